This is an optimization exercise on Yosys and OpenROAD, whose aim is small area, a short achievable clock period and few clock cycles per item, not a production implementation.
At most, simulation tests tie the RTL to the original design; equivalence was not proved.
Runs are listed by start time; runs that overlapped did not see each other's results, and the first one shown may already differ from the original design.
The series may have gaps, and a smaller design here may also do less where the tests do not look.
Function not checked in run 4: the RTL went through the layout flow alone.
No activity file was given, so power comes from the tool's default toggle rates.

==> design/flow/design.v <==
`timescale 1ns / 1ps
module signed_floating_point_multiplier(
  input wire [15:0] operand_a,
  input wire [15:0] operand_b,
  input clk,
  input rst,
  output reg [15:0] result
);
  wire sign_a;
  wire sign_b;
  wire sign;
  wire [4:0] exponent_a;
  wire [4:0] exponent_b;
  wire [9:0] fraction_a;
  wire [9:0] fraction_b;
  assign sign_a = operand_a[15];
  assign sign_b = operand_b[15];
  assign sign = sign_a ^ sign_b;
  assign exponent_a = operand_a[14:10];
  assign exponent_b = operand_b[14:10];
  assign fraction_a = operand_a[9:0];
  assign fraction_b = operand_b[9:0];
  reg [4:0] adjusted_exponent;
  reg [9:0] shifted_fraction;
  reg [21:0] multiplied_fraction;
  reg flag;
  always@(posedge clk)begin
    multiplied_fraction = {1'b1, fraction_a} * {1'b1, fraction_b};
    if(multiplied_fraction[21] == 0)
        flag = 0;
    else 
        flag = 1;
    adjusted_exponent = flag ? (exponent_a + exponent_b - 5'b01111 + 1'b1) : (exponent_a + exponent_b - 5'b01111);
    shifted_fraction = flag ? (multiplied_fraction[20:11]) : (multiplied_fraction[19:10]);
    if(operand_a == 16'b0000000000000000 || operand_b == 16'b0000000000000000)begin
        result = 16'b0000000000000000;
    end
    else begin
        result = {sign, adjusted_exponent, shifted_fraction};
    end
    end
endmodule
`timescale 1ns / 1ps
module signed_floating_point_adder(
  input wire [15:0] operand_a,
  input wire [15:0] operand_b,
  input clk,
  input rst,
  output reg [15:0] result
);
    wire sign_a;
    wire sign_b;
    reg sign;
    wire flag;
    wire [4:0] exponent_a;
    wire [4:0] exponent_b;
    wire [9:0] fraction_a;
    wire [9:0] fraction_b;
    assign sign_a = operand_a[15];
    assign sign_b = operand_b[15];
    assign flag = sign_a ^ sign_b;
    assign exponent_a = operand_a[14:10];
    assign exponent_b = operand_b[14:10];
    assign fraction_a = operand_a[9:0];
    assign fraction_b = operand_b[9:0];
    reg [4:0] adjusted_exponent;
    wire [10:0] normalized_fraction_a;
    wire [10:0] normalized_fraction_b;
    assign normalized_fraction_a = {1'b1, fraction_a};
    assign normalized_fraction_b = {1'b1, fraction_b};
    reg [11:0] sum_fraction;
    reg [10:0] shifted_fraction_a;
    reg [10:0] shifted_fraction_b;
    reg [9:0] normalized_sum_fraction;
    reg [3:0] nomal;
    reg [1:0] state;
    always@(posedge clk)begin
        if(rst)begin
            state = 0;
        end
        else begin
        case(state)
        1'b0: begin
            shifted_fraction_a = (exponent_a > exponent_b) ? normalized_fraction_a : normalized_fraction_a >> (exponent_b - exponent_a);
            shifted_fraction_b = (exponent_a > exponent_b) ? normalized_fraction_b >> (exponent_a - exponent_b) : normalized_fraction_b;
            if(flag)begin  
                if(shifted_fraction_a > shifted_fraction_b) begin  
                    sum_fraction = shifted_fraction_a - shifted_fraction_b;
                    sign = sign_a;
                end
                else begin   
                    sum_fraction = shifted_fraction_b - shifted_fraction_a;
                    sign = sign_b;
                end
            end
            else begin  
                sum_fraction = shifted_fraction_a + shifted_fraction_b;
                sign = sign_a;
            end
            state = 1;
        end
        1'b1: begin
            casex(sum_fraction)
                12'b1xxxxxxxxxxx: begin nomal = 4'b1011; end 
                12'b01xxxxxxxxxx: begin nomal = 4'b1010; end 
                12'b001xxxxxxxxx: begin nomal = 4'b1001; end 
                12'b0001xxxxxxxx: begin nomal = 4'b1000; end 
                12'b00001xxxxxxx: begin nomal = 4'b0111; end 
                12'b000001xxxxxx: begin nomal = 4'b0110; end 
                12'b0000001xxxxx: begin nomal = 4'b0101; end 
                12'b00000001xxxx: begin nomal = 4'b0100; end 
                12'b000000001xxx: begin nomal = 4'b0011; end 
                12'b0000000001xx: begin nomal = 4'b0010; end 
                12'b00000000001x: begin nomal = 4'b0001; end 
                12'b000000000001: begin nomal = 4'b0000; end 
                12'b000000000000: begin nomal = 4'b1111; end 
            endcase
            adjusted_exponent = (exponent_a > exponent_b) ? exponent_a : exponent_b;
            case(nomal)
                4'b1011: begin adjusted_exponent = adjusted_exponent + 1; 
                        normalized_sum_fraction = sum_fraction[10:1]; end 
                4'b1010: begin adjusted_exponent = adjusted_exponent; 
                        normalized_sum_fraction = sum_fraction[9:0]; end 
                4'b1001: begin adjusted_exponent = adjusted_exponent - 1; 
                        normalized_sum_fraction = {sum_fraction[8:0], 1'b0}; end 
                4'b1000: begin adjusted_exponent = adjusted_exponent - 2; 
                        normalized_sum_fraction = {sum_fraction[7:0], 2'b00}; end
                4'b0111: begin adjusted_exponent = adjusted_exponent - 3; 
                        normalized_sum_fraction = {sum_fraction[6:0], 3'b000}; end
                4'b0110: begin adjusted_exponent = adjusted_exponent - 4; 
                        normalized_sum_fraction = {sum_fraction[5:0], 4'b0000}; end
                4'b0101: begin adjusted_exponent = adjusted_exponent - 5; 
                        normalized_sum_fraction = {sum_fraction[4:0], 5'b00000}; end
                4'b0100: begin adjusted_exponent = adjusted_exponent - 6; 
                        normalized_sum_fraction = {sum_fraction[3:0], 6'b000000}; end
                4'b0011: begin adjusted_exponent = adjusted_exponent - 7; 
                        normalized_sum_fraction = {sum_fraction[2:0], 7'b0000000}; end
                4'b0010: begin adjusted_exponent = adjusted_exponent - 8; 
                        normalized_sum_fraction = {sum_fraction[1:0], 8'b00000000}; end
                4'b0001: begin adjusted_exponent = adjusted_exponent - 9; 
                        normalized_sum_fraction = {sum_fraction[0:0], 9'b000000000}; end
                4'b0000: begin adjusted_exponent = adjusted_exponent - 10; 
                        normalized_sum_fraction = {10'b0000000000}; end
                4'b1111: begin adjusted_exponent = 0;  
                        normalized_sum_fraction = {10'b0000000000}; end
            endcase
            if(operand_a == 16'b0000000000000000)
                result = operand_b;
            else if(operand_b == 16'b0000000000000000)
                result = operand_a;
            else if(operand_a == 16'b0000000000000000 && operand_b == 16'b0000000000000000)
                result = 16'b0000000000000000;
            else
                result = {sign, adjusted_exponent, normalized_sum_fraction};
            state = 0;
        end
        endcase
        end
    end
endmodule
`timescale 1ns / 1ps
module attention_score(
    input             clk,
    input             rst,
    input             wr_en,
    input             wr_sel,       
    input      [2:0]  wr_row,
    input      [2:0]  wr_col,
    input      [15:0] wr_data,
    input             start,
    input      [2:0]  rd_row,
    input      [2:0]  rd_col,
    output     [15:0] rd_data,
    output reg        done
    );
    reg [15:0] query [0:63];
    reg [15:0] key   [0:63];
    reg [15:0] QK    [0:63];
    localparam [15:0] scale_dk = 16'b0011010000000000;  
    localparam IDLE  = 4'd0,
               MUL   = 4'd1,
               MWAIT = 4'd2,
               ADD0  = 4'd3,
               ADD1  = 4'd4,
               ADD2  = 4'd5,
               ADD3  = 4'd6,
               ADD4  = 4'd7,
               SCALE = 4'd8,
               SWAIT = 4'd9,
               STORE = 4'd10;
    reg [3:0]  state;
    reg [2:0]  i, j, k;
    reg [15:0] acc;
    reg [15:0] m1_data, m2_data, m3_data, m4_data;
    wire [15:0] mul_num, sum_num;
    always @(posedge clk) begin
        if (wr_en) begin
            if (wr_sel)
                key[{wr_row, wr_col}] <= wr_data;
            else
                query[{wr_row, wr_col}] <= wr_data;
        end
    end
    always @(posedge clk) begin
        if (rst) begin
            state <= IDLE;
            done  <= 1'b0;
            i <= 3'd0;
            j <= 3'd0;
            k <= 3'd0;
            acc <= 16'd0;
            m1_data <= 16'd0;
            m2_data <= 16'd0;
            m3_data <= 16'd0;
            m4_data <= 16'd0;
        end
        else begin
            done <= 1'b0;
            case (state)
                IDLE: begin
                    if (start) begin
                        i <= 3'd0;
                        j <= 3'd0;
                        k <= 3'd0;
                        acc <= 16'd0;
                        state <= MUL;
                    end
                end
                MUL: begin
                    m1_data <= query[{i, j}];
                    m2_data <= key[{k, j}];
                    state <= MWAIT;
                end
                MWAIT: begin
                    state <= ADD0;
                end
                ADD0: begin
                    m3_data <= acc;
                    m4_data <= mul_num;
                    state <= ADD1;
                end
                ADD1: state <= ADD2;
                ADD2: state <= ADD3;
                ADD3: state <= ADD4;
                ADD4: begin
                    acc <= sum_num;
                    j <= j + 3'd1;
                    if (j == 3'd7)
                        state <= SCALE;
                    else
                        state <= MUL;
                end
                SCALE: begin
                    m1_data <= acc;
                    m2_data <= scale_dk;
                    state <= SWAIT;
                end
                SWAIT: begin
                    state <= STORE;
                end
                STORE: begin
                    QK[{i, k}] <= mul_num;
                    acc <= 16'd0;
                    k <= k + 3'd1;
                    if (k == 3'd7) begin
                        i <= i + 3'd1;
                        if (i == 3'd7) begin
                            done <= 1'b1;
                            state <= IDLE;
                        end
                        else
                            state <= MUL;
                    end
                    else
                        state <= MUL;
                end
                default: state <= IDLE;
            endcase
        end
    end
    assign rd_data = QK[{rd_row, rd_col}];
    signed_floating_point_multiplier SFPM(
        .operand_a(m1_data),
        .operand_b(m2_data),
        .clk(clk),
        .rst(rst),
        .result(mul_num)
    );
    signed_floating_point_adder SFPA(
        .operand_a(m3_data),
        .operand_b(m4_data),
        .clk(clk),
        .rst(rst),
        .result(sum_num)
    );
endmodule
==> design/flow/run.sh <==
#!/bin/bash
# synth_recipe.tcl (not shown) runs the flow's synth.tcl, then flattens the netlist and writes it again
# the make line also repeats each setting of config.mk as NAME=value (left out here)
make -C /OpenROAD-flow-scripts/flow DESIGN_CONFIG=/design/flow/config.mk WORK_HOME=/design/flow/orfs CLKGATE_MAP_FILE= SYNTH_SCRIPT=/design/flow/synth_recipe.tcl finish
==> design/flow/config.mk <==
export PLATFORM = sky130hd
export DESIGN_NAME = attention_score
export DESIGN_NICKNAME = attention_score
export VERILOG_FILES = /design/flow/design.v
export SDC_FILE = /design/flow/constraint.sdc
export NUM_CORES = 4
export LEC_CHECK = 0
export CAP_MARGIN = 20
export CORE_MARGIN = 2
export CORE_UTILIZATION = 40
export PLACE_DENSITY = 0.6
export SLEW_MARGIN = 20
==> design/flow/constraint.sdc <==
create_clock -name core_clock -period 10.0 [get_ports {clk}]
set_input_delay 2.0000 -clock core_clock [delete_from_list [all_inputs] [get_ports {clk}]]
set_output_delay 2.0000 -clock core_clock [all_outputs]
set_load 0.01 [all_outputs]
==> impl_metrics.toml, run 1 <==
[outcome]
status = "finished clean"

[grt]
grt_overflow = 0
grt_pass1_vias = 64726
gr-usage-all-layers_pct = 19.06
grt_max_degree = 110
grt_pass1_wl_mm = 461.7
antenna_found_initial = 14

[logic_synthesis]
syn-cell-area_sq_um = 130700
synth_area_per_cell_sq_um = 20.34
ys.flop_type = "edfxtp_1"
synth_nets = 6663
async_reset_ff_share_pct = 0
yosys.area.top_type = "edfxtp_1"
synthTopCellsByArea = "edfxtp_1 71%, mux4_2 16%, dfxtp_1 1.7%"
synth-seq-cells = 3212
yosysUniqueCellTypes = 86
yosysSeqAreaShare_pct = 72.92
synth_edf_count = 3101
yosys_warnings = 3
synthCells = 6427
yosysTopAreaCellShare_pct = 71.22

[floorplan]
num_rows = 209
die_area_sq_um = 331400
coreArea_sq_um = 324800
start_util_pct = 40.26
boundaryPins = 50
die_h_um = 575.7
die-width_um = 575.7

[critical_path]
cp_data_arrival_time_ps = 5370
path_depth = 6
critPathBufInv = 3
critPathLaunchType = "input pin"
critPathMaxFanout = 66
r2r_end = "SFPM.result[8]"
max_stage_delay_ps = 590
r2r_cells = 20
path_delay_family = "multiplexers"
required_ps = 8000
r2r_start = "m1_data[8]"
crit_chain = "buf_8 > buf_12 > mux4_2 > mux4_2 > mux4_2 > clkdlybuf4s50_1"
slowest_stage = "mux4_2"
worstSetupStartpoint = "rd_col[0]"
crit_end = "rd_data[0]"
path_common_cell = "mux4_2"
endpoint_kind = "primary output"
ff2ff_setup_slack_ps = 3300
path_class = "input pin to primary output"

[detailed_routing]
vias = 64246
ant_nets = 0
vias_per_cell = 5.669
wl_per_cell_um = 28.29
drcViolationCount = 0
wirelength_mm = 320.7
dr.pass1.iters = 6
drt_iter0_drc = 7196

[clocking]
clk_pin_slew_worst_paths_ps = 50
cts_setup_buffers = 0
clock-sinks = 3212
clk-insertion-delay-late_ps = 940
postCtsHoldBufs = 0
cts_tree = "yes"
numCtsBuffers = 336
cts.htree.levels = 5
clock-root-buffer = "clkbuf_16"
cts_buffer_depth = 4
cts_repair_resize_count = 0

[timing]
setup_viol = 0
slew_headroom_pct = 19.60
setup-tns-final_ps = 0
skew_ps = 107.2
finalHoldViolCount = 0
final.min_clock_period_ps = 7369
max_freq_mhz = 135.7
tightest_slew_ps = 1203
timing.final.crit_share_pct = 73.69
rsz0062_at_grt = "no"
report.final.slew_viol_count = 0

[final_layout]
final_common_cell = "edfxtp_1"
areaGrowthSynthToFinish_pct = 13.53
drive_gt1_share_pct = 25.72
fin_nets = 6964
instances_no_fill = 11333
final_cell_mix = "3,101 x edfxtp_1, 928 x mux4_2, 347 x clkbuf_16"
n_fill_cell = 27143
ff_latch_area_sq_um = 95390
multi_input_area_sq_um = 33330

[pwr]
powerDensity_nw_per_um2 = 200.9
power_frac_clock_pct = 41.1
ir_worst_vdd_v = 0.0001723
cellLeakagePower_nw = 46.20
comb_power_share_pct = 6.7
swShare_pct = 22.84
seq_power_share_pct = 52.2
power.total_mw = 29.82
power_switching_mw = 6.812
p_int_mw = 23.01

[placed_design]
post-dp-hpwl_mm = 185.3
gp_congestion = 0.8349
dp_cells = 10714
port_buffers = 49

[job]
max_cap_viol_count = 0

[worst_hold_path]
hp-class = "flip-flop to flip-flop"
## cell usage after synthesis (26+ instances only)
cell type  count
buf_2         60
nor2_1       352
mux2i_1      161
and2_1        54
nand3_1       35
nor4_1        38
o21ai_0       57
buf_4         34
nor3_1        43
mux4_2       928
buf_1         60
edfxtp_1    3101
clkbuf_1     197
a21oi_1      149
inv_1        191
nand2b_1      26
ha_1         116
o22ai_1       72
fa_1          87
nand2_1      218
dfxtp_1      111
## metal layers
metal / routed length (um) / up-vias / global-route usage (%)
met2: 156600 / 2279 / 31.23
met5: 61 / - / 0
met1: 135300 / 34561 / 26.79
li1: - / 26926 / -
met4: 8754 / 10 / 5.371
met3: 19930 / 470 / 2.595
## final cells by class
class / instances / share of cell area (%)
well taps: 4325 / 3.646
clock buffers: 423 / 6.069
multi-input cells: 2667 / 22.46
repair buffers: 319 / 1.815
clock inverters: 190 / 1.253
inverters: 192 / 0.4856
flip-flops and latches: 3212 / 64.26
diodes: 5 / 0.008430
## sequential cells by signal (all words and copies together), names as in the netlist, 3 cells and up
name and cells:
QK 1024, key 1024, query 1024, SFPA.result 16, SFPM.result 16, acc 16, m1_data 16, m2_data 16
m3_data 16, m4_data 16, SFPA.sum_fraction 12, state 4, i 3, j 3, k 3
## per-stage QoR
stage | setup WS [ps] | hold slack [ps] | util, % | area, sq um
after floorplan | 3550 | 393.5 | - | 130700
after global placement | 2622 | 407.0 | 42.31 | 137400
after detailed placement | 2571 | 414.4 | 42.33 | 137500
after CTS | 2571 | 427.8 | 45.68 | 148400
after global routing | 2417 | 482.1 | 45.70 | 148400
final | 2631 | 427.0 | 45.70 | 148400
## kinds of logic after synthesis
kind of cell    synth area share (%)
buf+inv                        1.752
compound gates                 2.289
xor+xnor                      0.2814
simple gates                   3.034
fa+ha+maj                      2.442
flops                          72.92
mux                            17.28
## worst min path at each step
stage,startpoint,cells past startpoint,endpoint
global placement,SFPA.state[0],1,SFPA.state[0]
global route,SFPA.state[0],1,SFPA.state[0]
CTS,SFPA.state[0],1,SFPA.state[0]
floorplan,SFPA.state[0],1,SFPA.state[0]
detailed placement,SFPA.state[0],1,SFPA.state[0]
finish,SFPA.state[0],1,SFPA.state[0]
## power by group through the flow
stage	combinational [mW]	clock [mW]	sequential, mW
5_1_grt	2.17	13.0	15.6
2_1_floorplan	1.08	0	15.9
3_3_place_gp	1.94	0	15.8
3_5_place_dp	1.99	0	15.9
4_1_cts	1.99	12.5	15.6
6_report	1.99	12.3	15.6
Testbench counts, summed over its fixed seeds: cycles 124,992, jobs 32.
==> run 2, diff against run 1 <==
==> design/flow/design.v (replaced) <==
`timescale 1ns / 1ps
module signed_floating_point_multiplier(
    input  wire [15:0] operand_a,
    input  wire [15:0] operand_b,
    output wire [15:0] result
);
    wire [11:0] m;
    fmul_core CORE(.fa(operand_a[9:0]), .fb(operand_b[9:0]), .m(m));
    wire [4:0]  es = operand_a[14:10] + operand_b[14:10] - 5'd15;
    wire [4:0]  e  = m[11] ? es + 5'd1 : es;
    wire [9:0]  f  = m[11] ? m[10:1] : m[9:0];
    wire        z  = (operand_a == 16'd0) || (operand_b == 16'd0);
    assign result = z ? 16'd0 : {operand_a[15] ^ operand_b[15], e, f};
endmodule
module fmul_core(
    input  wire [9:0]  fa,
    input  wire [9:0]  fb,
    output wire [11:0] m
    );
    wire pp0_0 = fa[0] & fb[0];
    wire pp0_1 = fa[1] & fb[0];
    wire pp0_2 = fa[2] & fb[0];
    wire pp0_3 = fa[3] & fb[0];
    wire pp0_4 = fa[4] & fb[0];
    wire pp0_5 = fa[5] & fb[0];
    wire pp0_6 = fa[6] & fb[0];
    wire pp0_7 = fa[7] & fb[0];
    wire pp0_8 = fa[8] & fb[0];
    wire pp0_9 = fa[9] & fb[0];
    wire pp1_0 = fa[0] & fb[1];
    wire pp1_1 = fa[1] & fb[1];
    wire pp1_2 = fa[2] & fb[1];
    wire pp1_3 = fa[3] & fb[1];
    wire pp1_4 = fa[4] & fb[1];
    wire pp1_5 = fa[5] & fb[1];
    wire pp1_6 = fa[6] & fb[1];
    wire pp1_7 = fa[7] & fb[1];
    wire pp1_8 = fa[8] & fb[1];
    wire pp1_9 = fa[9] & fb[1];
    wire pp2_0 = fa[0] & fb[2];
    wire pp2_1 = fa[1] & fb[2];
    wire pp2_2 = fa[2] & fb[2];
    wire pp2_3 = fa[3] & fb[2];
    wire pp2_4 = fa[4] & fb[2];
    wire pp2_5 = fa[5] & fb[2];
    wire pp2_6 = fa[6] & fb[2];
    wire pp2_7 = fa[7] & fb[2];
    wire pp2_8 = fa[8] & fb[2];
    wire pp2_9 = fa[9] & fb[2];
    wire pp3_0 = fa[0] & fb[3];
    wire pp3_1 = fa[1] & fb[3];
    wire pp3_2 = fa[2] & fb[3];
    wire pp3_3 = fa[3] & fb[3];
    wire pp3_4 = fa[4] & fb[3];
    wire pp3_5 = fa[5] & fb[3];
    wire pp3_6 = fa[6] & fb[3];
    wire pp3_7 = fa[7] & fb[3];
    wire pp3_8 = fa[8] & fb[3];
    wire pp3_9 = fa[9] & fb[3];
    wire pp4_0 = fa[0] & fb[4];
    wire pp4_1 = fa[1] & fb[4];
    wire pp4_2 = fa[2] & fb[4];
    wire pp4_3 = fa[3] & fb[4];
    wire pp4_4 = fa[4] & fb[4];
    wire pp4_5 = fa[5] & fb[4];
    wire pp4_6 = fa[6] & fb[4];
    wire pp4_7 = fa[7] & fb[4];
    wire pp4_8 = fa[8] & fb[4];
    wire pp4_9 = fa[9] & fb[4];
    wire pp5_0 = fa[0] & fb[5];
    wire pp5_1 = fa[1] & fb[5];
    wire pp5_2 = fa[2] & fb[5];
    wire pp5_3 = fa[3] & fb[5];
    wire pp5_4 = fa[4] & fb[5];
    wire pp5_5 = fa[5] & fb[5];
    wire pp5_6 = fa[6] & fb[5];
    wire pp5_7 = fa[7] & fb[5];
    wire pp5_8 = fa[8] & fb[5];
    wire pp5_9 = fa[9] & fb[5];
    wire pp6_0 = fa[0] & fb[6];
    wire pp6_1 = fa[1] & fb[6];
    wire pp6_2 = fa[2] & fb[6];
    wire pp6_3 = fa[3] & fb[6];
    wire pp6_4 = fa[4] & fb[6];
    wire pp6_5 = fa[5] & fb[6];
    wire pp6_6 = fa[6] & fb[6];
    wire pp6_7 = fa[7] & fb[6];
    wire pp6_8 = fa[8] & fb[6];
    wire pp6_9 = fa[9] & fb[6];
    wire pp7_0 = fa[0] & fb[7];
    wire pp7_1 = fa[1] & fb[7];
    wire pp7_2 = fa[2] & fb[7];
    wire pp7_3 = fa[3] & fb[7];
    wire pp7_4 = fa[4] & fb[7];
    wire pp7_5 = fa[5] & fb[7];
    wire pp7_6 = fa[6] & fb[7];
    wire pp7_7 = fa[7] & fb[7];
    wire pp7_8 = fa[8] & fb[7];
    wire pp7_9 = fa[9] & fb[7];
    wire pp8_0 = fa[0] & fb[8];
    wire pp8_1 = fa[1] & fb[8];
    wire pp8_2 = fa[2] & fb[8];
    wire pp8_3 = fa[3] & fb[8];
    wire pp8_4 = fa[4] & fb[8];
    wire pp8_5 = fa[5] & fb[8];
    wire pp8_6 = fa[6] & fb[8];
    wire pp8_7 = fa[7] & fb[8];
    wire pp8_8 = fa[8] & fb[8];
    wire pp8_9 = fa[9] & fb[8];
    wire pp9_0 = fa[0] & fb[9];
    wire pp9_1 = fa[1] & fb[9];
    wire pp9_2 = fa[2] & fb[9];
    wire pp9_3 = fa[3] & fb[9];
    wire pp9_4 = fa[4] & fb[9];
    wire pp9_5 = fa[5] & fb[9];
    wire pp9_6 = fa[6] & fb[9];
    wire pp9_7 = fa[7] & fb[9];
    wire pp9_8 = fa[8] & fb[9];
    wire pp9_9 = fa[9] & fb[9];
    wire hs0 = pp0_9 ^ pp1_8;
    wire hc0 = pp0_9 & pp1_8;
    wire fs1 = pp1_9 ^ pp2_8 ^ pp3_7;
    wire fc1 = (pp1_9 & pp2_8) | (pp1_9 & pp3_7) | (pp2_8 & pp3_7);
    wire hs2 = pp4_6 ^ pp5_5;
    wire hc2 = pp4_6 & pp5_5;
    wire fs3 = pp2_9 ^ pp3_8 ^ pp4_7;
    wire fc3 = (pp2_9 & pp3_8) | (pp2_9 & pp4_7) | (pp3_8 & pp4_7);
    wire hs4 = pp5_6 ^ pp6_5;
    wire hc4 = pp5_6 & pp6_5;
    wire fs5 = pp3_9 ^ pp4_8 ^ pp5_7;
    wire fc5 = (pp3_9 & pp4_8) | (pp3_9 & pp5_7) | (pp4_8 & pp5_7);
    wire hs6 = pp0_6 ^ pp1_5;
    wire hc6 = pp0_6 & pp1_5;
    wire fs7 = pp0_7 ^ pp1_6 ^ pp2_5;
    wire fc7 = (pp0_7 & pp1_6) | (pp0_7 & pp2_5) | (pp1_6 & pp2_5);
    wire hs8 = pp3_4 ^ pp4_3;
    wire hc8 = pp3_4 & pp4_3;
    wire fs9 = pp0_8 ^ pp1_7 ^ pp2_6;
    wire fc9 = (pp0_8 & pp1_7) | (pp0_8 & pp2_6) | (pp1_7 & pp2_6);
    wire fs10 = pp3_5 ^ pp4_4 ^ pp5_3;
    wire fc10 = (pp3_5 & pp4_4) | (pp3_5 & pp5_3) | (pp4_4 & pp5_3);
    wire hs11 = pp6_2 ^ pp7_1;
    wire hc11 = pp6_2 & pp7_1;
    wire fs12 = hs0 ^ pp2_7 ^ pp3_6;
    wire fc12 = (hs0 & pp2_7) | (hs0 & pp3_6) | (pp2_7 & pp3_6);
    wire fs13 = pp4_5 ^ pp5_4 ^ pp6_3;
    wire fc13 = (pp4_5 & pp5_4) | (pp4_5 & pp6_3) | (pp5_4 & pp6_3);
    wire fs14 = pp7_2 ^ pp8_1 ^ pp9_0;
    wire fc14 = (pp7_2 & pp8_1) | (pp7_2 & pp9_0) | (pp8_1 & pp9_0);
    wire fs15 = hc0 ^ fs1 ^ hs2;
    wire fc15 = (hc0 & fs1) | (hc0 & hs2) | (fs1 & hs2);
    wire fs16 = pp6_4 ^ pp7_3 ^ pp8_2;
    wire fc16 = (pp6_4 & pp7_3) | (pp6_4 & pp8_2) | (pp7_3 & pp8_2);
    wire fs17 = pp9_1 ^ fa[0] ^ fb[0];
    wire fc17 = (pp9_1 & fa[0]) | (pp9_1 & fb[0]) | (fa[0] & fb[0]);
    wire fs18 = fc1 ^ hc2 ^ fs3;
    wire fc18 = (fc1 & hc2) | (fc1 & fs3) | (hc2 & fs3);
    wire fs19 = hs4 ^ pp7_4 ^ pp8_3;
    wire fc19 = (hs4 & pp7_4) | (hs4 & pp8_3) | (pp7_4 & pp8_3);
    wire fs20 = pp9_2 ^ fa[1] ^ fb[1];
    wire fc20 = (pp9_2 & fa[1]) | (pp9_2 & fb[1]) | (fa[1] & fb[1]);
    wire fs21 = fc3 ^ hc4 ^ fs5;
    wire fc21 = (fc3 & hc4) | (fc3 & fs5) | (hc4 & fs5);
    wire fs22 = pp6_6 ^ pp7_5 ^ pp8_4;
    wire fc22 = (pp6_6 & pp7_5) | (pp6_6 & pp8_4) | (pp7_5 & pp8_4);
    wire fs23 = pp9_3 ^ fa[2] ^ fb[2];
    wire fc23 = (pp9_3 & fa[2]) | (pp9_3 & fb[2]) | (fa[2] & fb[2]);
    wire fs24 = fc5 ^ pp4_9 ^ pp5_8;
    wire fc24 = (fc5 & pp4_9) | (fc5 & pp5_8) | (pp4_9 & pp5_8);
    wire fs25 = pp6_7 ^ pp7_6 ^ pp8_5;
    wire fc25 = (pp6_7 & pp7_6) | (pp6_7 & pp8_5) | (pp7_6 & pp8_5);
    wire fs26 = pp9_4 ^ fa[3] ^ fb[3];
    wire fc26 = (pp9_4 & fa[3]) | (pp9_4 & fb[3]) | (fa[3] & fb[3]);
    wire fs27 = pp5_9 ^ pp6_8 ^ pp7_7;
    wire fc27 = (pp5_9 & pp6_8) | (pp5_9 & pp7_7) | (pp6_8 & pp7_7);
    wire fs28 = pp8_6 ^ pp9_5 ^ fa[4];
    wire fc28 = (pp8_6 & pp9_5) | (pp8_6 & fa[4]) | (pp9_5 & fa[4]);
    wire fs29 = pp6_9 ^ pp7_8 ^ pp8_7;
    wire fc29 = (pp6_9 & pp7_8) | (pp6_9 & pp8_7) | (pp7_8 & pp8_7);
    wire hs30 = pp0_4 ^ pp1_3;
    wire hc30 = pp0_4 & pp1_3;
    wire fs31 = pp0_5 ^ pp1_4 ^ pp2_3;
    wire fc31 = (pp0_5 & pp1_4) | (pp0_5 & pp2_3) | (pp1_4 & pp2_3);
    wire hs32 = pp3_2 ^ pp4_1;
    wire hc32 = pp3_2 & pp4_1;
    wire fs33 = hs6 ^ pp2_4 ^ pp3_3;
    wire fc33 = (hs6 & pp2_4) | (hs6 & pp3_3) | (pp2_4 & pp3_3);
    wire fs34 = pp4_2 ^ pp5_1 ^ pp6_0;
    wire fc34 = (pp4_2 & pp5_1) | (pp4_2 & pp6_0) | (pp5_1 & pp6_0);
    wire fs35 = hc6 ^ fs7 ^ hs8;
    wire fc35 = (hc6 & fs7) | (hc6 & hs8) | (fs7 & hs8);
    wire fs36 = pp5_2 ^ pp6_1 ^ pp7_0;
    wire fc36 = (pp5_2 & pp6_1) | (pp5_2 & pp7_0) | (pp6_1 & pp7_0);
    wire fs37 = fc7 ^ hc8 ^ fs9;
    wire fc37 = (fc7 & hc8) | (fc7 & fs9) | (hc8 & fs9);
    wire fs38 = fs10 ^ hs11 ^ pp8_0;
    wire fc38 = (fs10 & hs11) | (fs10 & pp8_0) | (hs11 & pp8_0);
    wire fs39 = fc9 ^ fc10 ^ hc11;
    wire fc39 = (fc9 & fc10) | (fc9 & hc11) | (fc10 & hc11);
    wire fs40 = fs12 ^ fs13 ^ fs14;
    wire fc40 = (fs12 & fs13) | (fs12 & fs14) | (fs13 & fs14);
    wire fs41 = fc12 ^ fc13 ^ fc14;
    wire fc41 = (fc12 & fc13) | (fc12 & fc14) | (fc13 & fc14);
    wire fs42 = fs15 ^ fs16 ^ fs17;
    wire fc42 = (fs15 & fs16) | (fs15 & fs17) | (fs16 & fs17);
    wire fs43 = fc15 ^ fc16 ^ fc17;
    wire fc43 = (fc15 & fc16) | (fc15 & fc17) | (fc16 & fc17);
    wire fs44 = fs18 ^ fs19 ^ fs20;
    wire fc44 = (fs18 & fs19) | (fs18 & fs20) | (fs19 & fs20);
    wire fs45 = fc18 ^ fc19 ^ fc20;
    wire fc45 = (fc18 & fc19) | (fc18 & fc20) | (fc19 & fc20);
    wire fs46 = fs21 ^ fs22 ^ fs23;
    wire fc46 = (fs21 & fs22) | (fs21 & fs23) | (fs22 & fs23);
    wire fs47 = fc21 ^ fc22 ^ fc23;
    wire fc47 = (fc21 & fc22) | (fc21 & fc23) | (fc22 & fc23);
    wire fs48 = fs24 ^ fs25 ^ fs26;
    wire fc48 = (fs24 & fs25) | (fs24 & fs26) | (fs25 & fs26);
    wire fs49 = fc24 ^ fc25 ^ fc26;
    wire fc49 = (fc24 & fc25) | (fc24 & fc26) | (fc25 & fc26);
    wire fs50 = fs27 ^ fs28 ^ fb[4];
    wire fc50 = (fs27 & fs28) | (fs27 & fb[4]) | (fs28 & fb[4]);
    wire fs51 = fc27 ^ fc28 ^ fs29;
    wire fc51 = (fc27 & fc28) | (fc27 & fs29) | (fc28 & fs29);
    wire fs52 = pp9_6 ^ fa[5] ^ fb[5];
    wire fc52 = (pp9_6 & fa[5]) | (pp9_6 & fb[5]) | (fa[5] & fb[5]);
    wire fs53 = fc29 ^ pp7_9 ^ pp8_8;
    wire fc53 = (fc29 & pp7_9) | (fc29 & pp8_8) | (pp7_9 & pp8_8);
    wire fs54 = pp9_7 ^ fa[6] ^ fb[6];
    wire fc54 = (pp9_7 & fa[6]) | (pp9_7 & fb[6]) | (fa[6] & fb[6]);
    wire fs55 = pp8_9 ^ pp9_8 ^ fa[7];
    wire fc55 = (pp8_9 & pp9_8) | (pp8_9 & fa[7]) | (pp9_8 & fa[7]);
    wire hs56 = pp0_3 ^ pp1_2;
    wire hc56 = pp0_3 & pp1_2;
    wire fs57 = hs30 ^ pp2_2 ^ pp3_1;
    wire fc57 = (hs30 & pp2_2) | (hs30 & pp3_1) | (pp2_2 & pp3_1);
    wire fs58 = hc30 ^ fs31 ^ hs32;
    wire fc58 = (hc30 & fs31) | (hc30 & hs32) | (fs31 & hs32);
    wire fs59 = fc31 ^ hc32 ^ fs33;
    wire fc59 = (fc31 & hc32) | (fc31 & fs33) | (hc32 & fs33);
    wire fs60 = fc33 ^ fc34 ^ fs35;
    wire fc60 = (fc33 & fc34) | (fc33 & fs35) | (fc34 & fs35);
    wire fs61 = fc35 ^ fc36 ^ fs37;
    wire fc61 = (fc35 & fc36) | (fc35 & fs37) | (fc36 & fs37);
    wire fs62 = fc37 ^ fc38 ^ fs39;
    wire fc62 = (fc37 & fc38) | (fc37 & fs39) | (fc38 & fs39);
    wire fs63 = fc39 ^ fc40 ^ fs41;
    wire fc63 = (fc39 & fc40) | (fc39 & fs41) | (fc40 & fs41);
    wire fs64 = fc41 ^ fc42 ^ fs43;
    wire fc64 = (fc41 & fc42) | (fc41 & fs43) | (fc42 & fs43);
    wire fs65 = fc43 ^ fc44 ^ fs45;
    wire fc65 = (fc43 & fc44) | (fc43 & fs45) | (fc44 & fs45);
    wire fs66 = fc45 ^ fc46 ^ fs47;
    wire fc66 = (fc45 & fc46) | (fc45 & fs47) | (fc46 & fs47);
    wire fs67 = fc47 ^ fc48 ^ fs49;
    wire fc67 = (fc47 & fc48) | (fc47 & fs49) | (fc48 & fs49);
    wire fs68 = fc49 ^ fc50 ^ fs51;
    wire fc68 = (fc49 & fc50) | (fc49 & fs51) | (fc50 & fs51);
    wire fs69 = fc51 ^ fc52 ^ fs53;
    wire fc69 = (fc51 & fc52) | (fc51 & fs53) | (fc52 & fs53);
    wire fs70 = fc53 ^ fc54 ^ fs55;
    wire fc70 = (fc53 & fc54) | (fc53 & fs55) | (fc54 & fs55);
    wire fs71 = fc55 ^ pp9_9 ^ fa[8];
    wire fc71 = (fc55 & pp9_9) | (fc55 & fa[8]) | (pp9_9 & fa[8]);
    wire hs72 = pp0_2 ^ pp1_1;
    wire hc72 = pp0_2 & pp1_1;
    wire fs73 = hs56 ^ pp2_1 ^ pp3_0;
    wire fc73 = (hs56 & pp2_1) | (hs56 & pp3_0) | (pp2_1 & pp3_0);
    wire fs74 = hc56 ^ fs57 ^ pp4_0;
    wire fc74 = (hc56 & fs57) | (hc56 & pp4_0) | (fs57 & pp4_0);
    wire fs75 = fc57 ^ fs58 ^ pp5_0;
    wire fc75 = (fc57 & fs58) | (fc57 & pp5_0) | (fs58 & pp5_0);
    wire fs76 = fc58 ^ fs59 ^ fs34;
    wire fc76 = (fc58 & fs59) | (fc58 & fs34) | (fs59 & fs34);
    wire fs77 = fc59 ^ fs60 ^ fs36;
    wire fc77 = (fc59 & fs60) | (fc59 & fs36) | (fs60 & fs36);
    wire fs78 = fc60 ^ fs61 ^ fs38;
    wire fc78 = (fc60 & fs61) | (fc60 & fs38) | (fs61 & fs38);
    wire fs79 = fc61 ^ fs62 ^ fs40;
    wire fc79 = (fc61 & fs62) | (fc61 & fs40) | (fs62 & fs40);
    wire fs80 = fc62 ^ fs63 ^ fs42;
    wire fc80 = (fc62 & fs63) | (fc62 & fs42) | (fs63 & fs42);
    wire fs81 = fc63 ^ fs64 ^ fs44;
    wire fc81 = (fc63 & fs64) | (fc63 & fs44) | (fs64 & fs44);
    wire fs82 = fc64 ^ fs65 ^ fs46;
    wire fc82 = (fc64 & fs65) | (fc64 & fs46) | (fs65 & fs46);
    wire fs83 = fc65 ^ fs66 ^ fs48;
    wire fc83 = (fc65 & fs66) | (fc65 & fs48) | (fs66 & fs48);
    wire fs84 = fc66 ^ fs67 ^ fs50;
    wire fc84 = (fc66 & fs67) | (fc66 & fs50) | (fs67 & fs50);
    wire fs85 = fc67 ^ fs68 ^ fs52;
    wire fc85 = (fc67 & fs68) | (fc67 & fs52) | (fs68 & fs52);
    wire fs86 = fc68 ^ fs69 ^ fs54;
    wire fc86 = (fc68 & fs69) | (fc68 & fs54) | (fs69 & fs54);
    wire fs87 = fc69 ^ fs70 ^ fb[7];
    wire fc87 = (fc69 & fs70) | (fc69 & fb[7]) | (fs70 & fb[7]);
    wire fs88 = fc70 ^ fs71 ^ fb[8];
    wire fc88 = (fc70 & fs71) | (fc70 & fb[8]) | (fs71 & fb[8]);
    wire fs89 = fc71 ^ fa[9] ^ fb[9];
    wire fc89 = (fc71 & fa[9]) | (fc71 & fb[9]) | (fa[9] & fb[9]);
    wire [21:0] ra = {1'b0, fc89, fc88, fc87, fc86, fc85, fc84, fc83, fc82, fc81, fc80, fc79, fc78, fc77, fc76, fc75, fc74, fc73, hc72, hs72, pp0_1, pp0_0};
    wire [21:0] rb = {1'b0, 1'b1, fs89, fs88, fs87, fs86, fs85, fs84, fs83, fs82, fs81, fs80, fs79, fs78, fs77, fs76, fs75, fs74, fs73, pp2_0, pp1_0, 1'b0};
    wire [21:0] s = ra + rb;
    assign m = s[21:10];
endmodule
`timescale 1ns / 1ps
module fadd_align(
    input  wire [15:0] operand_a,
    input  wire [15:0] operand_b,
    input  wire        a_zero,       
    output reg  [11:0] s,
    output reg  [4:0]  e,
    output reg         sg
);
    wire        sa = operand_a[15];
    wire        sb = operand_b[15];
    wire [4:0]  ea = operand_a[14:10];
    wire [4:0]  eb = operand_b[14:10];
    wire [10:0] na = {1'b1, operand_a[9:0]};
    wire [10:0] nb = {1'b1, operand_b[9:0]};
    wire        za = a_zero | (operand_a == 16'd0);
    wire        zb = (operand_b == 16'd0);
    wire [5:0]  dab  = {1'b0, ea} - {1'b0, eb};
    wire        a_gt = ~dab[5] & (dab[4:0] != 5'd0);
    wire [4:0]  d    = a_gt ? dab[4:0] : eb - ea;
    wire [4:0]  emax = a_gt ? ea : eb;
    wire [10:0] x    = a_gt ? na : nb;           
    wire [10:0] ys   = a_gt ? nb : na;
    wire [10:0] y    = ys >> d;                  
    wire [11:0] sum  = {1'b0, x} + {1'b0, y};
    wire [11:0] dxy  = {1'b0, x} - {1'b0, y};
    wire [11:0] dyx  = {1'b0, y} - {1'b0, x};
    wire        y_gt = dxy[11];                  
    always @* begin
        if (za) begin
            s  = {1'b0, nb};
            e  = eb;
            sg = sb;
        end else if (zb) begin
            s  = {1'b0, na};
            e  = ea;
            sg = sa;
        end else if (sa == sb) begin
            s  = sum;
            e  = emax;
            sg = sa;
        end else if (y_gt) begin
            s  = dyx;
            e  = emax;
            sg = sa;
        end else begin
            s  = dxy;
            e  = emax;
            sg = a_gt ? sa : sb;
        end
    end
endmodule
module fadd_norm(
    input  wire [11:0] s,
    input  wire [4:0]  e,
    input  wire        sg,
    output wire [15:0] result
);
    reg [3:0] lz;
    integer t;
    always @* begin
        lz = 4'd12;
        for (t = 0; t < 12; t = t + 1)
            if (s[t]) lz = 4'd11 - t[3:0];
    end
    wire [11:0] nrm = s << lz;
    wire [4:0]  en  = e + 5'd1 - {1'b0, lz};
    assign result = (s == 12'd0) ? {sg, 15'd0} : {sg, en, nrm[10:1]};
endmodule
module signed_floating_point_adder(
    input  wire [15:0] operand_a,
    input  wire [15:0] operand_b,
    output wire [15:0] result
);
    wire [11:0] s;
    wire [4:0]  e;
    wire        sg;
    fadd_align AL(.operand_a(operand_a), .operand_b(operand_b), .a_zero(1'b0),
                  .s(s), .e(e), .sg(sg));
    fadd_norm  NO(.s(s), .e(e), .sg(sg), .result(result));
endmodule
`timescale 1ns / 1ps
module attention_score(
    input             clk,
    input             rst,
    input             wr_en,
    input             wr_sel,       
    input      [2:0]  wr_row,
    input      [2:0]  wr_col,
    input      [15:0] wr_data,
    input             start,
    input      [2:0]  rd_row,
    input      [2:0]  rd_col,
    output     [15:0] rd_data,
    output reg        done
    );
    reg [15:0] query [0:63];
    reg [15:0] key   [0:63];
    reg [15:0] QK    [0:63];
    always @(posedge clk) begin
        if (wr_en) begin
            if (wr_sel)
                key[{wr_row, wr_col}] <= wr_data;
            else
                query[{wr_row, wr_col}] <= wr_data;
        end
    end
    reg        busy;
    reg [5:0]  step;       
    wire go = start | busy;
    wire [2:0] s_i = {step[5:4], step[0]};
    wire [2:0] s_j = step[3:1];
    reg        op_v,   prod_v,   mid_v;
    reg        op_f,   prod_f;
    reg        op_l,   prod_l,   mid_l;
    reg [2:0]  op_i,   prod_i,   mid_i;
    always @(posedge clk) begin
        if (rst) begin
            busy   <= 1'b0;
            step   <= 6'd0;
            op_v   <= 1'b0;
            prod_v <= 1'b0;
            mid_v  <= 1'b0;
            done   <= 1'b0;
        end else begin
            if (go) begin
                step <= step + 6'd1;
                busy <= (step != 6'd63);
            end
            op_v   <= go;
            prod_v <= op_v;
            mid_v  <= prod_v;
            done   <= mid_v & mid_l & (mid_i == 3'd7);
        end
    end
    always @(posedge clk) begin
        op_f   <= (s_j == 3'd0);
        op_l   <= (s_j == 3'd7);
        op_i   <= s_i;
        prod_f <= op_f;
        prod_l <= op_l;
        prod_i <= op_i;
        mid_l  <= prod_l;
        mid_i  <= prod_i;
    end
    reg [15:0] q_op;
    always @(posedge clk)
        q_op <= query[{s_i, s_j}];
    wire store = mid_v & mid_l;
    genvar g;
    generate
        for (g = 0; g < 8; g = g + 1) begin : lane
            reg  [15:0] k_op;
            reg  [15:0] prod;
            reg  [11:0] mid_s;
            reg  [4:0]  mid_e;
            reg         mid_sg;
            reg  [15:0] acc;
            wire [15:0] p_w;
            wire [11:0] s_w;
            wire [4:0]  e_w;
            wire        sg_w;
            wire [15:0] sum;
            always @(posedge clk)
                k_op <= key[{g[2:0], s_j}];
            signed_floating_point_multiplier MUL(
                .operand_a(q_op), .operand_b(k_op), .result(p_w));
            fadd_align AL(
                .operand_a(acc), .operand_b(prod), .a_zero(prod_f),
                .s(s_w), .e(e_w), .sg(sg_w));
            fadd_norm NO(
                .s(mid_s), .e(mid_e), .sg(mid_sg), .result(sum));
            wire [15:0] scaled = (sum == 16'd0) ? 16'd0 :
                                 {sum[15], sum[14:10] - 5'd2, sum[9:0]};
            always @(posedge clk) begin
                prod   <= p_w;
                mid_s  <= s_w;
                mid_e  <= e_w;
                mid_sg <= sg_w;
                acc    <= sum;
            end
            integer r;
            always @(posedge clk) begin
                for (r = 0; r < 8; r = r + 1)
                    if (store && mid_i == r)
                        QK[8*r+g] <= scaled;
            end
        end
    endgenerate
    assign rd_data = QK[{rd_row, rd_col}];
endmodule
==> impl_metrics.toml, run 2 <==
[detailed_routing]
drcViolationCount = 0
wirelength_mm = 548.3
drt_iter0_drc = 12246
dr.pass1.iters = 6
vias = 116528
vias_per_cell = 5.706
ant_nets = 0
wl_per_cell_um = 26.85

[logic_synthesis]
async_reset_ff_share_pct = 0
yosysTopAreaCellShare_pct = 49.34
synth_area_per_cell_sq_um = 13.56
syn-cell-area_sq_um = 187000
synth_nets = 15173
synthTopCellsByArea = "edfxtp_1 49%, mux4_2 7.6%, fa_1 7.5%"
synthTopCellsByCount = "3,072 x edfxtp_1, 1,316 x inv_1, 826 x nand2_1"
yosysSeqAreaShare_pct = 55.43
synth_edf_count = 3072
yosysUniqueCellTypes = 109
yosys_warnings = 4
post-synth-top-count-cell = "edfxtp_1"
synthCells = 13787
ys.flop_type = "edfxtp_1"
yosys.area.top_type = "edfxtp_1"
synth-seq-cells = 3641

[critical_path]
critPathMaxFanout = 10
r2r_end = "lane[7].mid_s[10]"
r2r_start = "lane[7].prod[10]"
cp_data_arrival_time_ps = 6440
r2r_cells = 26
critPathLaunchType = "input pin"
endpoint_kind = "primary output"
ff2ff_setup_slack_ps = 2640
required_ps = 8000
path_class = "input pin to primary output"

[timing]
setup_viol = 0
timing.final.crit_share_pct = 84.44
report.final.slew_viol_count = 0
final.min_clock_period_ps = 8444
slew_headroom_pct = 19.55
finalHoldViolCount = 0
skew_ps = 83.77
rsz0062_at_grt = "no"
max_freq_mhz = 118.4
hold_ws_ps = 327.5
setup-tns-final_ps = 0
tightest_slew_ps = 1205

[floorplan]
die_h_um = 687.7
die_area_sq_um = 472900
boundaryPins = 50
coreArea_sq_um = 466400
die-width_um = 687.7
num_rows = 251
start_util_pct = 40.09

[worst_hold_path]
hp-class = "flip-flop to flip-flop"
worstHoldStart = "op_i[0]"
hold_path_end = "prod_i[0]"
whs_path_depth = 0

[clocking]
cts_tree = "yes"
numCtsBuffers = 365
clock-sinks = 3641
postCtsHoldBufs = 0
clk_pin_slew_worst_paths_ps = 60
clk-insertion-delay-late_ps = 990
cts_setup_buffers = 0
cts.htree.levels = 5
cts_buffer_depth = 4
cts_repair_resize_count = 0
clock-root-buffer = "clkbuf_16"

[job]
max_cap_viol_count = 0

[final_layout]
final_common_cell = "edfxtp_1"
n_fill_cell = 41445
areaGrowthSynthToFinish_pct = 11.39
reg.largest.list = "QK (1024), key (1024), query (1024)"
utilization_pct = 44.66
drive_gt1_share_pct = 14.22
fin_nets = 15300
final_cell_mix = "3,072 x edfxtp_1, 1,316 x inv_1, 825 x nand2_1"

[grt]
grt_pass1_wl_mm = 799.4
antenna_found_initial = 25
grt_max_degree = 164
grt_overflow = 0
grt_pass1_vias = 113981
gr-usage-all-layers_pct = 22.78

[placed_design]
gp_congestion = 0.9433
post-dp-hpwl_mm = 369.9
port_buffers = 49

[outcome]
status = "finished clean"
-- run 2: cell types whose count changed in the layout (fill, tap and decap cells not counted), sizes merged, moves of 298 or more --
cell,before,now
and2,55,540
dfxtp,111,569
fa,87,696
ha,116,657
inv,203,1340
mux4,928,630
nand2,218,827
nor2,352,763
-- run 2: worst max path at each step --
stage	from	end	cells after the start
2_1_floorplan	mid_i[0]	QK[0][0]	2
3_3_place_gp	rd_row[1]	rd_data[4]	10
3_5_place_dp	rd_row[1]	rd_data[4]	10
4_1_cts	rd_row[1]	rd_data[4]	10
5_1_grt	rd_col[0]	rd_data[4]	10
6_report	rd_col[0]	rd_data[4]	10
-- run 2: logic make-up after synthesis --
group / share of synthesized area (%)
AO/OA/AOI/OAI: 8.167
multiplexers: 11.02
XOR/XNOR: 1.054
adder cells (fa/ha/maj): 11.85
flip-flops: 55.43
AND/OR/NAND/NOR: 8.493
buffers and inverters: 3.992
-- run 2: per-layer routing --
| layer | up-vias | part of all wire [%] | global-route usage, % |
|---|---|---|---|
| met2 | 5018 | 45 | 35.63 |
| met3 | 975 | 8.0 | 3.449 |
| met1 | 59271 | 43 | 32.41 |
| met5 | - | 0.0098 | 0 |
| li1 | 51256 | - | - |
| met4 | 8 | 4.1 | 8.000 |
-- run 2: layout make-up --
| cell class | instances | area, sq um | share of cell area, % |
|---|---|---|---|
| Antenna cell | 10 | 25.02 | 0.01202 |
| Clock buffer | 495 | 10040 | 4.820 |
| Clock inverter | 172 | 2054 | 0.9864 |
| Inverter | 1321 | 4959 | 2.381 |
| Multi-Input combinational cell | 8183 | 76340 | 36.65 |
| Sequential cell | 3641 | 103700 | 49.79 |
| Tap cell | 6198 | 7755 | 3.723 |
| Timing Repair Buffer | 402 | 3413 | 1.639 |
-- run 2: through the flow --
step	setup WS [ps]	cell area, sq um	std cells
5_1_grt	1654	208300	20414
2_1_floorplan	82.34	187000	13787
3_3_place_gp	1782	196000	19737
3_5_place_dp	1760	196100	19743
4_1_cts	1750	208200	20410
6_report	1556	208300	20422
-- run 2: worst max-delay path, cell delays in order --
cell	delay, ps
clkdlybuf4s50_1	690
nor2b_1	360
nand3_1	280
nor2_2	1000
buf_4	420
a22oi_1	190
nand4_1	180
nor3_1	70
a31oi_1	560
clkdlybuf4s50_1	670
Testbench counts for the RTL of run 2, summed over its fixed seeds: cycles 6,272, jobs 32.
Power of run 2 is not shown: the default activity estimate is doubtful for this run.
==> run 3, diff against run 2 <==
--- a/design/flow/config.mk
+++ b/design/flow/config.mk
@@ -10,3 +10,4 @@
 export CORE_UTILIZATION = 40
 export PLACE_DENSITY = 0.6
+export SETUP_SLACK_MARGIN = 3.5
 export SLEW_MARGIN = 20
==> impl_metrics.toml, run 3 <==
[critical_path]
r2r_cells = 28
critPathMaxFanout = 10
endpoint_kind = "primary output"
path_class = "input pin to primary output"
cp_data_arrival_time_ps = 4580
ff2ff_setup_slack_ps = 3720
r2r_end = "lane[3].mid_s[8]"
required_ps = 8000
r2r_start = "lane[3].acc[10]"
critPathLaunchType = "input pin"

[clocking]
clk-insertion-delay-late_ps = 1000
clk_pin_slew_worst_paths_ps = 60
postCtsHoldBufs = 0
clock-sinks = 3641
cts.htree.levels = 5
cts_tree = "yes"
clock-root-buffer = "clkbuf_16"
numCtsBuffers = 366
cts_buffer_depth = 4

[timing]
setup-tns-final_ps = 0
final.min_clock_period_ps = 6575
rsz0062_at_grt = "yes"
timing.final.crit_share_pct = 65.75
max_freq_mhz = 152.1
skew_ps = 88.64
tightest_slew_ps = 1237
slew_headroom_pct = 17.22
report.final.slew_viol_count = 0
setup_viol = 0
finalHoldViolCount = 0

[logic_synthesis]
syn-cell-area_sq_um = 187000
yosysSeqAreaShare_pct = 55.43
synth_area_per_cell_sq_um = 13.56
yosys.area.top_type = "edfxtp_1"
synth-seq-cells = 3641
yosysUniqueCellTypes = 109
synthCells = 13787
ys.flop_type = "edfxtp_1"
async_reset_ff_share_pct = 0
yosys_warnings = 4
synthTopCellsByArea = "edfxtp_1 49%, mux4_2 7.6%, fa_1 7.5%"
post-synth-top-count-cell = "edfxtp_1"
yosysTopAreaCellShare_pct = 49.34
synth_edf_count = 3072
synth_nets = 15173
synthTopCellsByCount = "3,072 x edfxtp_1, 1,316 x inv_1, 826 x nand2_1"

[floorplan]
start_util_pct = 40.09
die_area_sq_um = 472900
coreArea_sq_um = 466400
die-width_um = 687.7
boundaryPins = 50
die_h_um = 687.7
num_rows = 251

[detailed_routing]
vias = 117962
wl_per_cell_um = 27.04
dr.pass1.iters = 9
wirelength_mm = 558.1
drcViolationCount = 0
vias_per_cell = 5.714
ant_nets = 0
drt_iter0_drc = 12575

[grt]
antenna_found_initial = 23
grt_pass1_vias = 116272
grt_max_degree = 130
gr-usage-all-layers_pct = 23.09
grt_overflow = 0
grt_pass1_wl_mm = 809.2

[final_layout]
reg.largest.list = "QK (1024), key (1024), query (1024)"
final_common_cell = "edfxtp_1"
n_fill_cell = 41166
fin_nets = 15515
areaGrowthSynthToFinish_pct = 13.26
final_cell_mix = "3,072 x edfxtp_1, 1,315 x inv_1, 805 x nand2_1"
drive_gt1_share_pct = 17.24

[outcome]
status = "finished clean"

[placed_design]
post-dp-hpwl_mm = 374.1
gp_congestion = 0.9662
port_buffers = 49

[job]
max_cap_viol_count = 0

[worst_hold_path]
whs_path_depth = 0
worstHoldStart = "prod_l"
hp-class = "flip-flop to flip-flop"
hold_path_end = "mid_l"
## run 3: layout make-up
| type | count | area, sq um | area share [%] |
|---|---|---|---|
| Sequential cell | 3641 | 103700 | 48.97 |
| Multi-Input combinational cell | 8186 | 78180 | 36.92 |
| Clock buffer | 473 | 9818 | 4.636 |
| Tap cell | 6198 | 7755 | 3.662 |
| Timing Repair Buffer | 613 | 5361 | 2.532 |
| Inverter | 1321 | 4959 | 2.341 |
| Clock inverter | 202 | 1967 | 0.9288 |
| Antenna cell | 9 | 22.52 | 0.01064 |
## run 3: metrics by stage
stage / std cells / instance area [sq um] / hold slack (ps) / util (%) / worst slack (ps)
finish: 20643 / 211800 / 328.0 / 45.41 / 3425
global route: 20636 / 211800 / 333.7 / 45.40 / 3334
global placement: 19751 / 196000 / 312.7 / 42.02 / 1718
detailed placement: 19752 / 196000 / 313.2 / 42.03 / 1708
floorplan: 13787 / 187000 / 309.6 / - / 3517
CTS: 20560 / 210000 / 332.5 / 45.04 / 3331
## run 3: timing repair
item                       4_1_cts  5_1_grt
cloned                           2        4
setup endpoints to repair      193      174
pin swaps                       68       64
gates resized for setup        258      251
buffers inserted               131       68
## run 3: metal layers
metal  wire (um)  GRT usage [%]  vias to the layer above
li1            -              -                    51694
met1      231000          31.42                    59917
met2      254500          36.48                     5129
met3       43900          4.128                     1220
met4       28780          9.832                        2
met5          13              0                        -
## run 3: worst max-delay path by stage
| stage | startpoint | end | slack, ps | depth (start not counted) |
|---|---|---|---|---|
| final | rd_row[2] | rd_data[8] | 3420 | 11 |
| after detailed placement | rd_row[1] | rd_data[9] | 1710 | 9 |
| after floorplan | mid_i[0] | QK[48][0] | 3520 | 2 |
| after global routing | lane[6].acc[10] | lane[6].mid_s[10] | 3330 | 31 |
| after CTS | rd_row[1] | rd_data[3] | 3330 | 11 |
| after global placement | rd_row[1] | rd_data[9] | 1720 | 9 |
## run 3: kinds of logic (layout without fill, tap and decap cells)
kind of cell / after synthesis / count (layout) / share of synthesized area (%)
AOI/OAI and AO/OA: 2154 / 2156 / 8.167
other: 0 / 9 / 0
buffers and inverters: 1963 / 2609 / 3.992
and+or+nand+nor: 3212 / 3213 / 8.493
DFF: 3641 / 3641 / 55.43
adders and majority gates: 1353 / 1353 / 11.85
muxes: 1239 / 1239 / 11.02
xor gates and xnor gates: 225 / 225 / 1.054
## run 3: worst max-delay path, stage by stage
cell	delay [ps]
clkbuf_4	200
nand2b_4	240
buf_12	170
nor2_2	50
buf_4	230
a22o_1	250
a221oi_1	250
nand4_1	340
nor3_2	280
a31oi_4	190
dlygate4sd2_1	350
Power of run 3 is not shown: the default activity estimate is doubtful for this run.
==> run 4, diff against run 3 <==
--- a/design/flow/design.v
+++ b/design/flow/design.v
@@ -492,4 +492,14 @@
         end
     endgenerate
-    assign rd_data = QK[{rd_row, rd_col}];
+    wire [7:0]  rd_rs = 8'd1 << rd_row;
+    wire [7:0]  rd_cs = 8'd1 << rd_col;
+    reg  [15:0] rd_w;
+    integer x, y;
+    always @* begin
+        rd_w = 16'd0;
+        for (x = 0; x < 8; x = x + 1)
+            for (y = 0; y < 8; y = y + 1)
+                rd_w = rd_w | (QK[8*x+y] & {16{rd_rs[x] & rd_cs[y]}});
+    end
+    assign rd_data = rd_w;
 endmodule
--- a/design/flow/config.mk
+++ b/design/flow/config.mk
@@ -10,4 +10,4 @@
 export CORE_UTILIZATION = 40
 export PLACE_DENSITY = 0.6
-export SETUP_SLACK_MARGIN = 3.5
+export SETUP_SLACK_MARGIN = 4.0
 export SLEW_MARGIN = 20
==> impl_metrics.toml, run 4 <==
[timing]
report.final.slew_viol_count = 0
hold_ws_ps = 329.3
setup_viol = 0
slew_headroom_pct = 18.07
tightest_slew_ps = 1228
final.min_clock_period_ps = 6352
skew_ps = 134.4
max_freq_mhz = 157.4
setup-tns-final_ps = 0
rsz0062_at_grt = "yes"
timing.final.crit_share_pct = 63.52
finalHoldViolCount = 0

[detailed_routing]
vias = 118783
wirelength_mm = 569.0
drt_iter0_drc = 12785
ant_nets = 0
vias_per_cell = 5.695
drcViolationCount = 0
wl_per_cell_um = 27.28
dr.pass1.iters = 8

[logic_synthesis]
yosysUniqueCellTypes = 119
async_reset_ff_share_pct = 0
synthTopCellsByArea = "edfxtp_1 49%, fa_1 7.5%, mux4_2 7.3%"
synth_area_per_cell_sq_um = 13.60
synthTopCellsByCount = "3,072 x edfxtp_1, 1,544 x inv_1, 746 x nor2_1"
syn-cell-area_sq_um = 186400
ys.flop_type = "edfxtp_1"
yosys_warnings = 4
yosysTopAreaCellShare_pct = 49.49
synth-seq-cells = 3641
yosysSeqAreaShare_pct = 55.60
post-synth-top-count-cell = "edfxtp_1"
synth_nets = 15101
yosys.area.top_type = "edfxtp_1"
synth_edf_count = 3072
synthCells = 13707

[clocking]
clock-root-buffer = "clkbuf_16"
postCtsHoldBufs = 0
cts.htree.levels = 5
cts_buffer_depth = 4
numCtsBuffers = 373
cts_tree = "yes"
clk-insertion-delay-late_ps = 1020
clock-sinks = 3641
clk_pin_slew_worst_paths_ps = 60

[critical_path]
path_delay_family = "simple AND/OR/NAND/NOR gates"
critPathLaunchType = "input pin"
slowest_stage = "or4_4"
r2r_end = "lane[0].mid_s[4]"
endpoint_kind = "primary output"
required_ps = 8000
crit_end = "rd_data[0]"
worstSetupStartpoint = "rd_row[1]"
r2r_cells = 26
path_common_cell = "buf_6"
cp_data_arrival_time_ps = 4350
crit_chain = "buf_12 > or3b_4 > buf_4 > nor2_4 > buf_6 > a22o_1 > a221oi_1 > nand4_1 > or4_4 > buf_6"
critPathMaxFanout = 8
r2r_start = "lane[0].acc[10]"
max_stage_delay_ps = 610
critPathBufInv = 4
path_depth = 10
path_class = "input pin to primary output"
ff2ff_setup_slack_ps = 4010

[grt]
grt_max_degree = 130
grt_pass1_vias = 115707
grt_overflow = 0
antenna_found_initial = 26
grt_pass1_wl_mm = 813.7
gr-usage-all-layers_pct = 23.33

[worst_hold_path]
hp-class = "flip-flop to flip-flop"

[placed_design]
place_area_sq_um = 195200
gp_congestion = 0.9561
port_buffers = 49
post-dp-hpwl_mm = 365.4

[final_layout]
drive_gt1_share_pct = 21.93
design_area_sq_um = 217800
reg.largest.list = "QK (1024), key (1024), query (1024)"
final_cell_mix = "3,072 x edfxtp_1, 1,521 x inv_1, 695 x and2_1"
areaGrowthSynthToFinish_pct = 16.85
fin_nets = 15756
final_common_cell = "edfxtp_1"
n_fill_cell = 40302

[floorplan]
boundaryPins = 50
die-width_um = 686.6
die_area_sq_um = 471400
num_rows = 250
start_util_pct = 40.18
coreArea_sq_um = 463900
die_h_um = 686.6

[job]
max_cap_viol_count = 0

[outcome]
status = "finished clean"
-- run 4: timing repair --
item / 4_1_cts / 5_1_grt
gates cloned: 18 / 15
buffers inserted: 295 / 210
endpoints found under the setup margin: 230 / 194
pin swaps: 160 / 306
gates resized for setup: 670 / 637
-- run 4: per-stage QoR --
step	setup slack, ps	util [%]	std cells
2_1_floorplan	3517	-	13707
3_3_place_gp	2070	42.07	19614
3_5_place_dp	2023	42.08	19615
4_1_cts	3834	45.88	20608
5_1_grt	3677	46.94	20844
6_report	3648	46.95	20856
-- run 4: final cells by class --
type	count	area [sq um]	share of cell area [%]
diodes	15	37.54	0.01723
clock buffers	474	9981	4.583
clock inverters	206	1914	0.8790
inverters	1550	5829	2.677
multi-input cells	7883	79390	36.45
flip-flops and latches	3641	103800	47.65
well taps	6174	7725	3.547
repair buffers	913	9134	4.194
-- run 4: cells by family after synthesis --
kind of cell | count (synthesis) | synth area share, %
AND/OR/NAND/NOR | 2929 | 7.990
buffers and inverters | 2190 | 4.458
adder cells (fa/ha/maj) | 1362 | 11.94
flip-flops | 3641 | 55.60
AO/OA/AOI/OAI | 2128 | 8.114
multiplexers | 1208 | 10.72
XOR/XNOR | 249 | 1.170
-- run 4: how the worst min path moves through the flow --
stage | cells past startpoint | end | from | slack [ps]
finish | 0 | prod_f | op_f | 330
global route | 0 | prod_f | op_f | 340
CTS | 0 | prod_f | op_f | 330
detailed placement | 0 | prod_f | op_f | 310
global placement | 0 | mid_l | prod_l | 310
floorplan | 0 | mid_i[0] | prod_i[0] | 310
-- run 4: routing by layer --
metal	up-vias	share of wire (%)	wire (um)	GRT usage, %
met4	8	5.5	31470	10.25
met1	60103	41	231800	31.69
met2	5691	45	256800	36.49
met5	-	0.016	89	0.06122
li1	51561	-	-	-
met3	1420	8.6	48850	4.553
Power of run 4 is not shown: default switching activity piles up to over one toggle a cycle in this logic, so the estimate is an artifact.
==> run 5, diff against run 4 <==
==> design/flow/design.v (replaced) <==
`timescale 1ns / 1ps
module signed_floating_point_multiplier(
    input  wire [15:0] operand_a,
    input  wire [15:0] operand_b,
    output wire [15:0] result
);
    wire [11:0] m;
    fmul_core CORE(.fa(operand_a[9:0]), .fb(operand_b[9:0]), .m(m));
    wire [4:0]  es = operand_a[14:10] + operand_b[14:10] - 5'd15;
    wire [4:0]  e  = m[11] ? es + 5'd1 : es;
    wire [9:0]  f  = m[11] ? m[10:1] : m[9:0];
    wire        z  = (operand_a == 16'd0) || (operand_b == 16'd0);
    assign result = z ? 16'd0 : {operand_a[15] ^ operand_b[15], e, f};
endmodule
module fmul_core(
    input  wire [9:0]  fa,
    input  wire [9:0]  fb,
    output wire [11:0] m
    );
    wire pp0_0 = fa[0] & fb[0];
    wire pp0_1 = fa[1] & fb[0];
    wire pp0_2 = fa[2] & fb[0];
    wire pp0_3 = fa[3] & fb[0];
    wire pp0_4 = fa[4] & fb[0];
    wire pp0_5 = fa[5] & fb[0];
    wire pp0_6 = fa[6] & fb[0];
    wire pp0_7 = fa[7] & fb[0];
    wire pp0_8 = fa[8] & fb[0];
    wire pp0_9 = fa[9] & fb[0];
    wire pp1_0 = fa[0] & fb[1];
    wire pp1_1 = fa[1] & fb[1];
    wire pp1_2 = fa[2] & fb[1];
    wire pp1_3 = fa[3] & fb[1];
    wire pp1_4 = fa[4] & fb[1];
    wire pp1_5 = fa[5] & fb[1];
    wire pp1_6 = fa[6] & fb[1];
    wire pp1_7 = fa[7] & fb[1];
    wire pp1_8 = fa[8] & fb[1];
    wire pp1_9 = fa[9] & fb[1];
    wire pp2_0 = fa[0] & fb[2];
    wire pp2_1 = fa[1] & fb[2];
    wire pp2_2 = fa[2] & fb[2];
    wire pp2_3 = fa[3] & fb[2];
    wire pp2_4 = fa[4] & fb[2];
    wire pp2_5 = fa[5] & fb[2];
    wire pp2_6 = fa[6] & fb[2];
    wire pp2_7 = fa[7] & fb[2];
    wire pp2_8 = fa[8] & fb[2];
    wire pp2_9 = fa[9] & fb[2];
    wire pp3_0 = fa[0] & fb[3];
    wire pp3_1 = fa[1] & fb[3];
    wire pp3_2 = fa[2] & fb[3];
    wire pp3_3 = fa[3] & fb[3];
    wire pp3_4 = fa[4] & fb[3];
    wire pp3_5 = fa[5] & fb[3];
    wire pp3_6 = fa[6] & fb[3];
    wire pp3_7 = fa[7] & fb[3];
    wire pp3_8 = fa[8] & fb[3];
    wire pp3_9 = fa[9] & fb[3];
    wire pp4_0 = fa[0] & fb[4];
    wire pp4_1 = fa[1] & fb[4];
    wire pp4_2 = fa[2] & fb[4];
    wire pp4_3 = fa[3] & fb[4];
    wire pp4_4 = fa[4] & fb[4];
    wire pp4_5 = fa[5] & fb[4];
    wire pp4_6 = fa[6] & fb[4];
    wire pp4_7 = fa[7] & fb[4];
    wire pp4_8 = fa[8] & fb[4];
    wire pp4_9 = fa[9] & fb[4];
    wire pp5_0 = fa[0] & fb[5];
    wire pp5_1 = fa[1] & fb[5];
    wire pp5_2 = fa[2] & fb[5];
    wire pp5_3 = fa[3] & fb[5];
    wire pp5_4 = fa[4] & fb[5];
    wire pp5_5 = fa[5] & fb[5];
    wire pp5_6 = fa[6] & fb[5];
    wire pp5_7 = fa[7] & fb[5];
    wire pp5_8 = fa[8] & fb[5];
    wire pp5_9 = fa[9] & fb[5];
    wire pp6_0 = fa[0] & fb[6];
    wire pp6_1 = fa[1] & fb[6];
    wire pp6_2 = fa[2] & fb[6];
    wire pp6_3 = fa[3] & fb[6];
    wire pp6_4 = fa[4] & fb[6];
    wire pp6_5 = fa[5] & fb[6];
    wire pp6_6 = fa[6] & fb[6];
    wire pp6_7 = fa[7] & fb[6];
    wire pp6_8 = fa[8] & fb[6];
    wire pp6_9 = fa[9] & fb[6];
    wire pp7_0 = fa[0] & fb[7];
    wire pp7_1 = fa[1] & fb[7];
    wire pp7_2 = fa[2] & fb[7];
    wire pp7_3 = fa[3] & fb[7];
    wire pp7_4 = fa[4] & fb[7];
    wire pp7_5 = fa[5] & fb[7];
    wire pp7_6 = fa[6] & fb[7];
    wire pp7_7 = fa[7] & fb[7];
    wire pp7_8 = fa[8] & fb[7];
    wire pp7_9 = fa[9] & fb[7];
    wire pp8_0 = fa[0] & fb[8];
    wire pp8_1 = fa[1] & fb[8];
    wire pp8_2 = fa[2] & fb[8];
    wire pp8_3 = fa[3] & fb[8];
    wire pp8_4 = fa[4] & fb[8];
    wire pp8_5 = fa[5] & fb[8];
    wire pp8_6 = fa[6] & fb[8];
    wire pp8_7 = fa[7] & fb[8];
    wire pp8_8 = fa[8] & fb[8];
    wire pp8_9 = fa[9] & fb[8];
    wire pp9_0 = fa[0] & fb[9];
    wire pp9_1 = fa[1] & fb[9];
    wire pp9_2 = fa[2] & fb[9];
    wire pp9_3 = fa[3] & fb[9];
    wire pp9_4 = fa[4] & fb[9];
    wire pp9_5 = fa[5] & fb[9];
    wire pp9_6 = fa[6] & fb[9];
    wire pp9_7 = fa[7] & fb[9];
    wire pp9_8 = fa[8] & fb[9];
    wire pp9_9 = fa[9] & fb[9];
    wire hs0, hc0;
    assign {hc0, hs0} = pp0_9 + pp1_8;
    wire fs1, fc1;
    assign {fc1, fs1} = pp1_9 + pp2_8 + pp3_7;
    wire hs2, hc2;
    assign {hc2, hs2} = pp4_6 + pp5_5;
    wire fs3, fc3;
    assign {fc3, fs3} = pp2_9 + pp3_8 + pp4_7;
    wire hs4, hc4;
    assign {hc4, hs4} = pp5_6 + pp6_5;
    wire fs5, fc5;
    assign {fc5, fs5} = pp3_9 + pp4_8 + pp5_7;
    wire hs6, hc6;
    assign {hc6, hs6} = pp0_6 + pp1_5;
    wire fs7, fc7;
    assign {fc7, fs7} = pp0_7 + pp1_6 + pp2_5;
    wire hs8, hc8;
    assign {hc8, hs8} = pp3_4 + pp4_3;
    wire fs9, fc9;
    assign {fc9, fs9} = pp0_8 + pp1_7 + pp2_6;
    wire fs10, fc10;
    assign {fc10, fs10} = pp3_5 + pp4_4 + pp5_3;
    wire hs11, hc11;
    assign {hc11, hs11} = pp6_2 + pp7_1;
    wire fs12, fc12;
    assign {fc12, fs12} = hs0 + pp2_7 + pp3_6;
    wire fs13, fc13;
    assign {fc13, fs13} = pp4_5 + pp5_4 + pp6_3;
    wire fs14, fc14;
    assign {fc14, fs14} = pp7_2 + pp8_1 + pp9_0;
    wire fs15, fc15;
    assign {fc15, fs15} = hc0 + fs1 + hs2;
    wire fs16, fc16;
    assign {fc16, fs16} = pp6_4 + pp7_3 + pp8_2;
    wire fs17, fc17;
    assign {fc17, fs17} = pp9_1 + fa[0] + fb[0];
    wire fs18, fc18;
    assign {fc18, fs18} = fc1 + hc2 + fs3;
    wire fs19, fc19;
    assign {fc19, fs19} = hs4 + pp7_4 + pp8_3;
    wire fs20, fc20;
    assign {fc20, fs20} = pp9_2 + fa[1] + fb[1];
    wire fs21, fc21;
    assign {fc21, fs21} = fc3 + hc4 + fs5;
    wire fs22, fc22;
    assign {fc22, fs22} = pp6_6 + pp7_5 + pp8_4;
    wire fs23, fc23;
    assign {fc23, fs23} = pp9_3 + fa[2] + fb[2];
    wire fs24, fc24;
    assign {fc24, fs24} = fc5 + pp4_9 + pp5_8;
    wire fs25, fc25;
    assign {fc25, fs25} = pp6_7 + pp7_6 + pp8_5;
    wire fs26, fc26;
    assign {fc26, fs26} = pp9_4 + fa[3] + fb[3];
    wire fs27, fc27;
    assign {fc27, fs27} = pp5_9 + pp6_8 + pp7_7;
    wire fs28, fc28;
    assign {fc28, fs28} = pp8_6 + pp9_5 + fa[4];
    wire fs29, fc29;
    assign {fc29, fs29} = pp6_9 + pp7_8 + pp8_7;
    wire hs30, hc30;
    assign {hc30, hs30} = pp0_4 + pp1_3;
    wire fs31, fc31;
    assign {fc31, fs31} = pp0_5 + pp1_4 + pp2_3;
    wire hs32, hc32;
    assign {hc32, hs32} = pp3_2 + pp4_1;
    wire fs33, fc33;
    assign {fc33, fs33} = hs6 + pp2_4 + pp3_3;
    wire fs34, fc34;
    assign {fc34, fs34} = pp4_2 + pp5_1 + pp6_0;
    wire fs35, fc35;
    assign {fc35, fs35} = hc6 + fs7 + hs8;
    wire fs36, fc36;
    assign {fc36, fs36} = pp5_2 + pp6_1 + pp7_0;
    wire fs37, fc37;
    assign {fc37, fs37} = fc7 + hc8 + fs9;
    wire fs38, fc38;
    assign {fc38, fs38} = fs10 + hs11 + pp8_0;
    wire fs39, fc39;
    assign {fc39, fs39} = fc9 + fc10 + hc11;
    wire fs40, fc40;
    assign {fc40, fs40} = fs12 + fs13 + fs14;
    wire fs41, fc41;
    assign {fc41, fs41} = fc12 + fc13 + fc14;
    wire fs42, fc42;
    assign {fc42, fs42} = fs15 + fs16 + fs17;
    wire fs43, fc43;
    assign {fc43, fs43} = fc15 + fc16 + fc17;
    wire fs44, fc44;
    assign {fc44, fs44} = fs18 + fs19 + fs20;
    wire fs45, fc45;
    assign {fc45, fs45} = fc18 + fc19 + fc20;
    wire fs46, fc46;
    assign {fc46, fs46} = fs21 + fs22 + fs23;
    wire fs47, fc47;
    assign {fc47, fs47} = fc21 + fc22 + fc23;
    wire fs48, fc48;
    assign {fc48, fs48} = fs24 + fs25 + fs26;
    wire fs49, fc49;
    assign {fc49, fs49} = fc24 + fc25 + fc26;
    wire fs50, fc50;
    assign {fc50, fs50} = fs27 + fs28 + fb[4];
    wire fs51, fc51;
    assign {fc51, fs51} = fc27 + fc28 + fs29;
    wire fs52, fc52;
    assign {fc52, fs52} = pp9_6 + fa[5] + fb[5];
    wire fs53, fc53;
    assign {fc53, fs53} = fc29 + pp7_9 + pp8_8;
    wire fs54, fc54;
    assign {fc54, fs54} = pp9_7 + fa[6] + fb[6];
    wire fs55, fc55;
    assign {fc55, fs55} = pp8_9 + pp9_8 + fa[7];
    wire hs56, hc56;
    assign {hc56, hs56} = pp0_3 + pp1_2;
    wire fs57, fc57;
    assign {fc57, fs57} = hs30 + pp2_2 + pp3_1;
    wire fs58, fc58;
    assign {fc58, fs58} = hc30 + fs31 + hs32;
    wire fs59, fc59;
    assign {fc59, fs59} = fc31 + hc32 + fs33;
    wire fs60, fc60;
    assign {fc60, fs60} = fc33 + fc34 + fs35;
    wire fs61, fc61;
    assign {fc61, fs61} = fc35 + fc36 + fs37;
    wire fs62, fc62;
    assign {fc62, fs62} = fc37 + fc38 + fs39;
    wire fs63, fc63;
    assign {fc63, fs63} = fc39 + fc40 + fs41;
    wire fs64, fc64;
    assign {fc64, fs64} = fc41 + fc42 + fs43;
    wire fs65, fc65;
    assign {fc65, fs65} = fc43 + fc44 + fs45;
    wire fs66, fc66;
    assign {fc66, fs66} = fc45 + fc46 + fs47;
    wire fs67, fc67;
    assign {fc67, fs67} = fc47 + fc48 + fs49;
    wire fs68, fc68;
    assign {fc68, fs68} = fc49 + fc50 + fs51;
    wire fs69, fc69;
    assign {fc69, fs69} = fc51 + fc52 + fs53;
    wire fs70, fc70;
    assign {fc70, fs70} = fc53 + fc54 + fs55;
    wire fs71, fc71;
    assign {fc71, fs71} = fc55 + pp9_9 + fa[8];
    wire hs72, hc72;
    assign {hc72, hs72} = pp0_2 + pp1_1;
    wire fs73, fc73;
    assign {fc73, fs73} = hs56 + pp2_1 + pp3_0;
    wire fs74, fc74;
    assign {fc74, fs74} = hc56 + fs57 + pp4_0;
    wire fs75, fc75;
    assign {fc75, fs75} = fc57 + fs58 + pp5_0;
    wire fs76, fc76;
    assign {fc76, fs76} = fc58 + fs59 + fs34;
    wire fs77, fc77;
    assign {fc77, fs77} = fc59 + fs60 + fs36;
    wire fs78, fc78;
    assign {fc78, fs78} = fc60 + fs61 + fs38;
    wire fs79, fc79;
    assign {fc79, fs79} = fc61 + fs62 + fs40;
    wire fs80, fc80;
    assign {fc80, fs80} = fc62 + fs63 + fs42;
    wire fs81, fc81;
    assign {fc81, fs81} = fc63 + fs64 + fs44;
    wire fs82, fc82;
    assign {fc82, fs82} = fc64 + fs65 + fs46;
    wire fs83, fc83;
    assign {fc83, fs83} = fc65 + fs66 + fs48;
    wire fs84, fc84;
    assign {fc84, fs84} = fc66 + fs67 + fs50;
    wire fs85, fc85;
    assign {fc85, fs85} = fc67 + fs68 + fs52;
    wire fs86, fc86;
    assign {fc86, fs86} = fc68 + fs69 + fs54;
    wire fs87, fc87;
    assign {fc87, fs87} = fc69 + fs70 + fb[7];
    wire fs88, fc88;
    assign {fc88, fs88} = fc70 + fs71 + fb[8];
    wire fs89, fc89;
    assign {fc89, fs89} = fc71 + fa[9] + fb[9];
    wire [21:0] ra = {1'b0, fc89, fc88, fc87, fc86, fc85, fc84, fc83, fc82, fc81, fc80, fc79, fc78, fc77, fc76, fc75, fc74, fc73, hc72, hs72, pp0_1, pp0_0};
    wire [21:0] rb = {1'b0, 1'b1, fs89, fs88, fs87, fs86, fs85, fs84, fs83, fs82, fs81, fs80, fs79, fs78, fs77, fs76, fs75, fs74, fs73, pp2_0, pp1_0, 1'b0};
    wire [21:0] s = ra + rb;
    assign m = s[21:10];
endmodule
`timescale 1ns / 1ps
module fadd_align(
    input  wire [15:0] operand_a,
    input  wire [15:0] operand_b,
    input  wire        a_zero,       
    output reg  [11:0] s,
    output reg  [4:0]  e,
    output reg         sg
);
    wire        sa = operand_a[15];
    wire        sb = operand_b[15];
    wire [4:0]  ea = operand_a[14:10];
    wire [4:0]  eb = operand_b[14:10];
    wire [10:0] na = {1'b1, operand_a[9:0]};
    wire [10:0] nb = {1'b1, operand_b[9:0]};
    wire        za = a_zero | (operand_a == 16'd0);
    wire        zb = (operand_b == 16'd0);
    wire        a_gt  = ea > eb;
    wire        e_eq  = ea == eb;
    wire        a_big = a_gt | (e_eq & (operand_a[9:0] > operand_b[9:0]));
    wire [4:0]  d     = a_gt ? ea - eb : eb - ea;
    wire [4:0]  emax  = a_gt ? ea : eb;
    wire [10:0] x     = a_big ? na : nb;         
    wire [10:0] ys    = a_big ? nb : na;
    wire [10:0] y     = ys >> d;                 
    wire        sub   = sa ^ sb;
    wire [11:0] xy    = {1'b0, x} + ({1'b0, y} ^ {12{sub}}) + {11'd0, sub};
    always @* begin
        if (za) begin
            s  = {1'b0, nb};
            e  = eb;
            sg = sb;
        end else if (zb) begin
            s  = {1'b0, na};
            e  = ea;
            sg = sa;
        end else begin
            s  = xy;
            e  = emax;
            sg = a_big ? sa : sb;
        end
    end
endmodule
module fadd_norm(
    input  wire [11:0] s,
    input  wire [4:0]  e,
    input  wire        sg,
    output wire [15:0] result
);
    reg [3:0] lz;
    integer t;
    always @* begin
        lz = 4'd12;
        for (t = 0; t < 12; t = t + 1)
            if (s[t]) lz = 4'd11 - t[3:0];
    end
    wire [11:0] nrm = s << lz;
    wire [4:0]  en  = e + 5'd1 - {1'b0, lz};
    assign result = (s == 12'd0) ? {sg, 15'd0} : {sg, en, nrm[10:1]};
endmodule
module signed_floating_point_adder(
    input  wire [15:0] operand_a,
    input  wire [15:0] operand_b,
    output wire [15:0] result
);
    wire [11:0] s;
    wire [4:0]  e;
    wire        sg;
    fadd_align AL(.operand_a(operand_a), .operand_b(operand_b), .a_zero(1'b0),
                  .s(s), .e(e), .sg(sg));
    fadd_norm  NO(.s(s), .e(e), .sg(sg), .result(result));
endmodule
`timescale 1ns / 1ps
module attention_score(
    input             clk,
    input             rst,
    input             wr_en,
    input             wr_sel,       
    input      [2:0]  wr_row,
    input      [2:0]  wr_col,
    input      [15:0] wr_data,
    input             start,
    input      [2:0]  rd_row,
    input      [2:0]  rd_col,
    output     [15:0] rd_data,
    output reg        done
    );
    reg [15:0] query [0:63];
    reg [15:0] key   [0:63];
    reg [15:0] QK    [0:63];
    always @(posedge clk) begin
        if (wr_en) begin
            if (wr_sel)
                key[{wr_row, wr_col}] <= wr_data;
            else
                query[{wr_row, wr_col}] <= wr_data;
        end
    end
    reg        busy;
    reg [5:0]  step;       
    wire go = start | busy;
    wire [2:0] s_i = {step[5:4], step[0]};
    wire [2:0] s_j = step[3:1];
    reg        op_v,   prod_v,   mid_v;
    reg        op_f,   prod_f;
    reg        op_l,   prod_l,   mid_l;
    reg [2:0]  op_i,   prod_i,   mid_i;
    always @(posedge clk) begin
        if (rst) begin
            busy   <= 1'b0;
            step   <= 6'd0;
            op_v   <= 1'b0;
            prod_v <= 1'b0;
            mid_v  <= 1'b0;
            done   <= 1'b0;
        end else begin
            if (go) begin
                step <= step + 6'd1;
                busy <= (step != 6'd63);
            end
            op_v   <= go;
            prod_v <= op_v;
            mid_v  <= prod_v;
            done   <= mid_v & mid_l & (mid_i == 3'd7);
        end
    end
    always @(posedge clk) begin
        op_f   <= (s_j == 3'd0);
        op_l   <= (s_j == 3'd7);
        op_i   <= s_i;
        prod_f <= op_f;
        prod_l <= op_l;
        prod_i <= op_i;
        mid_l  <= prod_l;
        mid_i  <= prod_i;
    end
    reg [15:0] q_op;
    always @(posedge clk)
        q_op <= query[{s_i, s_j}];
    wire store = mid_v & mid_l;
    genvar g;
    generate
        for (g = 0; g < 8; g = g + 1) begin : lane
            reg  [15:0] k_op;
            reg  [15:0] prod;
            reg  [11:0] mid_s;
            reg  [4:0]  mid_e;
            reg         mid_sg;
            reg  [15:0] acc;
            wire [15:0] p_w;
            wire [11:0] s_w;
            wire [4:0]  e_w;
            wire        sg_w;
            wire [15:0] sum;
            always @(posedge clk)
                k_op <= key[{g[2:0], s_j}];
            signed_floating_point_multiplier MUL(
                .operand_a(q_op), .operand_b(k_op), .result(p_w));
            fadd_align AL(
                .operand_a(acc), .operand_b(prod), .a_zero(prod_f),
                .s(s_w), .e(e_w), .sg(sg_w));
            fadd_norm NO(
                .s(mid_s), .e(mid_e), .sg(mid_sg), .result(sum));
            wire [15:0] scaled = (sum == 16'd0) ? 16'd0 :
                                 {sum[15], sum[14:10] - 5'd2, sum[9:0]};
            always @(posedge clk) begin
                prod   <= p_w;
                mid_s  <= s_w;
                mid_e  <= e_w;
                mid_sg <= sg_w;
                acc    <= sum;
            end
            integer r;
            always @(posedge clk) begin
                for (r = 0; r < 8; r = r + 1)
                    if (store && mid_i == r)
                        QK[8*r+g] <= scaled;
            end
        end
    endgenerate
    wire [3:0]  rd_lo = 4'd1 << rd_col[1:0];
    wire [15:0] rd_hi = 16'd1 << {rd_row, rd_col[2]};
    reg  [15:0] rd_w, rd_g;
    integer x, y;
    always @* begin
        rd_w = 16'd0;
        for (x = 0; x < 16; x = x + 1) begin
            rd_g = 16'd0;
            for (y = 0; y < 4; y = y + 1)
                rd_g = rd_g | (QK[4*x+y] & {16{rd_lo[y]}});
            rd_w = rd_w | (rd_g & {16{rd_hi[x]}});
        end
    end
    assign rd_data = rd_w;
endmodule
--- a/design/flow/config.mk
+++ b/design/flow/config.mk
@@ -9,4 +9,6 @@
 export CORE_MARGIN = 2
 export CORE_UTILIZATION = 40
+export CTS_CLUSTER_DIAMETER = 145
+export CTS_CLUSTER_SIZE = 20
 export PLACE_DENSITY = 0.6
 export SETUP_SLACK_MARGIN = 4.0
==> impl_metrics.toml, run 5 <==
[outcome]
status = "finished clean"

[logic_synthesis]
syn-cell-area_sq_um = 183100
post-synth-top-count-cell = "edfxtp_1"
synth_nets = 14021
yosysSeqAreaShare_pct = 56.61
async_reset_ff_share_pct = 0
synthCells = 12731
synth-seq-cells = 3641
ys.flop_type = "edfxtp_1"
yosys.area.top_type = "edfxtp_1"
synth_area_per_cell_sq_um = 14.38
yosys_warnings = 4
yosysUniqueCellTypes = 104
synthTopCellsByCount = "3,072 x edfxtp_1, 1,184 x inv_1, 876 x mux4_2"
synthTopCellsByArea = "edfxtp_1 50%, mux4_2 11%, fa_1 7.4%"
synth_edf_count = 3072
yosysTopAreaCellShare_pct = 50.39

[placed_design]
post-dp-hpwl_mm = 306.0
place_area_sq_um = 191800
gp_congestion = 0.8745
port_buffers = 49

[final_layout]
areaGrowthSynthToFinish_pct = 9.515
final_cell_mix = "3,072 x edfxtp_1, 1,184 x inv_1, 876 x mux4_2"
fin_nets = 14129
n_fill_cell = 40410
multi_input_area_sq_um = 73910
drive_gt1_share_pct = 16.04
final_common_cell = "edfxtp_1"
reg.largest.list = "QK (1024), key (1024), query (1024)"
ff_latch_area_sq_um = 103700
utilization_pct = 43.96
design_area_sq_um = 200500

[timing]
max_freq_mhz = 167.4
final.min_clock_period_ps = 5972
setup_viol = 0
setup-tns-final_ps = 0
tightest_slew_ps = 1207
rsz0062_at_grt = "yes"
timing.final.crit_share_pct = 59.72
skew_ps = 123.2
finalHoldViolCount = 0
report.final.slew_viol_count = 0
slew_headroom_pct = 19.26
hold_ws_ps = 331.8

[critical_path]
critPathLaunchType = "input pin"
critPathMaxFanout = 9
path_class = "input pin to primary output"
r2r_cells = 19
required_ps = 8000
worstSetupStartpoint = "rd_col[0]"
r2r_start = "q_op[9]"
cp_data_arrival_time_ps = 3970
endpoint_kind = "primary output"

[clocking]
cts_tree = "yes"
clock-root-buffer = "clkbuf_16"
clock-sinks = 3641
numCtsBuffers = 205
cts.htree.levels = 4
postCtsHoldBufs = 0
clk_pin_slew_worst_paths_ps = 80
cts_buffer_depth = 4
clk-insertion-delay-late_ps = 970

[detailed_routing]
drt_iter0_drc = 10471
dr.pass1.iters = 6
wl_per_cell_um = 25.01
ant_nets = 0
drcViolationCount = 0
wirelength_mm = 474.2
vias_per_cell = 5.541
vias = 105054

[worst_hold_path]
worstHoldStart = "op_l"
whs_path_depth = 0
hp-class = "flip-flop to flip-flop"

[floorplan]
die_h_um = 680.5
boundaryPins = 50
num_rows = 248
die_area_sq_um = 463100
die-width_um = 680.5
coreArea_sq_um = 456100
start_util_pct = 40.14

[grt]
grt_max_degree = 135
gr-usage-all-layers_pct = 20.20
grt_pass1_wl_mm = 703.0
grt_overflow = 0
antenna_found_initial = 23
grt_pass1_vias = 104537

[job]
max_cap_viol_count = 0
run 5: cell count changes in the layout (fill, tap and decap cells not counted), sizes merged, moves of 65 or more:
cell / previous run / this run
mux4: 604 / 876
nor2: 748 / 671
inv: 1561 / 1192
a221oi: 273 / 13
mux2: 261 / 196
clkbuf: 485 / 307
buf: 884 / 451
a21oi: 437 / 344
clkinv: 157 / 10
mux2i: 343 / 241
a22oi: 25 / 138
nand2: 646 / 753
ha: 665 / 577
a22o: 276 / 38
run 5: final cells by class:
cell class                      count  share of cell area [%]
Antenna cell                        8                0.009985
Clock inverter                     15                  0.1417
Clock buffer                      304                   2.765
Timing Repair Buffer              489                   2.514
Sequential cell                  3641                   51.74
Multi-Input combinational cell   7313                   36.86
Inverter                         1189                   2.226
Tap cell                         6000                   3.744
run 5: stage by stage:
| step | worst slack [ps] | cells |
|---|---|---|
| global route | 3903 | 18954 |
| global placement | 2686 | 18506 |
| finish | 4028 | 18959 |
| floorplan | 3517 | 12731 |
| detailed placement | 2773 | 18509 |
| CTS | 3844 | 18898 |
run 5: layer usage:
layer,up-vias,wire [um],GRT usage (%)
met5,-,32,0
met4,6,12030,4.421
met3,503,29440,2.455
met2,3155,222700,32.82
met1,54399,210000,29.22
li1,46991,-,-
run 5: worst max-delay path, cell delays in order:
cell           delay, ps
buf_16               150
buf_12               120
buf_16               140
mux4_2               490
a22oi_1              240
nand4_1              150
or2_2                360
dlygate4sd2_1        300
run 5: worst paths after layout:
| kind | end | slack (ps) |
|---|---|---|
| worst max-delay path | rd_data[12] | 4030 |
| worst min register to register | prod_l | 330 |
| worst max register to register | lane[2].prod[6] | 4250 |
| worst min-delay path | prod_l | 330 |
run 5: cells by family after synthesis:
group           synth area share (%)
fa+ha+maj                      11.38
simple gates                   7.891
flops                          56.61
buf+inv                        3.679
compound gates                 5.568
xor+xnor                       1.560
mux                            13.31
run 5: timing repair:
| action | 4_1_cts | 5_1_grt |
|---|---|---|
| gates cloned | 19 | 5 |
| setup buffers | 51 | 39 |
| pin swaps | 9 | 15 |
| setup endpoints to repair | 140 | 139 |
| gates resized for setup | 159 | 171 |
Testbench counts for the RTL of run 5, summed over its fixed seeds: cycles 6,272, jobs 32.
Power of run 5 is not shown: the default activity estimate is doubtful for this run.
==> run 6, diff against run 5 <==
--- a/design/flow/config.mk
+++ b/design/flow/config.mk
@@ -12,4 +12,4 @@
 export CTS_CLUSTER_SIZE = 20
 export PLACE_DENSITY = 0.6
-export SETUP_SLACK_MARGIN = 4.0
+export SETUP_SLACK_MARGIN = 4.2
 export SLEW_MARGIN = 20
==> impl_metrics.toml, run 6 <==
[final_layout]
n_fill_cell = 40156
reg.largest.list = "QK (1024), key (1024), query (1024)"
fin_nets = 14258
final_common_cell = "edfxtp_1"
areaGrowthSynthToFinish_pct = 11.04
final_cell_mix = "3,072 x edfxtp_1, 1,183 x inv_1, 876 x mux4_2"
drive_gt1_share_pct = 18.11

[logic_synthesis]
synth-seq-cells = 3641
synthTopCellsByArea = "edfxtp_1 50%, mux4_2 11%, fa_1 7.4%"
yosys_warnings = 4
yosysTopAreaCellShare_pct = 50.39
async_reset_ff_share_pct = 0
post-synth-top-count-cell = "edfxtp_1"
yosysSeqAreaShare_pct = 56.61
yosys.area.top_type = "edfxtp_1"
synth_area_per_cell_sq_um = 14.38
ys.flop_type = "edfxtp_1"
synth_nets = 14021
syn-cell-area_sq_um = 183100
yosysUniqueCellTypes = 104
synthTopCellsByCount = "3,072 x edfxtp_1, 1,184 x inv_1, 876 x mux4_2"
synth_edf_count = 3072
synthCells = 12731

[clocking]
numCtsBuffers = 208
cts_tree = "yes"
cts_buffer_depth = 4
clk_pin_slew_worst_paths_ps = 80
clock-sinks = 3641
cts.htree.levels = 4
clk-insertion-delay-late_ps = 970
clock-root-buffer = "clkbuf_16"

[job]
max_cap_viol_count = 0

[floorplan]
boundaryPins = 50
die_area_sq_um = 463100
coreArea_sq_um = 456100
die-width_um = 680.5
die_h_um = 680.5
start_util_pct = 40.14
num_rows = 248

[critical_path]
required_ps = 8000
max_stage_delay_ps = 490
crit_chain = "buf_16 > buf_12 > buf_12 > buf_16 > buf_6 > mux4_2 > a22oi_2 > nand4_1 > or2_4 > buf_6"
path_class = "input pin to primary output"
path_depth = 10
critPathLaunchType = "input pin"
path_delay_family = "buffers and inverters"
slowest_stage = "mux4_2"
r2r_cells = 23
critPathMaxFanout = 6
endpoint_kind = "primary output"
critPathBufInv = 6
ff2ff_setup_slack_ps = 4340
cp_data_arrival_time_ps = 3870

[placed_design]
port_buffers = 49
post-dp-hpwl_mm = 305.1
gp_congestion = 0.8672

[detailed_routing]
drt_iter0_drc = 10331
ant_nets = 0
drcViolationCount = 0
dr.pass1.iters = 7
vias_per_cell = 5.542
wl_per_cell_um = 25.26
vias = 105818
wirelength_mm = 482.3

[timing]
setup-tns-final_ps = 0
timing.final.crit_share_pct = 58.69
rsz0062_at_grt = "yes"
skew_ps = 150.6
tightest_slew_ps = 1143
final.min_clock_period_ps = 5869
finalHoldViolCount = 0
slew_headroom_pct = 23.50
report.final.slew_viol_count = 0
max_freq_mhz = 170.4
setup_viol = 0

[grt]
grt_max_degree = 129
antenna_found_initial = 27
grt_pass1_wl_mm = 710.5
grt_overflow = 0
grt_pass1_vias = 105504
gr-usage-all-layers_pct = 20.46

[worst_hold_path]
hp-class = "flip-flop to flip-flop"
whs_path_depth = 0

[outcome]
status = "finished clean"
-- run 6: cell counts after synthesis --
No cell type changed its count.
-- run 6: path summary, 6_finish.rpt --
kind                           to       from
setup reg to reg  lane[3].prod[3]    q_op[9]
hold / removal             prod_l       op_l
hold reg to reg            prod_l       op_l
setup / recovery       rd_data[7]  rd_col[0]
-- run 6: stage by stage --
stage / cells / setup WS (ps) / hold WS [ps] / cell area (sq um) / util, %
global placement: 18511 / 2614 / 310.5 / 191700 / 42.02
finish: 19094 / 4131 / 333.1 / 203300 / 44.57
global route: 19086 / 4048 / 340.8 / 203300 / 44.56
CTS: 19001 / 4053 / 332.4 / 201300 / 44.14
floorplan: 12731 / 3517 / 309.6 / 183200 / -
detailed placement: 18512 / 2592 / 313.2 / 191700 / 42.03
-- run 6: kinds of logic (layout without fill, tap and decap cells) --
| logic type | count (synthesis) | count (layout) | share of synthesized area (%) |
|---|---|---|---|
| adders and majority gates | 1257 | 1257 | 11.38 |
| xor gates and xnor gates | 324 | 324 | 1.560 |
| AOI/OAI and AO/OA | 1522 | 1527 | 5.568 |
| other | 0 | 10 | 0 |
| buffers and inverters | 1779 | 2125 | 3.679 |
| muxes | 1313 | 1314 | 13.31 |
| DFF | 3641 | 3641 | 56.61 |
| and+or+nand+nor | 2895 | 2896 | 7.891 |
-- run 6: final cells by class --
class                   count  area (sq um)  area share, %
well taps                6000          7507          3.693
multi-input cells        7318         74760          36.78
repair buffers            610          6774          3.332
flip-flops and latches   3641        103800          51.05
diodes                     10         25.02        0.01231
clock buffers             311          5654          2.781
clock inverters            15         321.6         0.1582
inverters                1189          4463          2.195
-- run 6: timing repair --
item	CTS	global route
hold endpoints to repair	0	0
gates cloned	36	9
gates resized for setup	372	266
setup endpoints to repair	163	143
pin swaps	70	102
hold buffers	0	0
setup buffers	127	73
-- run 6: routing by layer --
metal / global-route usage (%) / vias to the layer above / wire length, um
met5: 0 / - / 87
met4: 4.526 / 12 / 11890
met3: 2.593 / 514 / 30520
met2: 33.47 / 3323 / 227000
met1: 29.29 / 54684 / 212800
li1: - / 47285 / -
Power of run 6 is not shown: the default activity estimate is doubtful for this run.
==> run 7, diff against run 6 <==
--- a/design/flow/config.mk
+++ b/design/flow/config.mk
@@ -12,4 +12,4 @@
 export CTS_CLUSTER_SIZE = 20
 export PLACE_DENSITY = 0.6
-export SETUP_SLACK_MARGIN = 4.2
+export SETUP_SLACK_MARGIN = 4.4
 export SLEW_MARGIN = 20
==> impl_metrics.toml, run 7 <==
[timing]
setup-tns-final_ps = 0
final.min_clock_period_ps = 5923
report.final.slew_viol_count = 0
timing.final.crit_share_pct = 59.23
setup_viol = 0
slew_headroom_pct = 22.10
max_freq_mhz = 168.8
finalHoldViolCount = 0
skew_ps = 154.8
rsz0062_at_grt = "yes"
tightest_slew_ps = 1168

[floorplan]
die_area_sq_um = 463100
num_rows = 248
die_h_um = 680.5
die-width_um = 680.5
boundaryPins = 50
start_util_pct = 40.14
coreArea_sq_um = 456100

[critical_path]
path_class = "input pin to primary output"
r2r_end = "lane[3].prod[5]"
r2r_start = "q_op[7]"
critPathMaxFanout = 6
ff2ff_setup_slack_ps = 4250
critPathLaunchType = "input pin"
endpoint_kind = "primary output"
required_ps = 8000
cp_data_arrival_time_ps = 3920
r2r_cells = 23

[clocking]
numCtsBuffers = 207
clk_pin_slew_worst_paths_ps = 90
cts_buffer_depth = 4
clock-sinks = 3641
cts_tree = "yes"
clock-root-buffer = "clkbuf_16"
clk-insertion-delay-late_ps = 1000
cts.htree.levels = 4

[detailed_routing]
drt_iter0_drc = 10352
wl_per_cell_um = 25.59
ant_nets = 0
vias = 107130
wirelength_mm = 491.3
dr.pass1.iters = 5
vias_per_cell = 5.580
drcViolationCount = 0

[final_layout]
final_common_cell = "edfxtp_1"
instances_no_fill = 19198
final_cell_mix = "3,072 x edfxtp_1, 1,160 x inv_1, 876 x mux4_2"
areaGrowthSynthToFinish_pct = 12.16
reg.largest.list = "QK (1024), key (1024), query (1024)"
drive_gt1_share_pct = 20.70
design_area_sq_um = 205400
utilization_pct = 45.02
fin_nets = 14351

[placed_design]
gp_congestion = 0.8724
post-dp-hpwl_mm = 309.2
place_area_sq_um = 191800
dp_cells = 18520
port_buffers = 49

[logic_synthesis]
synth-seq-cells = 3641
synth_edf_count = 3072
async_reset_ff_share_pct = 0
synthTopCellsByCount = "3,072 x edfxtp_1, 1,184 x inv_1, 876 x mux4_2"
post-synth-top-count-cell = "edfxtp_1"
synthTopCellsByArea = "edfxtp_1 50%, mux4_2 11%, fa_1 7.4%"
yosysSeqAreaShare_pct = 56.61
yosys.area.top_type = "edfxtp_1"
synthCells = 12731
yosysUniqueCellTypes = 104
syn-cell-area_sq_um = 183100
yosys_warnings = 4
yosysTopAreaCellShare_pct = 50.39
ys.flop_type = "edfxtp_1"
synth_area_per_cell_sq_um = 14.38
synth_nets = 14021

[grt]
globalRouteMet1Util_pct = 29.42
antenna_found_initial = 30
grt_max_degree = 145
met3_usage_pct = 2.399
gr-usage-all-layers_pct = 20.73
grt_overflow = 0
busiest_layer = "met2"
grt_pass1_wl_mm = 720.6
grt_pass1_vias = 106700
use_met2_pct = 34.37

[job]
max_cap_viol_count = 0

[worst_hold_path]
hp-class = "flip-flop to flip-flop"
worstHoldStart = "prod_i[1]"
whs_path_depth = 0
hold_path_end = "mid_i[1]"

[outcome]
status = "finished clean"
[run 7: cell counts after synthesis]
No cell type changed its count.
[run 7: worst max-delay path by stage]
stage	from	end	slack, ps	cells past startpoint
after floorplan	mid_i[0]	QK[48][0]	3520	2
after global placement	rd_row[2]	rd_data[9]	2750	8
after detailed placement	rd_col[2]	rd_data[9]	2720	8
after CTS	rd_col[0]	rd_data[1]	4090	11
after global routing	rd_col[0]	rd_data[1]	4050	10
final	rd_col[0]	rd_data[0]	4080	10
[run 7: final cells by class]
cell class | instances | area, sq um
clock buffers | 307 | 5555
fillers | 40146 | 250800
clock inverters | 18 | 327.8
multi-input cells | 7317 | 76200
flip-flops and latches | 3641 | 103800
diodes | 21 | 52.55
well taps | 6000 | 7507
repair buffers | 705 | 7402
inverters | 1189 | 4463
[run 7: logic make-up (layout without fill, tap and decap cells)]
logic type,Yosys count,count (layout),share of synthesized area (%)
AOI/OAI and AO/OA,1522,1525,5.568
xor gates and xnor gates,324,324,1.560
adders and majority gates,1257,1257,11.38
buffers and inverters,1779,2219,3.679
DFF,3641,3641,56.61
muxes,1313,1314,13.31
other,0,21,0
and+or+nand+nor,2895,2897,7.891
[run 7: layer usage]
metal  share of wire (%)  up-vias
li1                    -    47445
met1                  44    55733
met2                  48     3400
met3                 6.0      540
met4                 2.6       12
met5               0.014        -
[run 7: critical path: stages]
cell     delay (ps)
buf_16          120
buf_16          130
buf_12          130
buf_8           130
buf_16          150
mux4_2          520
a22oi_2         230
nand4_1         110
or2_4           250
buf_6           120
[run 7: through the flow]
stage / hold WS (ps) / worst slack, ps
floorplan: 309.6 / 3517
global placement: 312.8 / 2752
detailed placement: 313.6 / 2720
CTS: 322.4 / 4090
global route: 331.3 / 4046
finish: 319.1 / 4077
[run 7: timing repair]
action	in CTS	in global routing
endpoints found under the setup margin	183	187
gates cloned	33	12
hold buffers	0	0
buffers inserted	150	137
pin swaps	117	286
gates resized for setup	469	545
Power of run 7 is not shown: the default activity estimate is doubtful for this run.
==> run 8, diff against run 7 <==
--- a/design/flow/config.mk
+++ b/design/flow/config.mk
@@ -8,8 +8,8 @@
 export CAP_MARGIN = 20
 export CORE_MARGIN = 2
-export CORE_UTILIZATION = 40
+export CORE_UTILIZATION = 50
 export CTS_CLUSTER_DIAMETER = 145
 export CTS_CLUSTER_SIZE = 20
-export PLACE_DENSITY = 0.6
-export SETUP_SLACK_MARGIN = 4.4
+export PLACE_DENSITY = 0.65
+export SETUP_SLACK_MARGIN = 4.2
 export SLEW_MARGIN = 20
==> impl_metrics.toml, run 8 <==
[timing]
slew_headroom_pct = 17.71
finalHoldViolCount = 0
setup_viol = 0
setup-tns-final_ps = 0
report.final.slew_viol_count = 0
tightest_slew_ps = 1230
max_freq_mhz = 170.3
skew_ps = 139.1
timing.final.crit_share_pct = 58.73
hold_ws_ps = 321.2
final.min_clock_period_ps = 5873
rsz0062_at_grt = "yes"

[final_layout]
fin_nets = 14183
reg.largest.list = "QK (1024), key (1024), query (1024)"
ff_latch_area_sq_um = 103800
n_fill_cell = 28878
final_common_cell = "edfxtp_1"
areaGrowthSynthToFinish_pct = 9.950
final_cell_mix = "3,072 x edfxtp_1, 1,184 x inv_1, 876 x mux4_2"
utilization_pct = 55.15
multi_input_area_sq_um = 75010
drive_gt1_share_pct = 17.88

[outcome]
status = "finished clean"

[detailed_routing]
vias = 108679
vias_per_cell = 6.088
wl_per_cell_um = 27.28
dr.pass1.iters = 6
drcViolationCount = 0
ant_nets = 0
wirelength_mm = 487.0
drt_iter0_drc = 11753

[grt]
grt_pass1_vias = 109079
grt_overflow = 0
gr-usage-all-layers_pct = 25.70
antenna_found_initial = 23
grt_pass1_wl_mm = 715.6
grt_max_degree = 164

[floorplan]
num_rows = 222
start_util_pct = 50.16
coreArea_sq_um = 365000
boundaryPins = 50
die-width_um = 609.1
die_h_um = 609.1
die_area_sq_um = 371000

[placed_design]
port_buffers = 49
post-dp-hpwl_mm = 307.2
gp_congestion = 0.9120

[job]
max_cap_viol_count = 0

[logic_synthesis]
synth_edf_count = 3072
syn-cell-area_sq_um = 183100
synth_area_per_cell_sq_um = 14.38
ys.flop_type = "edfxtp_1"
yosysUniqueCellTypes = 104
synthCells = 12731
yosys.area.top_type = "edfxtp_1"
synth-seq-cells = 3641
yosys_warnings = 4
synthTopCellsByArea = "edfxtp_1 50%, mux4_2 11%, fa_1 7.4%"
yosysTopAreaCellShare_pct = 50.39
synthTopCellsByCount = "3,072 x edfxtp_1, 1,184 x inv_1, 876 x mux4_2"
async_reset_ff_share_pct = 0
yosysSeqAreaShare_pct = 56.61
synth_nets = 14021
post-synth-top-count-cell = "edfxtp_1"

[clocking]
clock-sinks = 3641
clock-root-buffer = "clkbuf_16"
cts_buffer_depth = 4
cts_tree = "yes"
clk_pin_slew_worst_paths_ps = 90
cts.htree.levels = 4
clk-insertion-delay-late_ps = 990
numCtsBuffers = 206

[critical_path]
critPathMaxFanout = 9
path_class = "input pin to primary output"
critPathLaunchType = "input pin"
endpoint_kind = "primary output"
cp_data_arrival_time_ps = 3870
required_ps = 8000

[worst_hold_path]
hp-class = "flip-flop to flip-flop"
[run 8: changes by cell type in the layout (fill, tap and decap cells not counted), sizes merged]
cell           change
a21oi              -1
buf              -176
bufbuf             -1
bufinv             -1
clkbuf            +26
clkdlybuf4s15      +3
clkinvlp           +1
diode             -16
inv                -1
nor2               -1
o21a               +2
o21bai             +2
[run 8: area by class of cell]
class,count,share of cell area [%]
Tap cell,4816,2.993
Clock buffer,328,2.804
Sequential cell,3641,51.56
Timing Repair Buffer,536,3.031
Antenna cell,5,0.006216
Multi-Input combinational cell,7319,37.26
Inverter,1189,2.217
Clock inverter,17,0.1224
[run 8: worst max-delay path: stages]
cell and delay, ps:
buf_16 160, buf_16 140, buf_8 140, buf_4 120
mux4_2 490, a22oi_2 170, nand4_1 130, or2_2 350
clkbuf_2 140
[run 8: kinds of logic after synthesis]
kind of cell	Yosys count	synth area share, %
buffers and inverters	1779	3.679
adders and majority gates	1257	11.38
AOI/OAI and AO/OA	1522	5.568
DFF	3641	56.61
muxes	1313	13.31
and+or+nand+nor	2895	7.891
xor gates and xnor gates	324	1.560
[run 8: final timing paths]
check	cells after the start	endpoint	slack, ps	start
setup / recovery	9	rd_data[1]	4130	rd_col[0]
hold / removal	0	prod_f	320	op_f
setup reg to reg	21	lane[2].prod[13]	4240	q_op[9]
hold reg to reg	0	prod_f	320	op_f
[run 8: what timing repair did]
| action | 4_1_cts | 5_1_grt |
|---|---|---|
| gates resized for setup | 316 | 282 |
| endpoints found under the setup margin | 177 | 153 |
| hold buffers | 0 | 0 |
| hold endpoints to repair | 0 | 0 |
| gates cloned | 36 | 20 |
| setup buffers | 91 | 98 |
| pin swaps | 40 | 89 |
[run 8: layer usage]
layer,vias up,GRT usage [%],wire [um]
met2,4378,41.86,233300
met5,-,0,23
met3,682,3.272,35850
met4,4,7.277,15080
met1,56473,36.55,202700
li1,47142,-,-
[run 8: metrics by stage]
step | cell area [sq um] | cells | worst slack (ps)
2_1_floorplan | 183200 | 12731 | 3517
3_3_place_gp | 189700 | 17248 | 2697
3_5_place_dp | 189800 | 17251 | 2620
4_1_cts | 198800 | 17723 | 4070
5_1_grt | 201300 | 17848 | 4091
6_report | 201300 | 17851 | 4127
Power of run 8 is not shown: the default activity estimate is doubtful for this run.

[port drivers added, routing unchanged]
No port has a modelled driver above. Below, the same layouts with a new extraction and two added sets of constraints. Step 1: set_driving_cell puts a clkbuf_16 on clk and a buf_2 on each other input, an assumption about the parent block. Step 2 also shifts input and output timing later by t, the mid clock arrival at the registers, as if the neighbouring blocks saw the same clock. Three values: ideal, step 1, step 2; two values: the first two.
run	shift t [ns]	setup slack, ns	slew at the worst register clock pin (ns)	worst data-port slew with drivers (ns)
run 1	0.989	2.631 / 2.581 / 2.581	0.07 / 0.07	0.16
run 2	1.064	1.556 / 1.531 / 1.531	0.07 / 0.07	0.06
run 3	1.067	3.425 / 3.398 / 3.398	0.08 / 0.08	0.10
run 4	1.069	3.648 / 3.598 / 3.598	0.08 / 0.08	0.08
run 5	1.023	4.028 / 3.557 / 3.557	0.10 / 0.10	0.55
run 6	1.014	4.131 / 3.799 / 3.799	0.11 / 0.11	0.37
run 7	1.042	4.077 / 3.731 / 3.731	0.10 / 0.10	0.39
run 8	1.016	4.127 / 3.491 / 3.491	0.10 / 0.10	0.78
After both steps every run listed still meets setup and hold. The setup slack of run 8, which loses most, moves by -0.636 ns with the drivers and by -0.636 ns with both steps.
